Background: an optimization exercise with open tools, aiming at a short achievable clock period and few clock cycles. Do not read the settings as production practice. Function was checked by simulation only, so behaviour that the tests miss may differ from the original. The runs stand in the order in which they began. Some may have run side by side, so a run need not build on the results above it, and the first need not be the original design. The series may have gaps, and a smaller design here may also do less where the tests do not look. Power figures rest on the tool's default switching activity, not on a simulated workload.

<file path="design/flow/design.v">
module ALU(
	input[31:0] SrcA,
	input[31:0] SrcB,
	input[3:0] ALUOp,
	output reg[31:0] ALUResult,
	output reg[3:0] ALUFlags
	);
	always @ (*)
	begin
		ALUFlags = 4'b0000;
		if(SrcA == SrcB)
			ALUFlags[2] = 1'b1;
		case(ALUOp)
			4'b0010:
			begin
				ALUResult = SrcA - SrcB;
			end
			4'b0100:
			begin
				ALUResult = SrcA + SrcB;
			end
			4'b1010:
			begin
				ALUResult = SrcA - SrcB;
			end
			4'b1101:
			begin
				ALUResult = SrcB;
			end
			default:
			begin
				ALUResult = 32'h00000000;
			end
		endcase
	end
endmodule
module Extend(  
	input[23:0] in,
	input[1:0] ImmSrc,
	output reg[31:0] ExtImm
	);
	integer i;
	always @ (*)
	begin
		case(ImmSrc  )
		  2'b00:
		begin
			ExtImm[7:0] = in[7:0];
			for(i=8; i<32; i=i+1)
				ExtImm[i] = in[7];
		end
		  2'b01:
		begin
			ExtImm[11:0] = in[11:0];
			for(i=12; i<32; i=i+1)
				ExtImm[i] = 'b0;
		end
		  2'b10:
		begin
			ExtImm[1:0] = 2'b00;
			ExtImm[25:2] = in[23:0];
			for(i=26; i<32; i=i+1)
				ExtImm[i] = in[23];
		end
		default:
			ExtImm = 'h00000000;
		endcase
	end
endmodule
module RegisterFile(
	input clk, 
	input reset, 
	input we,
	input[1:0] RegSrc,
	input[3:0] addr1,
	input[3:0] addr2,
	input[3:0] addr3,
	input[3:0] waddr,
	input[31:0] wdata,
	input[31:0] pcin,
	output reg[31:0] data1,
	output reg[31:0] data2,
	output reg[31:0] data3,
	output[31:0] pcout
	);
	reg[31:0] registers[15:0];
	integer idx;
	assign pcout = registers[15];
	always @ (posedge clk)
	begin
		if (reset)
		begin
			for(idx=0; idx<=15; idx=idx+1) begin
				registers[idx] <= 'h00000000;
			end
		end
		else  
		begin
			if(  we)
			begin
				if(RegSrc[0] != 1'b1)
					registers[waddr] <= wdata;
				else
					registers[14] <= registers[15] + 'd4;
			end
			if(  waddr != 4'b1111 || RegSrc[0] == 1'b1 || we == 1'b0)
				registers[15] <= pcin;
		end
	end
	always @ (*)
	begin
		begin
			if(  addr1 == 15)
			begin
				data1 = registers[15] + 32'd8;
			end
			else
			begin
				data1 = registers[addr1];
			end
			if(  addr2 == 15)
			begin
				data2 = registers[15] + 32'd8;
			end
			else
			begin
				if (  RegSrc[1] == 1'b0)
					data2 = registers[addr2];
				else
					data2 = registers[waddr];
			end
			if(  addr3 == 15)
			begin
				data3 = registers[15] + 32'd8;
			end
			else
			begin
				data3 = registers[addr3];
			end
		end
	end
endmodule
module Decoder (
	input[1:0] op,
	input[5:0] funct,
	output reg MemtoReg,
	output reg ALUSrc,
	output reg[1:0] ImmSrc,
	output reg[1:0] RegSrc,
	output reg[3:0] ALUOp,
	output reg Svalue
	);
	always @(*)
	begin
		case (op)
			2'b00:
			begin
				MemtoReg = 1'b0;
				ALUOp = funct[4:1];
				Svalue = funct[0];
				if(funct[5] == 1'b1)
				begin
					ALUSrc = 1'b1;
					ImmSrc = 2'b00;  
					RegSrc = 2'b00;
				end
				else
				begin
					ALUSrc = 1'b0;
					ImmSrc = 2'b00;
					RegSrc = 2'b00;
				end
			end
			2'b01:
			begin
				MemtoReg = 1'b1;
				ALUOp = (funct[3] == 1'b1) ? 4'b0100 : 4'b0010;
				Svalue = 1'b0;
				if(funct[5] == 1'b0)
				begin
					ALUSrc = 1'b1;
					ImmSrc = 2'b01;
					RegSrc = 2'b00;
				end
				else 
				begin
					ALUSrc = 1'b0;
					ImmSrc = 2'b01;
					RegSrc = 2'b00;				
				end
			end
			2'b10:
			begin
				MemtoReg = 1'b0;
				ALUOp = 4'b0100;
				Svalue = 1'b0;
				ALUSrc = 1'b1;
				ImmSrc = 2'b10;
				RegSrc = 2'b01;
			end
			default:
			begin
				MemtoReg = 1'b0;
				ALUOp = 4'b0000;
				Svalue = 1'b0;
				ALUSrc = 1'b0;
				ImmSrc = 2'b00;
				RegSrc = 2'b00;
			end
		endcase
	end
endmodule
module ConditionalLogic (
	input clk,
	input reset,
	input[1:0] op,
	input[5:0] funct,
	input[3:0] cond,
	input[3:0] ALUFlags,
	output reg PCSrc,
	output reg RegWrite,
	output reg MemWrite
	);
	reg condEx;
	reg Zero;
	always @(posedge clk)
	begin
		if (reset)
			Zero <= 1'b0;
		else if (op == 2'b00 && funct[4:1] == 4'b1010 && condEx == 1'b1)
			Zero <= ALUFlags[2];
	end
	always @(*)
	begin
		case(cond)
			4'b0000: condEx = (Zero == 1'b1) ? 1'b1 : 1'b0;
			4'b0001: condEx = (Zero == 1'b0) ? 1'b1 : 1'b0;
			default: condEx = 1'b1;
		endcase
	end
	always @(*)
	begin
		case(op)
			2'b00: 
			begin
				PCSrc = 1'b0;
				MemWrite = 1'b0;
				if(condEx == 1'b1)
					RegWrite = (funct[4:1] == 4'b0010 || funct[4:1] == 4'b0100 || funct[4:1] == 4'b1101) ? 1'b1 : 1'b0;
				else
					RegWrite = 1'b0;
			end
			2'b01:
			begin
				PCSrc = 1'b0;
				if(condEx == 1'b1)
				begin
					MemWrite = ~funct[0];
					RegWrite = funct[0];
				end
				else
				begin
					MemWrite = 1'b0;
					RegWrite = 1'b0;
				end
			end
			2'b10:
			begin
				MemWrite = 1'b0;
				if(condEx == 1'b1)
				begin
					PCSrc = 1'b1;
					RegWrite = (funct[4] == 1'b1) ? 1'b1 : 1'b0;
				end
				else
				begin
					PCSrc = 1'b0;
					RegWrite = 1'b0;
				end
			end
			default:
			begin
				PCSrc = 1'b0;
				MemWrite = 1'b0;
				RegWrite = 1'b0;
			end
		endcase
	end
endmodule
module ControlUnit(
	input clk,
	input reset,
	input[3:0] ALUFlags,
	input[3:0] cond,
	input[1:0] op,
	input[5:0] funct,
	output[3:0] ALUOp,
	output[1:0] ImmSrc,
	output[1:0] RegSrc,
	output PCSrc,
	output RegWrite,
	output MemWrite,
	output MemtoReg,
	output ALUSrc,
	output Svalue
	);
	Decoder _decoder(
		.op			(op),
		.funct		(funct),
		.MemtoReg	(MemtoReg),
		.ALUSrc		(ALUSrc),
		.ImmSrc		(ImmSrc),
		.RegSrc		(RegSrc),
		.ALUOp 		(ALUOp),
		.Svalue		(Svalue));
	ConditionalLogic _conditional(
		.clk		(clk),
		.reset		(reset),
		.op			(op),
		.funct		(funct),
		.cond		(cond),
		.ALUFlags	(ALUFlags),
		.PCSrc		(PCSrc),
		.RegWrite	(RegWrite),
		.MemWrite	(MemWrite));
endmodule
module ARMProcessor(
	input clk,
	input reset,
	output[31:0] pc,
	input[31:0] inst,
	input nIRQ,
	output[3:0] be,
	output[31:0] memaddr,
	output memwrite,
	output memread,
	output[31:0] writedata,
	input[31:0] readdata
	);
	assign pc = pctmp;
	assign be = 4'b1111;  
	wire[3:0] ReadAddr1, ReadAddr2, WriteAddr;
	wire[31:0] ReadData1, ReadData2, ReadData3;
	wire[31:0] Result, ExtImm, SrcB, ALUResult, PCPlus4, PCBranch, pctmp;
	wire[3:0] ALUOp, ALUFlags;
	wire[1:0] RegSrc, ImmSrc;
	wire PCSrc, RegWrite, MemWrite, MemtoReg, ALUSrc, Svalue;
	wire[31:0] NextPC;
	assign ReadAddr1 = inst[19:16];
	assign ReadAddr2 = inst[3:0];
	assign WriteAddr = inst[15:12];
	assign memaddr = ALUResult;
	assign memwrite = MemWrite;
	assign memread = 'b1;
	assign writedata = ReadData3;
	assign SrcB = (ALUSrc == 1'b0) ? ReadData2 : ExtImm;
	assign Result = (MemtoReg == 1'b0) ? ALUResult : readdata;
	assign PCPlus4 = pctmp + 32'd4;
	assign PCBranch = pctmp + ExtImm + 32'd8;
	assign NextPC = (PCSrc == 1'b0) ? PCPlus4 : PCBranch;
	ControlUnit _ControlUnit(
			.clk(clk),
			.reset(reset),
			.ALUFlags(ALUFlags), 
			.cond(inst[31:28]), 
			.op(inst[27:26]), 
			.funct(inst[25:20]), 
			.ALUOp(ALUOp), 
			.ImmSrc(ImmSrc), 
			.RegSrc(RegSrc),  
			.PCSrc(PCSrc), 
			.RegWrite(RegWrite), 
			.MemWrite(MemWrite), 
			.MemtoReg(MemtoReg), 
			.ALUSrc(ALUSrc), 
			.Svalue(Svalue)
	);
	RegisterFile _RegisterFile( 
			.clk(clk), 
			.reset(reset), 
			.we(RegWrite), 
			.RegSrc(RegSrc), 
			.addr1(ReadAddr1), 
			.addr2(ReadAddr2), 
			.addr3(WriteAddr),
			.waddr(WriteAddr), 
			.wdata(Result), 
			.pcin(NextPC), 
			.data1(ReadData1), 
			.data2(ReadData2), 
			.data3(ReadData3), 
			.pcout(pctmp)
	);
	Extend _Extend( 
		.in(inst[23:0]), 
		.ImmSrc(ImmSrc), 
		.ExtImm(ExtImm) 
	);
	ALU _ALU( 
		.SrcA(ReadData1), 
		.SrcB(SrcB), 
		.ALUOp(ALUOp), 
		.ALUFlags(ALUFlags), 
		.ALUResult(ALUResult) 
	); 
endmodule
</file>
<file path="design/flow/run.sh">
#!/bin/bash
# synth_recipe.tcl (not shown) runs the flow's synth.tcl, then flattens the netlist and writes it again
# the make line also repeats each setting of config.mk as NAME=value (left out here)
make -C /OpenROAD-flow-scripts/flow DESIGN_CONFIG=/design/flow/config.mk WORK_HOME=/design/flow/orfs CLKGATE_MAP_FILE= SYNTH_SCRIPT=/design/flow/synth_recipe.tcl finish
</file>
<file path="design/flow/config.mk">
export PLATFORM = sky130hd
export DESIGN_NAME = ARMProcessor
export DESIGN_NICKNAME = ARMProcessor
export VERILOG_FILES = /design/flow/design.v
export SDC_FILE = /design/flow/constraint.sdc
export NUM_CORES = 4
export LEC_CHECK = 0
export CAP_MARGIN = 20
export CORE_MARGIN = 2
export CORE_UTILIZATION = 40
export SETUP_SLACK_MARGIN = 2.5
export SLEW_MARGIN = 20
</file>
<file path="design/flow/constraint.sdc">
create_clock -name core_clock -period 9.0 [get_ports {clk}]
set_input_delay 1.8000 -clock core_clock [delete_from_list [all_inputs] [get_ports {clk}]]
set_output_delay 1.8000 -clock core_clock [all_outputs]
set_load 0.01 [all_outputs]
</file>
==> summary.txt, run 1 <==
STA
  • Final setup fails: 0
  • Clk_skew: 0.03386 ns
  • Hold Fails Final Rpt: 0
  • Final Slew Violations: 0
  • Tmin final: ~8 ns
  • Slew @ Worst Pin: ~1.1 ns
  • Fmax achieved: ~130 MHz
  • Total Neg Setup Slack: 0 ns
  • RSZ-0062 raised after global routing: yes
  • Worst rel slew slack: 22.06%
  • Hold WS: roughly 0.53 ns
  • Tcrit/Tclk final: 88.03%

Power
  • Leakage power: around 0.018 uW
  • Power, Total: 8808 uW
  • Power Density: ~180 nW/um2
  • Worst vdd ir: roughly 0.15 mV

Global route
  • Total GRT Usage: about 32%
  • Vias in the first global route: 33,458
  • Largest net degree at the start of global routing: 65
  • First-pass GRT wire length: ~230,000 um
  • Initial antenna violation count: 3
  • Overflow after GRT: 0

Clock network
  • # clock sinks: between 500 and 600
  • H-tree lvl count: 2
  • CTS Hold Buffers Added: 0
  • TritonCTS Buffers: 52
  • Root Driver: clkbuf_16
  • CTS tree: done
  • Clock Path Buffers: 3
  • Clock Latency Late Sink: around 0.66 ns
  • Clk slew on worst S/H paths: ~0.080 ns

Placement
  • DP HPWL: roughly 110,000 um
  • Area after DPL: about 44,000 um2
  • Placer Congestion: 0.9521
  • I/O Buffers: approximately 160

Routing
  • Drt first pass iters: 6
  • Vias: 34,413
  • Drt wl/cell: about 32 um
  • Final wirelength: ~170,000 um
  • Residual DRC: 0
  • Vias per cell: ~6.6
  • Routed Antenna Nets: 0
  • Iteration-0 DRC Markers: 4,916

Logic synthesis
  • Flops & latches, synth: 513
  • Cell Area, Synth: around 39,000 um2
  • Mapped Cells: around 3,500
  • Syn_area_per_cell: about 11 um2
  • Top cells by count, synth: edfxtp_1 (512), nor2_1 (503), mux4_2 (352), nand2_1 (234), clkbuf_1 (179)
  • Post-synth top area share: between 30% and 40%
  • Number of flops mapped to enable cells by yosys: around 510
  • Synth unique cells: between 100 and 150
  • Most common cell in the netlist: edfxtp_1
  • Yosys warns: 5
  • Top post-synthesis cells by area: edfxtp_1 (39%), mux4_2 (20%), nor2_1 (4.8%), ha_1 (4.2%), mux2i_1 (2.6%)
  • Synth area leader: edfxtp_1
  • Seq/Total Area, Yosys: between 30 and 40%
  • Top_reg_cell synth: edfxtp_1
  • Ys async rst share: 0%

Flow run
  • Max_cap viols: 0

Worst setup path
  • WP data required: between 7 and 8 ns
  • Setup Crit Path Kind: in2out
  • Crit-path max FO: 10
  • Critical path capture point type: primary output
  • Most used cell, CP: mux4_2
  • CP delay by family, top: compound AO/OA/AOI/OAI gates
  • WP data arrival: around 6 ns
  • Crit-path cells: clkbuf_16 -> mux4_2 -> mux4_2 -> o21ai_2 -> nor2_1 -> a21oi_2 -> ha_4 -> a21o_2 -> a311o_1 -> a21oi_4 -> a211oi_2 -> buf_4 -> or2_4 -> o41ai_4 -> xnor2_2 -> o22ai_2 -> a21o_1 -> clkdlybuf4s15_2
  • Startpoint Class: input port
  • Delay of the slowest critical-path stage: 0.51 ns
  • WP buf/inv: 3
  • Slowest CP cell: mux4_2

Die
  • Initial Util: between 40% and 50%
  • Die width: between 300 and 400 um
  • Die ar.: 100,700 um2
  • Die Height: about 320 um
  • Cell row count: roughly 110
  • Core ar.: around 97,000 um2
  • Top Ports: 169

Final layout
  • Final nets: approximately 4,100
  • Fill count: around 8,300
  • Syn-to-layout area delta: 27.63%
  • ANT cells: 0
  • Final instance area: between 50,000 and 60,000 um2
  • Layout cells sized above 1: between 30% and 40%
  • Layout Utilization: 51.68%

Status
  • Status: timing/DRC/antenna clean

Min path
  • Hold Path Class: reg2reg
==> cell families (layout without fill, tap and decap cells) <==
logic type      count (synthesis)  after routing  share of synthesized area (%)
compound gates                749            750                          13.30
xor+xnor                       98             98                          2.185
fa+ha+maj                     135            135                          4.358
buf+inv                       405            832                          4.562
flops                         513            513                          39.20
mux                           504            504                          24.35
other cells                     1             35                       0.009548
simple gates                 1050           1050                          12.04
==> through the flow <==
stage,setup WS [ns],cells
CTS,1.081,5122
global placement,0.05981,4876
finish,1.078,5193
floorplan,1.624,3489
detailed placement,0.1453,4876
global route,0.9604,5193
==> flip-flops by register name, summed over array words and instances (netlist names) <==
name                            flops
_RegisterFile.registers           512
_ControlUnit._conditional.Zero      1
==> worst paths after layout <==
check / startpoint / slack (ns) / cells past startpoint / end
worst max-delay path: inst[0] / 1.08 / 18 / memaddr[28]
worst min-delay path: _ControlUnit._conditional.Zero / 0.53 / 2 / _ControlUnit._conditional.Zero
worst max register to register: _RegisterFile.registers[15][4] / 1.58 / 38 / _RegisterFile.registers[8][23]
worst min register to register: _ControlUnit._conditional.Zero / 0.53 / 2 / _ControlUnit._conditional.Zero
==> worst register-to-register path, delay by kind of cell, from the launching register on <==
kind | cells | cell delay [ns]
adders and majority gates | 2 | 0.81
buffers and inverters | 21 | 2.65
AOI/OAI and AO/OA | 6 | 1.25
xor gates and xnor gates | 1 | 0.65
and+or+nand+nor | 7 | 1.02
DFF | 1 | 0.54
muxes | 1 | 0.18
==> timing repair <==
item,CTS,global route
setup endpoints to repair,174,94
gates resized for setup,447,168
buffers inserted,131,67
gates cloned,20,4
pin swaps,114,94
==> cell type report <==
| cell class | count | area (um2) | share of cell area, % |
|---|---|---|---|
| Timing Repair Buffer | 649 | 6633 | 13.23 |
| Clock inverter | 38 | 496.7 | 0.9909 |
| Sequential cell | 513 | 15390 | 30.71 |
| Multi-Input combinational cell | 2572 | 24320 | 48.52 |
| Inverter | 88 | 341.6 | 0.6814 |
| Clock buffer | 57 | 1341 | 2.676 |
| Tap cell | 1276 | 1597 | 3.185 |
==> placed cells by master, fill, tap and decap left out, drive strengths merged, types with 14 or more instances in the layout <==
cell type / count
mux2i: 115
nand3: 49
a221oi: 24
clkdlybuf4s50: 116
o211ai: 55
and3: 17
o21ai: 171
a21o: 29
a21boi: 16
edfxtp: 512
nand4: 22
clkinv: 19
xor2: 40
ha: 132
o22a: 14
clkbuf: 69
a211oi: 35
mux4: 352
nor2b: 36
xnor2: 58
a31oi: 15
nand2b: 17
a22oi: 19
or3: 14
o221ai: 37
o21bai: 15
nor3: 78
o21a: 21
o22ai: 62
nor2: 534
mux2: 37
nand2: 234
and2: 16
a21oi: 139
inv: 90
buf: 511
o31ai: 18
conb: 35
==> where the power goes <==
group / switching (uW) / internal [uW] / total, uW
Clock: 1040 / 1400 / 2430
Combinational: 1980 / 1550 / 3530
Sequential: 107 / 2730 / 2840
Total: 3120 / 5680 / 8810
==> metal layers <==
| metal | vias to the layer above | part of all wire, % | wire [um] | GRT usage (%) |
|---|---|---|---|---|
| li1 | 14222 | - | - | - |
| met1 | 17056 | 36 | 59210 | 39.78 |
| met2 | 2573 | 46 | 76310 | 51.73 |
| met3 | 562 | 13 | 21320 | 9.691 |
| met4 | 0 | 5.9 | 9848 | 16.13 |
| met5 | - | 0 | 0 | 0 |
Testbench counts, summed over its fixed seeds: cycles 35,358.
==> run 2: changes to the inputs <==
==> design/flow/design.v (replaced) <==
module ARMProcessor(
	input clk,
	input reset,
	output[31:0] pc,
	input[31:0] inst,
	input nIRQ,
	output[3:0] be,
	output[31:0] memaddr,
	output memwrite,
	output memread,
	output[31:0] writedata,
	input[31:0] readdata
	);
	assign be = 4'b1111;
	assign memread = 1'b1;
	reg [31:0] pcF;
	reg [31:0] rf [0:14];
	reg        Z;
	reg        vE;
	reg [31:0] opA, opB, opD;
	reg        cinE;
	reg        eqE, neE;         
	reg        wrRegE;           
	reg        blE;              
	reg        wrPcE;            
	reg        cmpE, ldE, stE, ldpcE;
	reg [3:0]  rdE;
	reg [31:0] maddrM, wdataM;
	reg        mwM, ldM, ldpcM;
	reg [3:0]  rdM;
	assign pc = pcF;
	assign memaddr = maddrM;
	assign memwrite = mwM;
	assign writedata = wdataM;
	wire        condE = ~((eqE & ~Z) | (neE & Z));
	wire        exE   = vE & condE;
	wire [31:0] sum   = opA + opB + {31'd0, cinE};
	wire        wrE   = exE & wrRegE;
	wire [31:0] wdE   = blE ? opD : sum;
	wire        redirE = exE & wrPcE;
	wire        ldpcEx = exE & ldE & ldpcE;
	wire        ldEx   = exE & ldE & ~ldpcE;
	wire [3:0]  cond = inst[31:28];
	wire [1:0]  op   = inst[27:26];
	wire [3:0]  cmd  = inst[24:21];
	wire [3:0]  rn   = inst[19:16];
	wire [3:0]  rd   = inst[15:12];
	wire [3:0]  rm   = inst[3:0];
	wire        isDP = (op == 2'b00);
	wire        isLS = (op == 2'b01);
	wire        isB  = (op == 2'b10);
	wire        cADD = (cmd == 4'b0100);
	wire        cSUB = (cmd == 4'b0010);
	wire        cMOV = (cmd == 4'b1101);
	wire        cCMP = (cmd == 4'b1010);
	wire        dpWr = isDP & (cADD | cSUB | cMOV);
	wire [31:0] pc8 = pcF + 32'd8;
	wire [31:0] pc4 = pcF + 32'd4;
	function [31:0] rd_rf;
		input [3:0] a;
		begin
			case (a)
			4'd0: rd_rf = rf[0];   4'd1: rd_rf = rf[1];
			4'd2: rd_rf = rf[2];   4'd3: rd_rf = rf[3];
			4'd4: rd_rf = rf[4];   4'd5: rd_rf = rf[5];
			4'd6: rd_rf = rf[6];   4'd7: rd_rf = rf[7];
			4'd8: rd_rf = rf[8];   4'd9: rd_rf = rf[9];
			4'd10: rd_rf = rf[10]; 4'd11: rd_rf = rf[11];
			4'd12: rd_rf = rf[12]; 4'd13: rd_rf = rf[13];
			4'd14: rd_rf = rf[14]; default: rd_rf = 32'd0;
			endcase
		end
	endfunction
	function [31:0] rdval;
		input [3:0] a;
		begin
			if (a == 4'd15)
				rdval = pc8;
			else if (wrE && rdE == a)
				rdval = wdE;
			else if (ldM && rdM == a)
				rdval = readdata;
			else
				rdval = rd_rf(a);
		end
	endfunction
	wire [31:0] vn = rdval(rn);
	wire [31:0] vm = rdval(rm);
	wire [31:0] vd = rdval(rd);
	wire [31:0] imm8  = {{24{inst[7]}}, inst[7:0]};
	wire [31:0] imm12 = {20'd0, inst[11:0]};
	wire [31:0] imm24 = {{6{inst[23]}}, inst[23:0], 2'b00};
	reg  [31:0] b0;
	reg  [31:0] a0;
	reg         inv;
	always @(*) begin
		case (op)
		2'b00: begin
			b0 = inst[25] ? imm8 : vm;
			a0 = cMOV ? 32'd0 : vn;
			inv = cSUB | cCMP;
		end
		2'b01: begin
			b0 = inst[25] ? vm : imm12;
			a0 = vn;
			inv = ~inst[23];
		end
		default: begin
			b0 = imm24;
			a0 = pc8;
			inv = 1'b0;
		end
		endcase
	end
	wire useRn = (isDP & (cADD | cSUB | cCMP)) | isLS;
	wire useRm = (isDP & ~inst[25] & (cADD | cSUB | cMOV | cCMP)) | (isLS & inst[25]);
	wire useRd = isLS & ~inst[20];
	wire stallF = ldEx & ((useRn & rn == rdE) | (useRm & rm == rdE) | (useRd & rd == rdE));
	wire killF = redirE | ldpcEx | ldpcM | stallF;
	integer i;
	always @(posedge clk) begin
		if (reset) begin
			pcF <= 32'd0;
			vE <= 1'b0;
			Z <= 1'b0;
			mwM <= 1'b0;
			ldM <= 1'b0;
			ldpcM <= 1'b0;
			for (i = 0; i < 15; i = i + 1)
				rf[i] <= 32'd0;
		end else begin
			if (ldpcM)
				pcF <= readdata;
			else if (redirE)
				pcF <= sum;
			else if (!stallF)
				pcF <= pc4;
			vE <= ~killF;
			for (i = 0; i < 15; i = i + 1) begin
				if (wrE && rdE == i)
					rf[i] <= wdE;
				else if (ldM && rdM == i)
					rf[i] <= readdata;
			end
			if (exE & cmpE)
				Z <= &(opA ^ opB);
			mwM <= exE & stE;
			ldM <= ldEx;
			ldpcM <= ldpcEx;
		end
		maddrM <= sum;
		wdataM <= opD;
		rdM <= rdE;
		opA <= a0;
		opB <= inv ? ~b0 : b0;
		cinE <= inv;
		opD <= isB ? pc4 : vd;
		eqE <= (cond == 4'b0000);
		neE <= (cond == 4'b0001);
		wrRegE <= (dpWr & rd != 4'd15) | (isB & inst[24]);
		blE <= isB;
		wrPcE <= (dpWr & rd == 4'd15) | isB;
		cmpE <= isDP & cCMP;
		ldE <= isLS & inst[20];
		stE <= isLS & ~inst[20];
		ldpcE <= rd == 4'd15;
		rdE <= isB ? 4'd14 : rd;
	end
endmodule
--- a/design/flow/config.mk
+++ b/design/flow/config.mk
@@ -7,2 +7,3 @@
 export LEC_CHECK = 0
+export ABC_CLOCK_PERIOD_IN_PS = 3000
 export CAP_MARGIN = 20
@@ -10,3 +11,3 @@
 export CORE_UTILIZATION = 40
-export SETUP_SLACK_MARGIN = 2.5
+export SETUP_SLACK_MARGIN = 5
 export SLEW_MARGIN = 20
==> run 2 against run 1 <==
Still clean; final area increased by 2.4%; final cell count increased by 29%; first-iteration DRC count increased by 120%; critical path depth decreased by 6; non-clock buffer count decreased by 236; via count increased by 44%; wire length increased by 51%; power decreased by 4.2%; combinational power decreased by 59%; largest cell class unchanged.
==> summary.txt, run 2 <==
Placement
  • Area after DPL: roughly 47,000 um2
  • I/O Buffers: around 160
  • DP HPWL: between 150,000 and 200,000 um
  • Placer Congestion: ~1.0

Worst setup path
  • Setup Crit Path Kind: in2reg
  • Worst setup path startpoint: inst[3]
  • Crit-path max FO: 28
  • Critical path capture point type: register
  • Crit path to: opB[12]
  • Startpoint Class: input port
  • R2r setup slk: 5.07 ns
  • WP data arrival: just under 5 ns
  • R2R depth: 10
  • Reg2Reg Launch Point: opA[4]
  • WP data required: just under 10 ns
  • RR Endpoint: opB[11]

Final layout
  • Max reg flops: 480
  • Layout cells sized above 1: about an eighth
  • Most frequent cells in the layout: dfxtp_1 (693), nor2_1 (659), a211oi_1 (613)
  • Syn-to-layout area delta: 16.99%
  • Leading cell type in the layout, fill and taps excluded: dfxtp_1
  • Final instance area: ~50,000 um2
  • Most flops, register: rf
  • Final nets: 5,328

Logic synthesis
  • Mux share of post-synthesis cell area: ~10%
  • Flops & latches, synth: just under 700
  • Post-synthesis compound-gate area fraction: 31.60%
  • Syn_area_per_cell: a little over 8 um2
  • Mapped Cells: 5,349
  • Number of flops mapped to enable cells by yosys: 0
  • Synth unique cells: roughly 120
  • Top_reg_cell synth: dfxtp_1
  • Synth area leader: dfxtp_1
  • Top cells by count, synth: nor2_1 (701), dfxtp_1 (695), a211oi_1 (615), clkbuf_1 (454), a22oi_1 (444)
  • Ys async rst share: 0%
  • Largest family of logic cells by synthesized area: compound AO/OA/AOI/OAI gates
  • Top post-synthesis cells by area: dfxtp_1 (32%), a211oi_1 (11%), mux2i_1 (9.2%), a22oi_1 (7.6%), nor2_1 (6.0%)
  • Seq/Total Area, Yosys: a little under a third
  • Adder-cell share of the synthesized area: 1.033%
  • Cell Area, Synth: around 44,000 um2
  • Post-synth top area share: a little under a third
  • Yosys warns: 2
  • Most common cell in the netlist: nor2_1
  • Xor and xnor area share after synthesis: around 2.5%
  • Synth Area in Simple Gates: roughly 17%

STA
  • Fmax achieved: ~240 MHz
  • Hold Fails Final Rpt: 0
  • Clk_skew: around 0.034 ns
  • Final setup fails: 0
  • Slew @ Worst Pin: about 1.3 ns
  • RSZ-0062 raised after global routing: yes
  • Tcrit/Tclk final: between 40% and 50%
  • Final Slew Violations: 0
  • Tmin final: roughly 4.2 ns
  • Total Neg Setup Slack: 0 ns
  • Worst rel slew slack: 11.54%

Global route
  • Met2 global-route usage: between 50% and 60%
  • Overflow after GRT: 0
  • Met1 Usage GRT: 52.29%
  • Total GRT Usage: 42.81%
  • First-pass GRT wire length: around 350,000 um
  • Vias in the first global route: between 40,000 and 50,000
  • Grt peak-use layer: met2
  • M3 GR Usage: roughly 20%
  • Initial antenna violation count: 14
  • Largest net degree at the start of global routing: 122

Routing
  • Iteration-0 DRC Markers: 10,579
  • Vias per cell: ~7.4
  • Drt wl/cell: approximately 37 um
  • Vias: between 40,000 and 50,000
  • Residual DRC: 0
  • Final wirelength: 251,600 um
  • Drt first pass iters: 13
  • Routed Antenna Nets: 0

Clock network
  • Clk slew on worst S/H paths: around 0.06 ns
  • # clock sinks: just under 700
  • CTS tree: done
  • CTS Hold Buffers Added: 0
  • H-tree lvl count: 3
  • TritonCTS Buffers: slightly above 80
  • Clock Latency Late Sink: about 0.7 ns
  • Clock Path Buffers: 3
  • Root Driver: clkbuf_16

Status
  • Status: timing/DRC/antenna clean

Min path
  • Hold Crit Start: opD[15]
  • Hold Path Class: reg2reg

Die
  • Initial Util: a little over 40%
  • Die width: around 340 um
  • Cell row count: around 120
  • Top Ports: ~170
  • Die Height: between 300 and 400 um
  • Core ar.: roughly 110,000 um2
  • Die ar.: 112,300 um2

Power
  • Power Density: 164.5 nW/um2
  • Power, Total: between 8000 and 9000 uW
  • Reg power frac: 38.8%
  • Sw frac: a little under a third
  • Worst vdd ir: between 0.1 and 0.15 mV
  • Internal power: roughly 6000 uW
  • Combinational share of power: roughly 17%
  • Clock share of power: between 40 and 50%
  • Leakage power: approximately 0.019 uW
  • Sw power: 2591 uW

Flow run
  • Max_cap viols: 0
[run 2: stage by stage]
| stage | hold WS [ns] | setup slack [ns] | utilization, % | std cells |
|---|---|---|---|---|
| 2_1_floorplan | 0.3236 | 5.020 | - | 5353 |
| 3_3_place_gp | 0.3428 | 2.857 | 42.80 | 6486 |
| 3_5_place_dp | 0.3367 | 2.819 | 42.80 | 6486 |
| 4_1_cts | 0.3504 | 5.003 | 46.58 | 6685 |
| 5_1_grt | 0.3541 | 4.888 | 47.12 | 6709 |
| 6_report | 0.3502 | 4.794 | 47.14 | 6715 |
[run 2: area by class of cell]
type / count / area [um2]
Sequential cell: 695 / 13920
Multi-Input combinational cell: 4000 / 28270
Tap cell: 1414 / 1769
Fill cell: 10457 / 57540
Clock buffer: 113 / 2371
Antenna cell: 10 / 25.02
Timing Repair Buffer: 413 / 4278
Clock inverter: 36 / 548.0
Inverter: 34 / 130.1
[run 2: what timing repair did]
| item | in CTS | in global routing |
|---|---|---|
| setup endpoints to repair | 141 | 130 |
| pin swaps | 19 | 13 |
| cloned | 10 | 3 |
| setup buffers | 40 | 16 |
| resized for setup | 172 | 84 |
[run 2: cell families (layout without fill, tap and decap cells)]
kind of cell / after synthesis / in the layout
AOI/OAI and AO/OA: 1858 / 1858
and+or+nand+nor: 1531 / 1536
DFF: 695 / 695
buffers and inverters: 663 / 596
muxes: 443 / 443
xor gates and xnor gates: 123 / 123
adders and majority gates: 35 / 35
other: 1 / 15
[run 2: per-layer routing]
metal	share of wire, %	routed length (um)
met1	36	91280
met3	16	39950
met2	39	98310
met4	8.6	21720
met5	0.12	309
[run 2: worst min path at each step]
stage / end / slack [ns] / cells past startpoint
6_report: wdataM[15] / 0.35 / 0
5_1_grt: wdataM[15] / 0.35 / 0
4_1_cts: wdataM[15] / 0.35 / 0
3_5_place_dp: wdataM[15] / 0.34 / 0
3_3_place_gp: wdataM[7] / 0.34 / 0
2_1_floorplan: wdataM[25] / 0.32 / 0
[run 2: power groups by stage]
stage	clock [uW]	combinational, uW	sequential, uW
after global routing	3840	1440	3280
after floorplan	0	689	3320
final	3730	1430	3270
after global placement	0	1260	3340
after detailed placement	0	1260	3340
after CTS	3720	1320	3270
[run 2: critical path, cell delays in order]
cell	delay, ns
buf_8	0.16
buf_12	0.24
nor2_1	0.79
buf_4	0.34
nand3_1	0.09
nand2_1	0.07
a222oi_1	0.05
and3_2	0.28
a21oi_1	0.20
a2111oi_2	0.09
a311oi_1	0.43
mux2i_1	0.22
Testbench counts for the RTL of run 2, summed over its fixed seeds: cycles 41,778.
==> run 3: changes to the inputs <==
--- a/design/flow/design.v
+++ b/design/flow/design.v
@@ -57,2 +57,3 @@
 	wire [31:0] pc8 = pcF + 32'd8;
+	wire [31:0] imm8  = {{24{inst[7]}}, inst[7:0]};
 	wire [31:0] pc4 = pcF + 32'd4;
@@ -89,3 +90,2 @@
 	wire [31:0] vd = rdval(rd);
-	wire [31:0] imm8  = {{24{inst[7]}}, inst[7:0]};
 	wire [31:0] imm12 = {20'd0, inst[11:0]};
@@ -118,2 +118,20 @@
 	wire stallF = ldEx & ((useRn & rn == rdE) | (useRm & rm == rdE) | (useRd & rd == rdE));
+	wire        zE   = &(opA ^ opB);
+	wire        Zeff = (exE & cmpE) ? zE : Z;
+	wire        condF = ~(((cond == 4'b0000) & ~Zeff) | ((cond == 4'b0001) & Zeff));
+	wire [5:0]  hi   = pc8[31:26];
+	wire [5:0]  hiP  = hi + 6'd1;
+	wire [5:0]  hiM  = hi - 6'd1;
+	wire [24:0] loB  = {1'b0, pc8[25:2]} + {1'b0, inst[23:0]};
+	wire [5:0]  hiB  = inst[23] ? (loB[24] ? hi : hiM) : (loB[24] ? hiP : hi);
+	wire [31:0] tgtB = {hiB, loB[23:0], pc8[1:0]};
+	wire [23:0] hj   = pc8[31:8];
+	wire [23:0] hjP  = hj + 24'd1;
+	wire [23:0] hjM  = hj - 24'd1;
+	wire [8:0]  loJ  = {1'b0, pc8[7:0]} + {1'b0, inst[7:0]};
+	wire [23:0] hiJ  = inst[7] ? (loJ[8] ? hj : hjM) : (loJ[8] ? hjP : hj);
+	wire [31:0] tgtJ = cMOV ? imm8 : {hiJ, loJ[7:0]};
+	wire jmpF = isDP & inst[25] & (rd == 4'd15) & (cMOV | (cADD & rn == 4'd15));
+	wire brF  = isB & condF;
+	wire jF   = jmpF & condF;
 	wire killF = redirE | ldpcEx | ldpcM | stallF;
@@ -135,3 +153,9 @@
 				pcF <= sum;
-			else if (!stallF)
+			else if (ldpcEx | stallF)
+				pcF <= pcF;
+			else if (brF)
+				pcF <= tgtB;
+			else if (jF)
+				pcF <= tgtJ;
+			else
 				pcF <= pc4;
@@ -161,3 +185,3 @@
 		blE <= isB;
-		wrPcE <= (dpWr & rd == 4'd15) | isB;
+		wrPcE <= dpWr & rd == 4'd15 & ~jmpF;
 		cmpE <= isDP & cCMP;
==> run 3 against run 2 <==
Still clean; wire length up 9.5%; global-route usage up 1.3 points; critical path depth up 2; non-clock buffer count up 178; maximum frequency down 1.8%; area after synthesis up 5.5%; final area up 11%; clock skew down 0.0014 ns.
==> summary.txt, run 3 <==
STA
  • Final Slew Violations: 0
  • Hold WS: around 0.35 ns
  • Total Neg Setup Slack: 0 ns
  • Tmin final: 4.284 ns
  • Hold Fails Final Rpt: 0
  • Final setup fails: 0
  • Fmax achieved: 233.4 MHz
  • Slew @ Worst Pin: about 1.2 ns
  • Clk_skew: 0.03273 ns
  • Tcrit/Tclk final: a little under half
  • Worst rel slew slack: around 20%
  • RSZ-0062 raised after global routing: yes
  • Final worst setup slack: ~4.7 ns

Routing
  • Residual DRC: 0
  • Vias: 55,167
  • Drt wl/cell: between 30 and 40 um
  • Drt first pass iters: 11
  • Final wirelength: between 200,000 and 300,000 um
  • Vias per cell: about 7.4
  • Iteration-0 DRC Markers: between 10,000 and 15,000
  • Routed Antenna Nets: 0

Worst setup path
  • Reg2Reg Launch Point: pcF[3]
  • Worst setup path startpoint: inst[0]
  • R2r setup slk: roughly 5.0 ns
  • Startpoint Class: input port
  • Crit-path max FO: 3
  • WP data required: between 9 and 10 ns
  • Critical path capture point type: register
  • Setup Crit Path Kind: in2reg
  • WP data arrival: 4.89 ns

Clock network
  • CTS tree: done
  • TritonCTS Buffers: between 80 and 90
  • H-tree lvl count: 3
  • Root Driver: clkbuf_16
  • CTS Hold Buffers Added: 0
  • Clock Latency Late Sink: 0.72 ns
  • Clk slew on worst S/H paths: roughly 0.07 ns
  • Clock Path Buffers: 3
  • # clock sinks: roughly 700

Final layout
  • Register area: about 14,000 um2
  • Fill count: 10,798
  • Area of the multi-input gates: roughly 32,000 um2
  • Syn-to-layout area delta: 23.17%
  • Max reg flops: between 400 and 500
  • Most frequent cells in the layout: nor2_1 (737), dfxtp_1 (676), a211oi_1 (527)
  • Final nets: 5,962
  • Layout cells sized above 1: ~16%
  • Leading cell type in the layout, fill and taps excluded: nor2_1
  • Most flops, register: rf

Logic synthesis
  • Top post-synthesis cells by area: dfxtp_1 (30%), mux2i_1 (11%), a211oi_1 (8.7%), a22oi_1 (6.9%), nor2_1 (6.4%)
  • Cell Area, Synth: 46,280 um2
  • Post-synth top area share: around 30%
  • Synth unique cells: 89
  • Number of flops mapped to enable cells by yosys: 0
  • Mapped Cells: about 5,800
  • Flops & latches, synth: approximately 700
  • Syn_area_per_cell: 8.011 um2
  • Seq/Total Area, Yosys: 30.06%
  • Most common cell in the netlist: nor2_1
  • Synth area leader: dfxtp_1
  • Ys async rst share: 0%
  • Top cells by count, synth: nor2_1 (784), dfxtp_1 (695), clkbuf_1 (550), a211oi_1 (539), mux2i_1 (486)
  • Top_reg_cell synth: dfxtp_1
  • Yosys warns: 2

Power
  • Clock share of power: just under 40%
  • Power Density: roughly 150 nW/um2
  • Sw frac: approximately 35%
  • Reg power frac: between 30% and 40%
  • Power, Total: ~9000 uW
  • Combinational share of power: 23.4%
  • Internal power: around 5800 uW
  • Leakage power: about 0.021 uW
  • Worst vdd ir: approximately 0.12 mV
  • Sw power: 3037 uW

Die
  • Die width: 344.2 um
  • Die ar.: around 120,000 um2
  • Top Ports: ~170
  • Die Height: between 300 and 400 um
  • Core ar.: 114,500 um2
  • Initial Util: around two fifths
  • Cell row count: approximately 120

Placement
  • DP HPWL: roughly 160,000 um
  • Placer Congestion: ~1.1
  • Pre-CTS setup slack: about 2.8 ns
  • I/O Buffers: 162

Global route
  • Vias in the first global route: 49,638
  • Overflow after GRT: 0
  • Largest net degree at the start of global routing: between 200 and 250
  • Total GRT Usage: between 40% and 50%
  • First-pass GRT wire length: 376,900 um
  • Initial antenna violation count: 20

Min path
  • Hold Crit Start: opD[9]
  • Hold Path Class: reg2reg

Status
  • Status: timing/DRC/antenna clean

Flow run
  • Max_cap viols: 0
==> run 3: cell count changes after synthesis, sizes merged, moves of 29 or more <==
cell,before,now
a211oi,626,539
a221oi,64,101
a22o,59,88
buf,175,84
clkbuf,454,550
ha,33,67
inv,31,65
mux2i,407,486
nor2,702,784
nor2b,86,16
o21ai,143,243
==> run 3: power groups by stage <==
stage,logic (uW),registers (uW),clock network [uW]
after global placement,1690,3380,0
after floorplan,956,3340,0
after global routing,2090,3320,3510
final,2060,3320,3410
after CTS,1830,3310,3390
after detailed placement,1690,3380,0
==> run 3: path summary, 6_finish.rpt <==
check / endpoint / cells after the start
worst max-delay path: pcF[29] / 14
worst min-delay path: wdataM[9] / 0
worst max register to register: pcF[29] / 15
worst min register to register: wdataM[9] / 0
==> run 3: cells by family after synthesis <==
kind of cell / count (synthesis) / share of synthesized area [%]
adders and majority gates: 71 / 1.984
muxes: 513 / 11.17
DFF: 695 / 30.06
other: 1 / 0.008103
AOI/OAI and AO/OA: 2017 / 31.49
and+or+nand+nor: 1608 / 16.23
xor gates and xnor gates: 167 / 3.177
buffers and inverters: 705 / 5.883
==> run 3: metrics by stage <==
step           instance area, um2  instances  util (%)
6_report                    57000       7413     49.78
4_1_cts                     54890       7288     47.94
5_1_grt                     56970       7402     49.76
2_1_floorplan               46780       5781         -
3_3_place_gp                49600       7012     43.32
3_5_place_dp                49630       7013     43.34
==> run 3: per-layer routing <==
metal | global-route usage [%] | up-vias | wire (um)
li1 | - | 22205 | -
met1 | 53.33 | 25852 | 97230
met2 | 60.38 | 5345 | 106800
met3 | 20.10 | 1737 | 43920
met4 | 33.18 | 28 | 26890
met5 | 2.003 | - | 641
==> run 3: repair_timing <==
action,in CTS,in global routing
endpoints found under the setup margin,291,210
gates cloned,11,6
buffers inserted,117,105
pin swaps,61,82
resized for setup,353,268
==> run 3: area by class of cell <==
| class | instances | area share, % |
|---|---|---|
| diodes | 13 | 0.05707 |
| clock buffers | 118 | 4.243 |
| clock inverters | 29 | 0.3600 |
| inverters | 71 | 0.4917 |
| multi-input cells | 4384 | 56.07 |
| flip-flops and latches | 695 | 24.50 |
| well taps | 1512 | 3.319 |
| repair buffers | 591 | 10.96 |
==> run 3: worst max-delay path, stage by stage <==
cell       delay [ns]
buf_16           0.12
ha_4             0.15
fa_2             0.37
a211oi_4         0.33
o21ai_4          0.12
a211oi_4         0.28
nand4_1          0.16
buf_6            0.19
or2_4            0.24
or4_4            0.45
a2bb2oi_4        0.20
xnor2_1          0.14
o22ai_1          0.09
o32ai_1          0.25
Testbench counts for the RTL of run 3, summed over its fixed seeds: cycles 35,561.
==> run 4: changes to the inputs <==
==> design/flow/design.v (replaced) <==
module Adder32(
	input  [31:0] a,
	input  [31:0] b,
	input         cin,
	output [31:0] s
	);
	wire [32:0] t = {a, 1'b1} + {b, cin};
	assign s = t[32:1];
endmodule
module PcInc(
	input  [31:0] pc,
	output [31:0] pc4,
	output [31:0] pc8,
	output [21:0] bhiP,    
	output [21:0] bhiM,    
	output [23:0] jhiP,    
	output [23:0] jhiM     
	);
	assign pc4 = pc + 32'd4;
	assign pc8 = pc + 32'd8;
	wire [31:0] bp = pc + 32'd8 + 32'd1024;
	wire [31:0] bm = pc + 32'd8 - 32'd1024;
	wire [31:0] jp = pc + 32'd8 + 32'd256;
	wire [31:0] jm = pc + 32'd8 - 32'd256;
	assign bhiP = bp[31:10];
	assign bhiM = bm[31:10];
	assign jhiP = jp[31:8];
	assign jhiM = jm[31:8];
endmodule
module ShortTarget(
	input  [31:0] pc8,
	input  [21:0] bhiP,
	input  [21:0] bhiM,
	input  [23:0] jhiP,
	input  [23:0] jhiM,
	input  [7:0]  imm,
	output [31:0] tgtB,
	output [31:0] tgtJ
	);
	wire [8:0]  lb = {1'b0, pc8[9:2]} + {1'b0, imm};
	wire [21:0] hb = imm[7] ? (lb[8] ? pc8[31:10] : bhiM) : (lb[8] ? bhiP : pc8[31:10]);
	assign tgtB = {hb, lb[7:0], pc8[1:0]};
	wire [8:0]  lj = {1'b0, pc8[7:0]} + {1'b0, imm};
	wire [23:0] hj = imm[7] ? (lj[8] ? pc8[31:8] : jhiM) : (lj[8] ? jhiP : pc8[31:8]);
	assign tgtJ = {hj, lj[7:0]};
endmodule
module RegRead(
	input  [479:0] regs,
	input  [31:0]  pc8,
	input  [3:0]   a,
	output reg [31:0] d
	);
	always @(*) begin
		case (a)
		4'd0:  d = regs[0*32 +: 32];
		4'd1:  d = regs[1*32 +: 32];
		4'd2:  d = regs[2*32 +: 32];
		4'd3:  d = regs[3*32 +: 32];
		4'd4:  d = regs[4*32 +: 32];
		4'd5:  d = regs[5*32 +: 32];
		4'd6:  d = regs[6*32 +: 32];
		4'd7:  d = regs[7*32 +: 32];
		4'd8:  d = regs[8*32 +: 32];
		4'd9:  d = regs[9*32 +: 32];
		4'd10: d = regs[10*32 +: 32];
		4'd11: d = regs[11*32 +: 32];
		4'd12: d = regs[12*32 +: 32];
		4'd13: d = regs[13*32 +: 32];
		4'd14: d = regs[14*32 +: 32];
		default: d = pc8;
		endcase
	end
endmodule
module ARMProcessor(
	input clk,
	input reset,
	output[31:0] pc,
	input[31:0] inst,
	input nIRQ,
	output[3:0] be,
	output[31:0] memaddr,
	output memwrite,
	output memread,
	output[31:0] writedata,
	input[31:0] readdata
	);
	assign be = 4'b1111;
	assign memread = 1'b1;
	reg [31:0] pcF;
	reg [31:0] rf [0:14];
	reg        Z;
	reg        vE;
	reg [31:0] rawA, rawB, rawD;
	reg        f1A, f2A, f1B, f2B, f1D, f2D;    
	reg        invE;
	reg        eqE, neE;         
	reg        wrRegE;           
	reg        pcAluE;           
	reg        pcBrE;            
	reg        cmpE, ldE, stE, ldpcE;
	reg [3:0]  rdE;
	reg [31:0] pc8E, offE;
	reg [31:0] resM, maddrM, wdataM, btgtM;
	reg        mwM, wrM, ldM, ldpcM;
	reg        pendM, pendBrM;   
	reg [3:0]  rdM;
	reg [31:0] resW;
	assign pc = pcF;
	assign memaddr = maddrM;
	assign memwrite = mwM;
	assign writedata = wdataM;
	wire        condE = ~((eqE & ~Z) | (neE & Z));
	wire        exE   = vE & condE;
	wire [31:0] opA = f1A ? resM : f2A ? resW : rawA;
	wire [31:0] opB = (f1B ? resM : f2B ? resW : rawB) ^ {32{invE}};
	wire [31:0] opD = f1D ? resM : f2D ? resW : rawD;
	wire [31:0] sum;
	Adder32 _add(.a(opA), .b(opB), .cin(invE), .s(sum));
	wire [31:0] btgt;
	Adder32 _badd(.a(pc8E), .b(offE), .cin(1'b0), .s(btgt));
	wire        zE    = &(opA ^ opB);
	wire        wrE   = exE & wrRegE;
	wire        redirE = exE & (pcAluE | pcBrE);
	wire        ldpcEx = exE & ldE & ldpcE;
	wire        ldEx   = exE & ldE & ~ldpcE;
	wire        memE   = exE & (ldE | stE);
	wire [3:0]  cond = inst[31:28];
	wire [1:0]  op   = inst[27:26];
	wire [3:0]  cmd  = inst[24:21];
	wire [3:0]  rn   = inst[19:16];
	wire [3:0]  rd   = inst[15:12];
	wire [3:0]  rm   = inst[3:0];
	wire        isDP = (op == 2'b00);
	wire        isLS = (op == 2'b01);
	wire        isB  = (op == 2'b10);
	wire        cADD = (cmd == 4'b0100);
	wire        cSUB = (cmd == 4'b0010);
	wire        cMOV = (cmd == 4'b1101);
	wire        cCMP = (cmd == 4'b1010);
	wire        dpWr = isDP & (cADD | cSUB | cMOV);
	wire [31:0] pc4, pc8;
	wire [21:0] bhiP, bhiM;
	wire [23:0] jhiP, jhiM;
	PcInc _inc(.pc(pcF), .pc4(pc4), .pc8(pc8), .bhiP(bhiP), .bhiM(bhiM), .jhiP(jhiP), .jhiM(jhiM));
	wire [31:0] tgtB, tgtJ;
	ShortTarget _tgt(.pc8(pc8), .bhiP(bhiP), .bhiM(bhiM), .jhiP(jhiP), .jhiM(jhiM),
		.imm(inst[7:0]), .tgtB(tgtB), .tgtJ(tgtJ));
	wire [31:0] imm8  = {{24{inst[7]}}, inst[7:0]};
	wire [31:0] imm12 = {20'd0, inst[11:0]};
	wire [31:0] imm24 = {{6{inst[23]}}, inst[23:0], 2'b00};
	wire [479:0] regs;
	genvar g;
	generate
		for (g = 0; g < 15; g = g + 1) begin : pack
			assign regs[g*32 +: 32] = rf[g];
		end
	endgenerate
	wire [31:0] rvn, rvm, rvd;
	RegRead _rn(.regs(regs), .pc8(pc8), .a(rn), .d(rvn));
	RegRead _rm(.regs(regs), .pc8(pc8), .a(rm), .d(rvm));
	RegRead _rd(.regs(regs), .pc8(pc8), .a(rd), .d(rvd));
	wire useRn = (isDP & (cADD | cSUB | cCMP)) | isLS;
	wire useRm = (isDP & ~inst[25] & (cADD | cSUB | cMOV | cCMP)) | (isLS & inst[25]);
	wire useRd = isLS & ~inst[20];
	wire wrE1 = wrE;                  
	wire n1 = wrE1 & (rdE == rn), n2 = wrM & (rdM == rn);
	wire m1 = wrE1 & (rdE == rm), m2 = wrM & (rdM == rm);
	wire d1 = wrE1 & (rdE == rd), d2 = wrM & (rdM == rd);
	wire stallF = ldEx & ((useRn & rn == rdE) | (useRm & rm == rdE) | (useRd & rd == rdE));
	wire        Zeff = (exE & cmpE) ? zE : Z;
	wire        condF = ~(((cond == 4'b0000) & ~Zeff) | ((cond == 4'b0001) & Zeff));
	wire shortB = (inst[23:7] == 17'h1ffff) | (inst[23:7] == 17'h0);
	wire jmpF = isDP & inst[25] & (rd == 4'd15) & (cMOV | (cADD & rn == 4'd15));
	wire brF  = isB & shortB & condF;
	wire jF   = jmpF & condF;
	wire killF = ldpcM | pendM | redirE | ldpcEx | stallF;
	integer i;
	always @(posedge clk) begin
		if (reset) begin
			pcF <= 32'd0;
			vE <= 1'b0;
			Z <= 1'b0;
			mwM <= 1'b0;
			wrM <= 1'b0;
			ldM <= 1'b0;
			ldpcM <= 1'b0;
			pendM <= 1'b0;
			for (i = 0; i < 15; i = i + 1)
				rf[i] <= 32'd0;
		end else begin
			if (ldpcM)
				pcF <= readdata;
			else if (pendM)
				pcF <= pendBrM ? btgtM : resM;
			else if (redirE | ldpcEx | stallF)
				pcF <= pcF;
			else if (brF)
				pcF <= tgtB;
			else if (jF)
				pcF <= (isDP & cMOV) ? imm8 : tgtJ;
			else
				pcF <= pc4;
			vE <= ~killF;
			for (i = 0; i < 15; i = i + 1)
				if (wrM && rdM == i)
					rf[i] <= ldM ? readdata : resM;
			if (exE & cmpE)
				Z <= zE;
			mwM <= exE & stE;
			wrM <= wrE | ldEx;
			ldM <= ldEx;
			ldpcM <= ldpcEx;
			pendM <= redirE;
		end
		resM <= sum;
		if (memE)
			maddrM <= sum;
		if (exE & stE)
			wdataM <= opD;
		btgtM <= btgt;
		pendBrM <= pcBrE;
		rdM <= rdE;
		resW <= ldM ? readdata : resM;
		if (isB) begin
			rawA <= pc4;              
			rawB <= 32'd0;
		end else begin
			rawA <= (isDP & cMOV) ? 32'd0 : rvn;
			rawB <= (isDP ? inst[25] : ~inst[25]) ? (isDP ? imm8 : imm12) : rvm;
		end
		rawD <= rvd;
		f1A <= useRn & n1;  f2A <= useRn & n2;
		f1B <= useRm & m1;  f2B <= useRm & m2;
		f1D <= useRd & d1;  f2D <= useRd & d2;
		invE <= (isDP & (cSUB | cCMP)) | (isLS & ~inst[23]);
		pc8E <= pc8;
		offE <= imm24;
		eqE <= (cond == 4'b0000);
		neE <= (cond == 4'b0001);
		wrRegE <= (dpWr & rd != 4'd15) | (isB & inst[24]);
		pcAluE <= dpWr & rd == 4'd15 & ~jmpF;
		pcBrE <= isB & ~shortB;
		cmpE <= isDP & cCMP;
		ldE <= isLS & inst[20];
		stE <= isLS & ~inst[20];
		ldpcE <= rd == 4'd15;
		rdE <= isB ? 4'd14 : rd;
	end
endmodule
==> design/flow/flow/run.sh (new file) <==
#!/bin/bash
set -euo pipefail
bash standard.sh SETUP_SLACK_MARGIN=6.0 finish > standard.log 2>&1
==> design/flow/standard.sh (new file) <==
#!/bin/bash
# synth_recipe.tcl (not shown) runs the flow's synth.tcl, then flattens the netlist and writes it again
# the make line also repeats each setting of config.mk as NAME=value (left out here)
make -C /OpenROAD-flow-scripts/flow DESIGN_CONFIG=/design/flow/config.mk WORK_HOME=/design/flow/orfs CLKGATE_MAP_FILE= SYNTH_SCRIPT=/design/flow/synth_recipe.tcl "${@:-finish}"
--- a/design/flow/config.mk
+++ b/design/flow/config.mk
@@ -7,3 +7,2 @@
 export LEC_CHECK = 0
-export ABC_CLOCK_PERIOD_IN_PS = 3000
 export CAP_MARGIN = 20
@@ -11,3 +10,3 @@
 export CORE_UTILIZATION = 40
-export SETUP_SLACK_MARGIN = 5
 export SLEW_MARGIN = 20
+export SYNTH_HIERARCHICAL = 1
removed: design/flow/run.sh
==> run 4 against run 3 <==
Still clean on timing, DRC and antenna; power increased by 30%; wire length grew 10%; largest cell class unchanged; combinational power increased by 34%; via count grew 7.4%; count of clock-buffer cells in the layout up 17; sequential power rose by 29%; register-to-register slack better by 0.23 ns; final area is 24% higher; hold slack better by 0.087 ns; first-iteration DRC count fell by 13%.
==> summary.txt, run 4 <==
Status
  • Status: timing/DRC/antenna clean

Worst setup path
  • R2r setup slk: ~5.2 ns
  • Startpoint Class: register
  • Critical path capture point type: register
  • Worst setup path startpoint: pcF[3]
  • RR Endpoint: pcF[24]
  • R2R depth: 17
  • WP data required: 9.66 ns
  • Most used cell, CP: or4_4
  • Crit-path max FO: 5
  • Delay of the slowest critical-path stage: a little under 0.5 ns
  • Setup Crit Path Kind: reg2reg
  • Slowest CP cell: or4_4
  • WP data arrival: ~4.5 ns
  • Reg2Reg Launch Point: pcF[3]
  • Crit-path cells: ha_4 -> nand2_1 -> nor4_2 -> nor2_2 -> clkinvlp_4 -> ha_2 -> nand2_4 -> o21bai_4 -> or4_4 -> or4_4 -> buf_6 -> nor2_4 -> xnor2_1 -> nand4b_1 -> o211ai_2 -> a211oi_2 -> o31ai_1

Power
  • Power, Total: approximately 11,000 uW
  • Sw power: ~3900 uW
  • Sw frac: about 34%
  • Power Density: around 160 nW/um2
  • Clock share of power: about two fifths
  • Reg power frac: 37.4%
  • Worst vdd ir: roughly 0.15 mV
  • Combinational share of power: about 24%
  • Internal power: 7583 uW
  • Leakage power: 0.02500 uW

Placement
  • I/O Buffers: 162
  • DP HPWL: about 170,000 um
  • Placer Congestion: between 0.9 and 1
  • Area after DPL: roughly 56,000 um2

Clock network
  • TritonCTS Buffers: 96
  • Clk slew on worst S/H paths: around 0.070 ns
  • Root Driver: clkbuf_16
  • Clock Path Buffers: 3
  • H-tree lvl count: 3
  • Clock Latency Late Sink: 0.76 ns
  • CTS Hold Buffers Added: 0
  • CTS tree: done
  • # clock sinks: around 860

Routing
  • Iteration-0 DRC Markers: 10,424
  • Vias: between 50,000 and 60,000
  • Drt wl/cell: between 30 and 40 um
  • Vias per cell: 7.060
  • Final wirelength: roughly 300,000 um
  • Routed Antenna Nets: 0
  • Residual DRC: 0
  • Drt first pass iters: 13

STA
  • Final Slew Violations: 0
  • Hold Fails Final Rpt: 0
  • Tmin final: between 3 and 4 ns
  • Total Neg Setup Slack: 0 ns
  • Clk_skew: approximately 0.039 ns
  • Final setup fails: 0
  • RSZ-0062 raised after global routing: yes
  • Fmax achieved: between 200 and 300 MHz
  • Tcrit/Tclk final: ~42%
  • Worst rel slew slack: 17.00%
  • Slew @ Worst Pin: about 1.2 ns

Logic synthesis
  • Synth area leader: dfxtp_1
  • Synth Area in Simple Gates: 16.08%
  • Mapped Cells: 6,193
  • Number of flops mapped to enable cells by yosys: between 60 and 70
  • Cell Area, Synth: approximately 53,000 um2
  • Adder-cell share of the synthesized area: 2.188%
  • Largest family of logic cells by synthesized area: compound AO/OA/AOI/OAI gates
  • Mux share of post-synthesis cell area: slightly above 8%
  • Post-synth top area share: between 20% and 30%
  • Yosys warns: 9
  • Top cells by count, synth: dfxtp_1 (792), nor2_1 (626), a211oi_1 (505), nand2_1 (443), clkbuf_1 (362)
  • Most common cell in the netlist: dfxtp_1
  • Post-synthesis compound-gate area fraction: between 20% and 30%
  • Flops & latches, synth: around 860
  • Top_reg_cell synth: dfxtp_1
  • Syn_area_per_cell: roughly 8.6 um2
  • Top post-synthesis cells by area: dfxtp_1 (30%), a211oi_1 (7.1%), mux2i_1 (5.6%), nor2_1 (4.4%), a22oi_1 (3.8%)
  • Xor and xnor area share after synthesis: 4.346%
  • Seq/Total Area, Yosys: between 30% and 40%
  • Ys async rst share: 0%
  • Synth unique cells: around 110

Die
  • Die ar.: roughly 140,000 um2
  • Top Ports: 169
  • Initial Util: between 40% and 50%
  • Core ar.: between 100,000 and 150,000 um2
  • Die Height: between 300 and 400 um
  • Die width: around 370 um
  • Cell row count: about 130

Min path
  • Min-Delay Path Depth: 0
  • Hold path endpoint: rdM[2]
  • Hold Crit Start: rdE[2]
  • Hold Path Class: reg2reg

Global route
  • Total GRT Usage: a little over 40%
  • Largest net degree at the start of global routing: between 100 and 150
  • Initial antenna violation count: 29
  • First-pass GRT wire length: ~410,000 um
  • Overflow after GRT: 0
  • Vias in the first global route: around 53,000

Final layout
  • Final instance area: a little over 70,000 um2
  • Final nets: roughly 6,700
  • Leading cell type in the layout, fill and taps excluded: dfxtp_1
  • Max reg flops: 480
  • Layout Utilization: ~53%
  • Most flops, register: rf
  • Syn-to-layout area delta: 32.72%
  • Layout cells sized above 1: roughly 28%
  • Most frequent cells in the layout: dfxtp_1 (749), nor2_1 (599), a211oi_1 (495)

Flow run
  • Max_cap viols: 0
==> run 4: logic make-up (layout without fill, tap and decap cells) <==
family / Yosys count / count (layout)
fa+ha+maj: 91 / 91
mux: 426 / 426
other cells: 2 / 27
simple gates: 1724 / 1742
buf+inv: 698 / 1086
compound gates: 2131 / 2132
flops: 856 / 856
xor+xnor: 265 / 265
==> run 4: layout make-up <==
type	instances	area, um2
Fill cell	11760	62070
Multi-Input combinational cell	4666	36940
Antenna cell	17	42.54
Tap cell	1768	2212
Timing Repair Buffer	812	9896
Inverter	96	400.4
Clock inverter	43	624.3
Sequential cell	856	17910
Clock buffer	135	2854
==> run 4: power groups by stage <==
| stage | logic, uW | clock network, uW | registers (uW) |
|---|---|---|---|
| 2_1_floorplan | 1290 | 0 | 4180 |
| 3_3_place_gp | 1980 | 0 | 4330 |
| 3_5_place_dp | 1990 | 0 | 4330 |
| 4_1_cts | 2430 | 4380 | 4250 |
| 5_1_grt | 2790 | 4550 | 4270 |
| 6_report | 2760 | 4400 | 4280 |
==> run 4: Yosys stat by module, one instance, submodules excluded <==
module	cell area (um2)	flip-flops and latches
RegRead	4290	0
ARMProcessor	31520	856
Adder32	1735	0
PcInc	2929	0
ShortTarget	2618	0
==> run 4: stage by stage <==
step	setup WS (ns)	instances	hold WS (ns)
2_1_floorplan	5.082	6201	0.3745
3_3_place_gp	3.501	7665	0.3997
3_5_place_dp	3.497	7666	0.3982
4_1_cts	5.323	8197	0.4333
5_1_grt	5.019	8378	0.4468
6_report	5.184	8393	0.4354
==> run 4: how the worst max path moves through the flow <==
stage | end | cells after the start
after floorplan | pcF[14] | 11
after global placement | pcF[30] | 15
after detailed placement | pcF[30] | 15
after CTS | pcF[13] | 12
after global routing | pcF[21] | 17
final | pcF[24] | 17
==> run 4: per-layer routing <==
metal | track usage [%] | part of all wire [%] | routed length [um]
met1 | 49.45 | 35 | 105900
met2 | 57.92 | 39 | 118800
met3 | 17.13 | 15 | 45820
met4 | 32.32 | 10 | 31810
met5 | 1.318 | 0.23 | 686
==> run 4: timing repair <==
action	4_1_cts	5_1_grt
resized for setup	1260	360
setup buffers	274	160
gates cloned	79	18
pin swaps	159	169
setup endpoints to repair	498	277
==> run 4: worst max-delay path, delay by kind of cell (launching register included) <==
family | cells | cell delay [ns]
and+or+nand+nor | 8 | 1.80
AOI/OAI and AO/OA | 4 | 0.65
adders and majority gates | 2 | 0.47
DFF | 1 | 0.40
buffers and inverters | 2 | 0.26
xor gates and xnor gates | 1 | 0.13
Testbench counts for the RTL of run 4, summed over its fixed seeds: cycles 35,561.
==> run 5: changes to the inputs <==
--- a/design/flow/design.v
+++ b/design/flow/design.v
@@ -13,34 +13,72 @@
 	output [31:0] pc8,
-	output [21:0] bhiP,    
-	output [21:0] bhiM,    
-	output [23:0] jhiP,    
-	output [23:0] jhiM     
-	);
+	output [21:0] bM1, bP1, bP2,    
+	output [23:0] jM1, jP1, jP2,    
+	output [8:0]  pb,               
+	output [8:0]  pj                
+	);
+	assign pb = {1'b0, pc[9:2]} + 9'd2;
+	assign pj = {1'b0, pc[7:0]} + 9'd8;
 	assign pc4 = pc + 32'd4;
 	assign pc8 = pc + 32'd8;
-	wire [31:0] bp = pc + 32'd8 + 32'd1024;
-	wire [31:0] bm = pc + 32'd8 - 32'd1024;
-	wire [31:0] jp = pc + 32'd8 + 32'd256;
-	wire [31:0] jm = pc + 32'd8 - 32'd256;
-	assign bhiP = bp[31:10];
-	assign bhiM = bm[31:10];
-	assign jhiP = jp[31:8];
-	assign jhiM = jm[31:8];
-endmodule
-module ShortTarget(
-	input  [31:0] pc8,
-	input  [21:0] bhiP,
-	input  [21:0] bhiM,
-	input  [23:0] jhiP,
-	input  [23:0] jhiM,
+	assign bM1 = pc[31:10] - 22'd1;
+	assign bP1 = pc[31:10] + 22'd1;
+	assign bP2 = pc[31:10] + 22'd2;
+	assign jM1 = pc[31:8] - 24'd1;
+	assign jP1 = pc[31:8] + 24'd1;
+	assign jP2 = pc[31:8] + 24'd2;
+endmodule
+module ShortAdd(
+	input  [8:0]  pb,               
+	input  [8:0]  pj,               
 	input  [7:0]  imm,
-	output [31:0] tgtB,
-	output [31:0] tgtJ
-	);
-	wire [8:0]  lb = {1'b0, pc8[9:2]} + {1'b0, imm};
-	wire [21:0] hb = imm[7] ? (lb[8] ? pc8[31:10] : bhiM) : (lb[8] ? bhiP : pc8[31:10]);
-	assign tgtB = {hb, lb[7:0], pc8[1:0]};
-	wire [8:0]  lj = {1'b0, pc8[7:0]} + {1'b0, imm};
-	wire [23:0] hj = imm[7] ? (lj[8] ? pc8[31:8] : jhiM) : (lj[8] ? jhiP : pc8[31:8]);
-	assign tgtJ = {hj, lj[7:0]};
+	input         mov,
+	output [7:0]  lb,
+	output        cb,
+	output [7:0]  lj,
+	output        cj
+	);
+	wire [8:0] b = {1'b0, pb[7:0]} + {1'b0, imm};
+	wire [8:0] j = {1'b0, pj[7:0]} + {1'b0, imm};
+	assign lb = b[7:0];
+	assign cb = b[8];
+	assign lj = mov ? imm : j[7:0];
+	assign cj = j[8];
+endmodule
+module HiCand(
+	input  [31:0] pc,
+	input  [21:0] bM1, bP1, bP2,    
+	input  [23:0] jM1, jP1, jP2,    
+	input         pb8, pj8, s, mov,
+	output [21:0] xb0, xb1,
+	output [23:0] xj0, xj1
+	);
+	wire [21:0] b0 = pc[31:10];
+	wire [23:0] j0 = pc[31:8];
+	assign xb0 = pb8 ? (s ? b0 : bP1) : (s ? bM1 : b0);
+	assign xb1 = pb8 ? (s ? bP1 : bP2) : (s ? b0 : bP1);
+	assign xj0 = mov ? {24{s}} : pj8 ? (s ? j0 : jP1) : (s ? jM1 : j0);
+	assign xj1 = mov ? {24{s}} : pj8 ? (s ? jP1 : jP2) : (s ? j0 : jP1);
+endmodule
+module PcRest(
+	input  [31:0] rdata, resM, btgtM, tgtE, pc4E, pc, pc4,
+	input         rst, sRd, sResM, sBtgt, sTgtE, sPc4E, sHold,
+	output [31:0] rest
+	);
+	assign rest = rst ? 32'd0 : sRd ? rdata : sResM ? resM : sBtgt ? btgtM : sTgtE ? tgtE :
+	              sPc4E ? pc4E : sHold ? pc : pc4;
+endmodule
+module PcSel(
+	input  [31:0] b0, b1, j0, j1, rest,
+	input         sB, sJ, cb, cj,
+	output [31:0] next
+	);
+	wire sb1 = sB & cb, sb0 = sB & ~cb, sj1 = sJ & cj, sj0 = sJ & ~cj, sr = ~sB & ~sJ;
+	assign next = ({32{sb1}} & b1) | ({32{sb0}} & b0) | ({32{sj1}} & j1) | ({32{sj0}} & j0) |
+	              ({32{sr}} & rest);
+endmodule
+module Pass(
+	input  [31:0] i,
+	output [31:0] o
+	);
+	assign o = i;
 endmodule
@@ -73,2 +111,35 @@
 endmodule
+module FetchCtl(
+	input  [31:0] inst,
+	input         Z,          
+	input         cmpInE,     
+	input         ldEx,       
+	input  [3:0]  rdE,
+	output        brF,        
+	output        jF,         
+	output        stallF      
+	);
+	wire [3:0] cond = inst[31:28];
+	wire [1:0] op   = inst[27:26];
+	wire [3:0] cmd  = inst[24:21];
+	wire [3:0] rn   = inst[19:16];
+	wire [3:0] rd   = inst[15:12];
+	wire [3:0] rm   = inst[3:0];
+	wire isDP = (op == 2'b00);
+	wire isLS = (op == 2'b01);
+	wire cADD = (cmd == 4'b0100);
+	wire cSUB = (cmd == 4'b0010);
+	wire cMOV = (cmd == 4'b1101);
+	wire cCMP = (cmd == 4'b1010);
+	wire condZ = ~(((cond == 4'b0000) & ~Z) | ((cond == 4'b0001) & Z));
+	wire isEqNe = (cond[3:1] == 3'b000);
+	wire condB = cmpInE ? (~isEqNe | inst[23]) : condZ;
+	wire condJ = cmpInE ? ~isEqNe : condZ;
+	assign brF = (op == 2'b10) & condB;
+	assign jF  = isDP & inst[25] & (rd == 4'd15) & (cMOV | (cADD & rn == 4'd15)) & condJ;
+	wire useRn = (isDP & (cADD | cSUB | cCMP)) | isLS;
+	wire useRm = (isDP & ~inst[25] & (cADD | cSUB | cMOV | cCMP)) | (isLS & inst[25]);
+	wire useRd = isLS & ~inst[20];
+	assign stallF = ldEx & ((useRn & rn == rdE) | (useRm & rm == rdE) | (useRd & rd == rdE));
+endmodule
 module ARMProcessor(
@@ -89,2 +160,3 @@
 	reg [31:0] pcF;
+	reg [31:0] pcOut;            
 	reg [31:0] rf [0:14];
@@ -93,3 +165,4 @@
 	reg [31:0] rawA, rawB, rawD;
-	reg        f1A, f2A, f1B, f2B, f1D, f2D;    
+	reg        a1, a2, a0, d1, d2, d0;    
+	reg        b1p, b1n, b2p, b2n, b0;    
 	reg        invE;
@@ -102,2 +175,5 @@
 	reg [31:0] pc8E, offE;
+	reg [31:0] tgtE, pc4E;       
+	reg        ftE;              
+	reg        shortE;           
 	reg [31:0] resM, maddrM, wdataM, btgtM;
@@ -107,3 +183,4 @@
 	reg [31:0] resW;
-	assign pc = pcF;
+	reg [31:0] resMn, resWn;
+	assign pc = pcOut;
 	assign memaddr = maddrM;
@@ -113,5 +190,6 @@
 	wire        exE   = vE & condE;
-	wire [31:0] opA = f1A ? resM : f2A ? resW : rawA;
-	wire [31:0] opB = (f1B ? resM : f2B ? resW : rawB) ^ {32{invE}};
-	wire [31:0] opD = f1D ? resM : f2D ? resW : rawD;
+	wire [31:0] opA = ({32{a1}} & resM) | ({32{a2}} & resW) | ({32{a0}} & rawA);
+	wire [31:0] opB = ({32{b1p}} & resM) | ({32{b1n}} & resMn) | ({32{b2p}} & resW) |
+	                  ({32{b2n}} & resWn) | ({32{b0}} & rawB);
+	wire [31:0] opD = ({32{d1}} & resM) | ({32{d2}} & resW) | ({32{d0}} & rawD);
 	wire [31:0] sum;
@@ -126,2 +204,5 @@
 	wire        memE   = exE & (ldE | stE);
+	wire        fixTake = exE & shortE & ~ftE;
+	wire        fixFall = vE & ~condE & ftE;
+	wire        cmpInE  = exE & cmpE;
 	wire [3:0]  cond = inst[31:28];
@@ -141,8 +222,18 @@
 	wire [31:0] pc4, pc8;
-	wire [21:0] bhiP, bhiM;
-	wire [23:0] jhiP, jhiM;
-	PcInc _inc(.pc(pcF), .pc4(pc4), .pc8(pc8), .bhiP(bhiP), .bhiM(bhiM), .jhiP(jhiP), .jhiM(jhiM));
-	wire [31:0] tgtB, tgtJ;
-	ShortTarget _tgt(.pc8(pc8), .bhiP(bhiP), .bhiM(bhiM), .jhiP(jhiP), .jhiM(jhiM),
-		.imm(inst[7:0]), .tgtB(tgtB), .tgtJ(tgtJ));
+	wire [21:0] bM1, bP1, bP2;
+	wire [23:0] jM1, jP1, jP2;
+	wire [8:0]  pbI, pjI;
+	PcInc _inc(.pc(pcF), .pc4(pc4), .pc8(pc8), .bM1(bM1), .bP1(bP1), .bP2(bP2),
+		.jM1(jM1), .jP1(jP1), .jP2(jP2), .pb(pbI), .pj(pjI));
+	wire [7:0]  lb, lj;
+	wire        cb, cj;
+	ShortAdd _sa(.pb(pbI), .pj(pjI), .imm(inst[7:0]), .mov(cMOV), .lb(lb), .cb(cb), .lj(lj), .cj(cj));
+	wire [21:0] xb0, xb1;
+	wire [23:0] xj0, xj1;
+	HiCand _hc(.pc(pcF), .bM1(bM1), .bP1(bP1), .bP2(bP2), .jM1(jM1), .jP1(jP1), .jP2(jP2),
+		.pb8(pbI[8]), .pj8(pjI[8]), .s(inst[7]), .mov(cMOV), .xb0(xb0), .xb1(xb1), .xj0(xj0), .xj1(xj1));
+	wire [31:0] tb0 = {xb0, lb, pcF[1:0]};
+	wire [31:0] tb1 = {xb1, lb, pcF[1:0]};
+	wire [31:0] tj0 = {xj0, lj};
+	wire [31:0] tj1 = {xj1, lj};
 	wire [31:0] imm8  = {{24{inst[7]}}, inst[7:0]};
@@ -164,18 +255,25 @@
 	wire useRd = isLS & ~inst[20];
-	wire wrE1 = wrE;                  
-	wire n1 = wrE1 & (rdE == rn), n2 = wrM & (rdM == rn);
-	wire m1 = wrE1 & (rdE == rm), m2 = wrM & (rdM == rm);
-	wire d1 = wrE1 & (rdE == rd), d2 = wrM & (rdM == rd);
-	wire stallF = ldEx & ((useRn & rn == rdE) | (useRm & rm == rdE) | (useRd & rd == rdE));
-	wire        Zeff = (exE & cmpE) ? zE : Z;
-	wire        condF = ~(((cond == 4'b0000) & ~Zeff) | ((cond == 4'b0001) & Zeff));
+	wire n1 = useRn & wrE & (rdE == rn), n2 = useRn & wrM & (rdM == rn);
+	wire m1 = useRm & wrE & (rdE == rm), m2 = useRm & wrM & (rdM == rm);
+	wire e1 = useRd & wrE & (rdE == rd), e2 = useRd & wrM & (rdM == rd);
+	wire brF, jF, stallF;
+	FetchCtl _fc(.inst(inst), .Z(Z), .cmpInE(cmpInE), .ldEx(ldEx), .rdE(rdE), .brF(brF), .jF(jF), .stallF(stallF));
 	wire shortB = (inst[23:7] == 17'h1ffff) | (inst[23:7] == 17'h0);
 	wire jmpF = isDP & inst[25] & (rd == 4'd15) & (cMOV | (cADD & rn == 4'd15));
-	wire brF  = isB & shortB & condF;
-	wire jF   = jmpF & condF;
-	wire killF = ldpcM | pendM | redirE | ldpcEx | stallF;
+	wire invF = (isDP & (cSUB | cCMP)) | (isLS & ~inst[23]);
+	wire killF = ldpcM | pendM | fixTake | fixFall | redirE | ldpcEx | stallF;
+	wire early = ldpcM | pendM | fixTake | fixFall | redirE | ldpcEx | reset;
+	wire [31:0] pcRest, pcNext, pcNext2;
+	PcRest _pr(.rdata(readdata), .resM(resM), .btgtM(btgtM), .tgtE(tgtE), .pc4E(pc4E),
+		.pc(pcF), .pc4(pc4), .rst(reset),
+		.sRd(ldpcM), .sResM(pendM & ~pendBrM), .sBtgt(pendM & pendBrM), .sTgtE(fixTake),
+		.sPc4E(fixFall), .sHold(redirE | ldpcEx | stallF), .rest(pcRest));
+	PcSel _ps(.b0(tb0), .b1(tb1), .j0(tj0), .j1(tj1), .rest(pcRest),
+		.sB(brF & ~early), .sJ(jF & ~early), .cb(cb), .cj(cj), .next(pcNext));
+	Pass _pp(.i(pcNext), .o(pcNext2));
 	integer i;
 	always @(posedge clk) begin
+		pcF <= pcNext;
+		pcOut <= pcNext2;
 		if (reset) begin
-			pcF <= 32'd0;
 			vE <= 1'b0;
@@ -190,14 +288,2 @@
 		end else begin
-			if (ldpcM)
-				pcF <= readdata;
-			else if (pendM)
-				pcF <= pendBrM ? btgtM : resM;
-			else if (redirE | ldpcEx | stallF)
-				pcF <= pcF;
-			else if (brF)
-				pcF <= tgtB;
-			else if (jF)
-				pcF <= (isDP & cMOV) ? imm8 : tgtJ;
-			else
-				pcF <= pc4;
 			vE <= ~killF;
@@ -223,2 +309,4 @@
 		resW <= ldM ? readdata : resM;
+		resMn <= ~sum;
+		resWn <= ~(ldM ? readdata : resM);
 		if (isB) begin
@@ -228,10 +316,15 @@
 			rawA <= (isDP & cMOV) ? 32'd0 : rvn;
-			rawB <= (isDP ? inst[25] : ~inst[25]) ? (isDP ? imm8 : imm12) : rvm;
+			rawB <= ((isDP ? inst[25] : ~inst[25]) ? (isDP ? imm8 : imm12) : rvm) ^ {32{invF}};
 		end
 		rawD <= rvd;
-		f1A <= useRn & n1;  f2A <= useRn & n2;
-		f1B <= useRm & m1;  f2B <= useRm & m2;
-		f1D <= useRd & d1;  f2D <= useRd & d2;
-		invE <= (isDP & (cSUB | cCMP)) | (isLS & ~inst[23]);
+		a1 <= n1;  a2 <= ~n1 & n2;  a0 <= ~n1 & ~n2;
+		b1p <= m1 & ~invF;  b2p <= ~m1 & m2 & ~invF;
+		b1n <= m1 & invF;   b2n <= ~m1 & m2 & invF;   b0 <= ~m1 & ~m2;
+		d1 <= e1;  d2 <= ~e1 & e2;  d0 <= ~e1 & ~e2;
+		invE <= invF;
 		pc8E <= pc8;
+		pc4E <= pc4;
+		tgtE <= isB ? (cb ? tb1 : tb0) : (cj ? tj1 : tj0);
+		ftE <= brF | jF;
+		shortE <= (isB & shortB) | jmpF;
 		offE <= imm24;
--- a/design/flow/config.mk
+++ b/design/flow/config.mk
@@ -9,3 +9,3 @@
 export CORE_MARGIN = 2
-export CORE_UTILIZATION = 40
+export CORE_UTILIZATION = 45
 export SLEW_MARGIN = 20
==> run 5 against run 4 <==
Synthesized cell count grew 10%; highest routed layer unchanged; final cell count grew 7.3%; sequential cell count is 167 higher; largest cell class unchanged.
==> summary.txt, run 5 <==
STA
  • Final Slew Violations: 0
  • RSZ-0062 raised after global routing: yes
  • Tcrit/Tclk final: around two fifths
  • Final setup fails: 0
  • Slew @ Worst Pin: ~1.2 ns
  • Fmax achieved: approximately 280 MHz
  • Final worst setup slack: around 5.4 ns
  • Worst rel slew slack: between 20% and 30%
  • Tmin final: approximately 3.6 ns
  • Clk_skew: 0.09094 ns
  • Hold Fails Final Rpt: 0
  • Total Neg Setup Slack: 0 ns

Global route
  • Total GRT Usage: a little over two fifths
  • Vias in the first global route: between 50,000 and 60,000
  • Initial antenna violation count: 23
  • Largest net degree at the start of global routing: 178
  • Met1 Usage GRT: 51.91%
  • Overflow after GRT: 0
  • Met2 global-route usage: a little over three fifths
  • M3 GR Usage: about 17%
  • First-pass GRT wire length: roughly 430,000 um
  • Grt peak-use layer: met2

Die
  • Cell row count: 134
  • Top Ports: around 170
  • Die ar.: 137,400 um2
  • Die Height: around 370 um
  • Core ar.: about 130,000 um2
  • Die width: ~370 um
  • Initial Util: between 40% and 50%

Placement
  • I/O Buffers: around 160
  • Pre-CTS setup slack: around 3.3 ns
  • Placer Congestion: 1.006
  • DP HPWL: about 180,000 um

Clock network
  • # clock sinks: just over 1,000
  • Clock Path Buffers: 3
  • CTS Hold Buffers Added: 0
  • Clock Latency Late Sink: just over 0.8 ns
  • H-tree lvl count: 3
  • TritonCTS Buffers: 114
  • Clk slew on worst S/H paths: 0.07 ns
  • CTS tree: done
  • Root Driver: clkbuf_16

Logic synthesis
  • Post-synth top area share: a little under a third
  • Top cells by count, synth: dfxtp_1 (959), nor2_1 (692), a211oi_1 (519), clkbuf_1 (382), nand2_1 (367)
  • Yosys warns: 9
  • Most common cell in the netlist: dfxtp_1
  • Top post-synthesis cells by area: dfxtp_1 (32%), a211oi_1 (6.4%), mux2i_1 (4.8%), nor2_1 (4.3%), a22oi_1 (3.7%)
  • Number of flops mapped to enable cells by yosys: 64
  • Syn_area_per_cell: between 8 and 9 um2
  • Mapped Cells: 6,825
  • Seq/Total Area, Yosys: 34.90%
  • Synth area leader: dfxtp_1
  • Synth unique cells: 110
  • Cell Area, Synth: 60,510 um2
  • Top_reg_cell synth: dfxtp_1
  • Flops & latches, synth: 1,023
  • Ys async rst share: 0%

Worst setup path
  • Critical path capture point type: register
  • R2r setup slk: about 5.4 ns
  • Crit-path max FO: 10
  • Setup Crit Path Kind: in2reg
  • Delay of the slowest critical-path stage: 0.54 ns
  • Crit-path cells: buf_16 -> buf_4 -> buf_12 -> buf_16 -> buf_12 -> and4b_4 -> a2bb2oi_1 -> o221ai_1 -> o32a_1 -> o21ai_2 -> xnor2_1 -> nor2_1
  • Reg2Reg Launch Point: pcF[9]
  • Slowest CP cell: o32a_1
  • WP data required: ~9.7 ns
  • RR Endpoint: pcOut[23]
  • WP data arrival: about 4.3 ns
  • Startpoint Class: input port
  • R2R depth: 10

Final layout
  • Syn-to-layout area delta: 29.87%
  • Most frequent cells in the layout: dfxtp_1 (913), nor2_1 (662), a211oi_1 (507)
  • Leading cell type in the layout, fill and taps excluded: dfxtp_1
  • Most flops, register: rf
  • Layout cells sized above 1: 27.83%
  • Final nets: about 7,300
  • Max reg flops: 480
  • Fill count: around 11,000

Min path
  • Hold path endpoint: pendBrM
  • Hold Crit Start: pcBrE
  • Hold Path Class: reg2reg
  • Min-Delay Path Depth: 0

Power
  • Power Density: ~190 nW/um2
  • Worst vdd ir: around 0.19 mV
  • Leakage power: between 0.02 and 0.03 uW

Routing
  • Final wirelength: around 320,000 um
  • Routed Antenna Nets: 0
  • Drt wl/cell: ~36 um
  • Iteration-0 DRC Markers: approximately 11,000
  • Residual DRC: 0
  • Vias: 63,648
  • Drt first pass iters: 9
  • Vias per cell: a little over 7

Flow run
  • Max_cap viols: 0

Status
  • Status: timing/DRC/antenna clean
run 5: kinds of logic (layout without fill, tap and decap cells):
| family | count (synthesis) | count (layout) | share of synthesized area, % |
|---|---|---|---|
| AO/OA/AOI/OAI | 2212 | 2212 | 27.22 |
| flip-flops | 1023 | 1023 | 34.90 |
| AND/OR/NAND/NOR | 1735 | 1752 | 14.26 |
| multiplexers | 533 | 533 | 9.501 |
| adder cells (fa/ha/maj) | 97 | 97 | 2.055 |
| other | 2 | 27 | 0.01241 |
| buffers and inverters | 891 | 1261 | 7.245 |
| XOR/XNOR | 332 | 332 | 4.805 |
run 5: layout make-up:
cell class	count	area, um2	area share (%)
clock inverters	50	571.8	0.7276
clock buffers	157	3236	4.117
well taps	1768	2212	2.815
multi-input cells	4936	39910	50.78
inverters	180	686.9	0.8741
repair buffers	874	10700	13.62
diodes	17	42.54	0.05413
flip-flops and latches	1023	21230	27.01
run 5: Yosys stat by module (local to each module, per instance), a selection:
| module | flip-flops and latches | cells |
|---|---|---|
| Adder32 | 0 | 243 |
| FetchCtl | 0 | 41 |
| Pass | 0 | 32 |
| PcRest | 0 | 367 |
| PcSel | 0 | 180 |
| ShortAdd | 0 | 99 |
run 5: per-layer routing:
layer	wire (um)	vias to the layer above
li1	-	26286
met1	112100	30276
met2	128800	5304
met3	45810	1768
met4	33700	14
met5	220	-
run 5: timing repair:
action / in CTS / in global routing
pin swaps: 239 / 239
gates resized for setup: 1255 / 359
setup endpoints to repair: 748 / 685
setup buffers: 304 / 156
cloned: 82 / 19
run 5: critical path, delay by kind of cell:
| family | cells | cell delay (ns) |
|---|---|---|
| buf+inv | 5 | 0.70 |
| compound gates | 4 | 1.29 |
| xor+xnor | 1 | 0.13 |
| simple gates | 2 | 0.37 |
run 5: how the worst max path moves through the flow:
stage / slack, ns / depth (start not counted) / startpoint / endpoint
2_1_floorplan: 4.97 / 14 / inst[0] / pcOut[27]
3_3_place_gp: 3.38 / 13 / inst[1] / pcOut[23]
3_5_place_dp: 3.34 / 13 / inst[1] / pcOut[23]
4_1_cts: 5.52 / 15 / inst[0] / pcOut[25]
5_1_grt: 5.40 / 15 / inst[0] / pcOut[21]
6_report: 5.37 / 12 / inst[0] / rawB[20]
run 5: power by group:
part           switching, uW  total, uW  internal (uW)
sequential               397       5410           5010
combinational           2580       4330           1750
clock                   2170       4840           2670
total                   5150      14600           9430
run 5: stage by stage:
step                      total power [uW]  cells  instance area [um2]  utilization (%)  hold slack [ns]
after floorplan                       7404   6833                61810                -           0.3314
after global placement                8569   8219                62960            47.18           0.3632
after detailed placement              8597   8219                62960            47.18           0.3611
after CTS                            14030   8812                75030            56.22           0.3799
after global routing                 14840   8988                78540            58.85           0.3869
final                                14580   9005                78580            58.88           0.3845
Testbench counts for the RTL of run 5, summed over its fixed seeds: cycles 36,525.
==> run 6: changes to the inputs <==
--- a/design/flow/design.v
+++ b/design/flow/design.v
@@ -1 +1,14 @@
+module PNode(
+	input  g, p, gl, pl,
+	output go, po
+	);
+	assign go = g | (p & gl);
+	assign po = p & pl;
+endmodule
+module GNode(
+	input  g, p, gl,
+	output go
+	);
+	assign go = g | (p & gl);
+endmodule
 module Adder32(
@@ -6,4 +19,68 @@
 	);
-	wire [32:0] t = {a, 1'b1} + {b, cin};
-	assign s = t[32:1];
+	wire [32:0] g0 = {a & b, cin};
+	wire [32:0] p0 = {a | b, 1'b0};
+	wire [32:0] g1, p1, g2, p2, g3, p3, g4, p4, g5;
+	genvar i;
+	generate
+		for (i = 0; i < 33; i = i + 1) begin : l
+			if (i >= 1) begin : n1
+				PNode n(.g(g0[i]), .p(p0[i]), .gl(g0[i-1]), .pl(p0[i-1]), .go(g1[i]), .po(p1[i]));
+			end else begin : w1
+				assign g1[i] = g0[i]; assign p1[i] = p0[i];
+			end
+			if (i >= 2) begin : n2
+				PNode n(.g(g1[i]), .p(p1[i]), .gl(g1[i-2]), .pl(p1[i-2]), .go(g2[i]), .po(p2[i]));
+			end else begin : w2
+				assign g2[i] = g1[i]; assign p2[i] = p1[i];
+			end
+			if (i >= 4) begin : n3
+				PNode n(.g(g2[i]), .p(p2[i]), .gl(g2[i-4]), .pl(p2[i-4]), .go(g3[i]), .po(p3[i]));
+			end else begin : w3
+				assign g3[i] = g2[i]; assign p3[i] = p2[i];
+			end
+			if (i >= 8) begin : n4
+				PNode n(.g(g3[i]), .p(p3[i]), .gl(g3[i-8]), .pl(p3[i-8]), .go(g4[i]), .po(p4[i]));
+			end else begin : w4
+				assign g4[i] = g3[i]; assign p4[i] = p3[i];
+			end
+			if (i >= 16) begin : n5
+				GNode n(.g(g4[i]), .p(p4[i]), .gl(g4[i-16]), .go(g5[i]));
+			end else begin : w5
+				assign g5[i] = g4[i];
+			end
+		end
+	endgenerate
+	assign s = a ^ b ^ g5[31:0];
+endmodule
+module Adder8(
+	input  [7:0] a,
+	input  [7:0] b,
+	output [7:0] s,
+	output       co
+	);
+	wire [7:0] g0 = a & b;
+	wire [7:0] p0 = a | b;
+	wire [7:0] g1, p1, g2, p2, g3;
+	genvar i;
+	generate
+		for (i = 0; i < 8; i = i + 1) begin : l
+			if (i >= 1) begin : n1
+				PNode n(.g(g0[i]), .p(p0[i]), .gl(g0[i-1]), .pl(p0[i-1]), .go(g1[i]), .po(p1[i]));
+			end else begin : w1
+				assign g1[i] = g0[i]; assign p1[i] = p0[i];
+			end
+			if (i >= 2) begin : n2
+				PNode n(.g(g1[i]), .p(p1[i]), .gl(g1[i-2]), .pl(p1[i-2]), .go(g2[i]), .po(p2[i]));
+			end else begin : w2
+				assign g2[i] = g1[i]; assign p2[i] = p1[i];
+			end
+			if (i >= 4) begin : n3
+				GNode n(.g(g2[i]), .p(p2[i]), .gl(g2[i-4]), .go(g3[i]));
+			end else begin : w3
+				assign g3[i] = g2[i];
+			end
+		end
+	endgenerate
+	assign s = a ^ b ^ {g3[6:0], 1'b0};
+	assign co = g3[7];
 endmodule
@@ -39,8 +116,6 @@
 	);
-	wire [8:0] b = {1'b0, pb[7:0]} + {1'b0, imm};
-	wire [8:0] j = {1'b0, pj[7:0]} + {1'b0, imm};
-	assign lb = b[7:0];
-	assign cb = b[8];
-	assign lj = mov ? imm : j[7:0];
-	assign cj = j[8];
+	wire [7:0] jl;
+	Adder8 _b(.a(pb[7:0]), .b(imm), .s(lb), .co(cb));
+	Adder8 _j(.a(pj[7:0]), .b(imm), .s(jl), .co(cj));
+	assign lj = mov ? imm : jl;
 endmodule
@@ -165,2 +240,4 @@
 	reg [31:0] rawA, rawB, rawD;
+	reg [31:0] immE;             
+	reg        aL, bI;           
 	reg        a1, a2, a0, d1, d2, d0;    
@@ -190,5 +267,5 @@
 	wire        exE   = vE & condE;
-	wire [31:0] opA = ({32{a1}} & resM) | ({32{a2}} & resW) | ({32{a0}} & rawA);
+	wire [31:0] opA = ({32{a1}} & resM) | ({32{a2}} & resW) | ({32{a0}} & rawA) | ({32{aL}} & pc4E);
 	wire [31:0] opB = ({32{b1p}} & resM) | ({32{b1n}} & resMn) | ({32{b2p}} & resW) |
-	                  ({32{b2n}} & resWn) | ({32{b0}} & rawB);
+	                  ({32{b2n}} & resWn) | ({32{b0}} & rawB) | ({32{bI}} & immE);
 	wire [31:0] opD = ({32{d1}} & resM) | ({32{d2}} & resW) | ({32{d0}} & rawD);
@@ -238,2 +315,5 @@
 	wire [31:0] tj1 = {xj1, lj};
+	wire [7:0]  lbE, ljE;
+	wire        cbE, cjE;
+	ShortAdd _saE(.pb(pbI), .pj(pjI), .imm(inst[7:0]), .mov(cMOV), .lb(lbE), .cb(cbE), .lj(ljE), .cj(cjE));
 	wire [31:0] imm8  = {{24{inst[7]}}, inst[7:0]};
@@ -263,2 +343,4 @@
 	wire invF = (isDP & (cSUB | cCMP)) | (isLS & ~inst[23]);
+	wire movF = isDP & cMOV;
+	wire regB = ~isB & (isDP ? ~inst[25] : inst[25]);    
 	wire killF = ldpcM | pendM | fixTake | fixFall | redirE | ldpcEx | stallF;
@@ -311,13 +393,11 @@
 		resWn <= ~(ldM ? readdata : resM);
-		if (isB) begin
-			rawA <= pc4;              
-			rawB <= 32'd0;
-		end else begin
-			rawA <= (isDP & cMOV) ? 32'd0 : rvn;
-			rawB <= ((isDP ? inst[25] : ~inst[25]) ? (isDP ? imm8 : imm12) : rvm) ^ {32{invF}};
-		end
+		rawA <= rvn;
+		rawB <= rvm ^ {32{invF}};
+		immE <= (isDP ? imm8 : imm12) ^ {32{invF}};
 		rawD <= rvd;
-		a1 <= n1;  a2 <= ~n1 & n2;  a0 <= ~n1 & ~n2;
-		b1p <= m1 & ~invF;  b2p <= ~m1 & m2 & ~invF;
-		b1n <= m1 & invF;   b2n <= ~m1 & m2 & invF;   b0 <= ~m1 & ~m2;
+		aL <= isB;
+		a1 <= ~isB & ~movF & n1;  a2 <= ~isB & ~movF & ~n1 & n2;  a0 <= ~isB & ~movF & ~n1 & ~n2;
+		b1p <= regB & m1 & ~invF;  b2p <= regB & ~m1 & m2 & ~invF;
+		b1n <= regB & m1 & invF;   b2n <= regB & ~m1 & m2 & invF;   b0 <= regB & ~m1 & ~m2;
+		bI <= ~isB & ~regB;
 		d1 <= e1;  d2 <= ~e1 & e2;  d0 <= ~e1 & ~e2;
@@ -326,3 +406,3 @@
 		pc4E <= pc4;
-		tgtE <= isB ? (cb ? tb1 : tb0) : (cj ? tj1 : tj0);
+		tgtE <= isB ? {cbE ? xb1 : xb0, lbE, pcF[1:0]} : {cjE ? xj1 : xj0, ljE};
 		ftE <= brF | jF;
==> run 6 against run 5 <==
Still clean on timing, DRC and antenna; final cell count is 4.4% higher; power decreased by 1.2%; critical path depth is 2 higher; global-route usage fell by 2.6 points; sequential cell count up 15; via count shrank 0.40%; hold slack lost 0.031 ns; synthesized cell count is 7.7% higher; register-to-register slack gained 0.14 ns; core utilization is 4.2 points lower; sequential power is essentially flat; area after synthesis rose by 7.1%; largest power group unchanged.
==> summary.txt, run 6 <==
Placement
  • DP HPWL: just under 200,000 um
  • Area after DPL: a little under 70,000 um2
  • Pre-CTS setup slack: approximately 3.4 ns
  • Placer Congestion: between 1 and 1.5
  • I/O Buffers: approximately 160

STA
  • Slew @ Worst Pin: about 1.1 ns
  • Final Slew Violations: 0
  • Final worst setup slack: 5.524 ns
  • Final setup fails: 0
  • Fmax achieved: around 290 MHz
  • Total Neg Setup Slack: 0 ns
  • RSZ-0062 raised after global routing: yes
  • Clk_skew: around 0.044 ns
  • Tcrit/Tclk final: between 30 and 40%
  • Hold Fails Final Rpt: 0
  • Tmin final: about 3.5 ns
  • Worst rel slew slack: 22.18%

Global route
  • Vias in the first global route: 59,865
  • Total GRT Usage: between 40% and 50%
  • Largest net degree at the start of global routing: 202
  • Overflow after GRT: 0
  • First-pass GRT wire length: between 400,000 and 500,000 um
  • Initial antenna violation count: 21

Routing
  • Routed Antenna Nets: 0
  • Final wirelength: roughly 320,000 um
  • Drt first pass iters: 10
  • Iteration-0 DRC Markers: between 10,000 and 15,000
  • Vias per cell: around 6.7
  • Vias: roughly 63,000
  • Drt wl/cell: 34.00 um
  • Residual DRC: 0

Final layout
  • Most frequent cells in the layout: dfxtp_1 (930), nor2_1 (599), a211oi_1 (482)
  • Layout Utilization: between 50% and 60%
  • Syn-to-layout area delta: 20.85%
  • Leading cell type in the layout, fill and taps excluded: dfxtp_1
  • Register area: 21,510 um2
  • Fill count: about 13,000
  • Layout cells sized above 1: between 20% and 30%
  • Final nets: about 7,700
  • Final instance area: a little under 80,000 um2
  • Max reg flops: 480
  • Most flops, register: rf
  • Area of the multi-input gates: 41,620 um2

Worst setup path
  • WP data required: around 9.7 ns
  • Crit-path max FO: 8
  • CP delay by family, top: simple AND/OR/NAND/NOR gates
  • Crit-path cells: buf_12 -> or3b_1 -> a21oi_2 -> o2111ai_2 -> o41a_1 -> o21ai_2 -> or2_4 -> buf_12 -> buf_16 -> mux2_4 -> o2111ai_2 -> o21ai_1 -> nand2_1 -> nand2_2
  • Startpoint Class: input port
  • Slowest CP cell: or3b_1
  • Delay of the slowest critical-path stage: ~0.38 ns
  • Critical path capture point type: register
  • WP buf/inv: 3
  • WP data arrival: between 4 and 5 ns
  • Setup Crit Path Kind: in2reg

Die
  • Die width: 383.4 um
  • Top Ports: about 170
  • Cell row count: around 140
  • Initial Util: a little under half
  • Core ar.: approximately 140,000 um2
  • Die Height: between 300 and 400 um
  • Die ar.: around 150,000 um2

Power
  • Leakage power: about 0.031 uW
  • Power Density: roughly 180 nW/um2
  • Power, Total: 14,400 uW
  • Worst vdd ir: 0.1704 mV

Clock network
  • TritonCTS Buffers: about 110
  • # clock sinks: ~1,000
  • Clock Latency Late Sink: approximately 0.8 ns
  • Root Driver: clkbuf_16
  • H-tree lvl count: 3
  • Clk slew on worst S/H paths: roughly 0.060 ns
  • CTS tree: done
  • Clock Path Buffers: 3

Logic synthesis
  • Yosys warns: 9
  • Cell Area, Synth: about 65,000 um2
  • Mapped Cells: ~7,300
  • Syn_area_per_cell: ~8.8 um2

Flow run
  • Max_cap viols: 0

Min path
  • Hold Path Class: reg2reg

Status
  • Status: timing/DRC/antenna clean
==> run 6: worst paths after layout <==
| path | from | endpoint | slack (ns) | depth (start not counted) |
|---|---|---|---|---|
| setup / recovery | inst[22] | pcOut[13] | 5.52 | 14 |
| hold / removal | pcBrE | pendBrM | 0.35 | 0 |
| setup reg to reg | pcF[2] | pcOut[28] | 5.58 | 11 |
| hold reg to reg | pcBrE | pendBrM | 0.35 | 0 |
==> run 6: per-stage QoR <==
step                hold WS [ns]  instances
detailed placement        0.3394       8903
floorplan                 0.3314       7361
global placement          0.3415       8901
CTS                       0.3523       9303
global route              0.3673       9384
finish                    0.3536       9404
==> run 6: area by class of cell <==
| class | count | share of cell area [%] |
|---|---|---|
| Multi-Input combinational cell | 5247 | 53.15 |
| Clock inverter | 50 | 0.7367 |
| Timing Repair Buffer | 574 | 9.309 |
| Antenna cell | 21 | 0.06712 |
| Clock buffer | 160 | 4.165 |
| Inverter | 411 | 2.058 |
| Sequential cell | 1038 | 27.47 |
| Tap cell | 1903 | 3.041 |
==> run 6: routing by layer <==
metal / share of wire, % / global-route usage (%) / routed length (um) / up-vias
met3: 12 / 12.56 / 39450 / 1647
met1: 36 / 48.51 / 114300 / 30056
met4: 10 / 31.96 / 31870 / 14
met5: 0.074 / 0.5848 / 236 / -
li1: - / - / - / 26959
met2: 42 / 61.71 / 133800 / 4716
==> run 6: report_power, final <==
group / leakage, uW / total, uW / switching [uW] / internal [uW]
registers: 0.00858 / 5420 / 376 / 5050
clock network: 0.00189 / 4900 / 2120 / 2790
logic: 0.0210 / 4070 / 2490 / 1590
==> run 6: what timing repair did <==
| action | CTS | global route |
|---|---|---|
| setup buffers | 126 | 64 |
| gates resized for setup | 959 | 247 |
| setup endpoints to repair | 523 | 429 |
| hold buffers | 0 | 0 |
| cloned | 64 | 16 |
| pin swaps | 75 | 83 |
Testbench counts for the RTL of run 6, summed over its fixed seeds: cycles 36,525.
==> run 7: changes to the inputs <==
--- a/design/flow/design.v
+++ b/design/flow/design.v
@@ -144,10 +144,37 @@
 endmodule
+module SelGen(
+	input  sB, sJ, cb, cj, sH,
+	input  early,               
+	input  rst,                 
+	output sb1, sb0, sj1, sj0, sh, sr
+	);
+	assign sb1 = sB & ~early & cb & ~rst;
+	assign sb0 = sB & ~early & ~cb & ~rst;
+	assign sj1 = sJ & ~early & cj & ~rst;
+	assign sj0 = sJ & ~early & ~cj & ~rst;
+	assign sh  = sH & ~rst;
+	assign sr  = ((~sB & ~sJ & ~sH) | early) & ~rst;
+endmodule
+module Ao6(
+	input  b0, b1, j0, j1, h, r,
+	input  sb0, sb1, sj0, sj1, sh, sr,
+	output o
+	);
+	assign o = (sb1 & b1) | (sb0 & b0) | (sj1 & j1) | (sj0 & j0) | (sh & h) | (sr & r);
+endmodule
 module PcSel(
-	input  [31:0] b0, b1, j0, j1, rest,
-	input         sB, sJ, cb, cj,
+	input  [31:0] b0, b1, j0, j1, hold, rest,
+	input         sB, sJ, cb, cj, sH, early, rst,
 	output [31:0] next
 	);
-	wire sb1 = sB & cb, sb0 = sB & ~cb, sj1 = sJ & cj, sj0 = sJ & ~cj, sr = ~sB & ~sJ;
-	assign next = ({32{sb1}} & b1) | ({32{sb0}} & b0) | ({32{sj1}} & j1) | ({32{sj0}} & j0) |
-	              ({32{sr}} & rest);
+	wire sb1, sb0, sj1, sj0, sh, sr;
+	SelGen _g(.sB(sB), .sJ(sJ), .cb(cb), .cj(cj), .sH(sH), .early(early), .rst(rst),
+		.sb1(sb1), .sb0(sb0), .sj1(sj1), .sj0(sj0), .sh(sh), .sr(sr));
+	genvar i;
+	generate
+		for (i = 0; i < 32; i = i + 1) begin : sel
+			Ao6 _m(.b0(b0[i]), .b1(b1[i]), .j0(j0[i]), .j1(j1[i]), .h(hold[i]), .r(rest[i]),
+				.sb0(sb0), .sb1(sb1), .sj0(sj0), .sj1(sj1), .sh(sh), .sr(sr), .o(next[i]));
+		end
+	endgenerate
 endmodule
@@ -186,2 +213,32 @@
 endmodule
+module BrCtl(
+	input  [31:0] inst,
+	output        b0, b1, bp,   
+	output        j0, j1, jp    
+	);
+	wire [3:0] cond = inst[31:28];
+	wire [1:0] op   = inst[27:26];
+	wire [3:0] cmd  = inst[24:21];
+	wire [3:0] rn   = inst[19:16];
+	wire [3:0] rd   = inst[15:12];
+	wire isEQ = (cond == 4'b0000);
+	wire isNE = (cond == 4'b0001);
+	wire isB  = (op == 2'b10);
+	wire isJ  = (op == 2'b00) & inst[25] & (rd == 4'd15) &
+	            ((cmd == 4'b1101) | ((cmd == 4'b0100) & rn == 4'd15));
+	assign b0 = isB & ~isEQ;
+	assign b1 = isB & ~isNE;
+	assign bp = isB & ((~isEQ & ~isNE) | inst[23]);
+	assign j0 = isJ & ~isEQ;
+	assign j1 = isJ & ~isNE;
+	assign jp = isJ & ~isEQ & ~isNE;
+endmodule
+module BrSel(
+	input  b0, b1, bp, j0, j1, jp,
+	input  Z, cmpInE,
+	output sB, sJ
+	);
+	assign sB = cmpInE ? bp : Z ? b1 : b0;
+	assign sJ = cmpInE ? jp : Z ? j1 : j0;
+endmodule
 module FetchCtl(
@@ -219,2 +276,25 @@
 endmodule
+module StallCtl(
+	input  [31:0] inst,
+	input         ldEx,
+	input  [3:0]  rdE,
+	input         block,      
+	output        sH          
+	);
+	wire [1:0] op  = inst[27:26];
+	wire [3:0] cmd = inst[24:21];
+	wire [3:0] rn  = inst[19:16];
+	wire [3:0] rd  = inst[15:12];
+	wire [3:0] rm  = inst[3:0];
+	wire isDP = (op == 2'b00);
+	wire isLS = (op == 2'b01);
+	wire cADD = (cmd == 4'b0100);
+	wire cSUB = (cmd == 4'b0010);
+	wire cMOV = (cmd == 4'b1101);
+	wire cCMP = (cmd == 4'b1010);
+	wire useRn = (isDP & (cADD | cSUB | cCMP)) | isLS;
+	wire useRm = (isDP & ~inst[25] & (cADD | cSUB | cMOV | cCMP)) | (isLS & inst[25]);
+	wire useRd = isLS & ~inst[20];
+	assign sH = ldEx & ~block & ((useRn & rn == rdE) | (useRm & rm == rdE) | (useRd & rd == rdE));
+endmodule
 module ARMProcessor(
@@ -273,2 +353,4 @@
 	Adder32 _add(.a(opA), .b(opB), .cin(invE), .s(sum));
+	wire [31:0] sumM;
+	Pass _ps2(.i(sum), .o(sumM));
 	wire [31:0] btgt;
@@ -346,10 +428,18 @@
 	wire killF = ldpcM | pendM | fixTake | fixFall | redirE | ldpcEx | stallF;
-	wire early = ldpcM | pendM | fixTake | fixFall | redirE | ldpcEx | reset;
+	wire early = ldpcM | pendM | fixTake | fixFall | redirE | ldpcEx;
+	wire sB, sJ;
+	wire bc0, bc1, bcp, jc0, jc1, jcp;
+	BrCtl _bc(.inst(inst), .b0(bc0), .b1(bc1), .bp(bcp), .j0(jc0), .j1(jc1), .jp(jcp));
+	BrSel _bs(.b0(bc0), .b1(bc1), .bp(bcp), .j0(jc0), .j1(jc1), .jp(jcp), .Z(Z), .cmpInE(cmpInE),
+		.sB(sB), .sJ(sJ));
 	wire [31:0] pcRest, pcNext, pcNext2;
 	PcRest _pr(.rdata(readdata), .resM(resM), .btgtM(btgtM), .tgtE(tgtE), .pc4E(pc4E),
-		.pc(pcF), .pc4(pc4), .rst(reset),
+		.pc(pcF), .pc4(pc4), .rst(1'b0),
 		.sRd(ldpcM), .sResM(pendM & ~pendBrM), .sBtgt(pendM & pendBrM), .sTgtE(fixTake),
-		.sPc4E(fixFall), .sHold(redirE | ldpcEx | stallF), .rest(pcRest));
-	PcSel _ps(.b0(tb0), .b1(tb1), .j0(tj0), .j1(tj1), .rest(pcRest),
-		.sB(brF & ~early), .sJ(jF & ~early), .cb(cb), .cj(cj), .next(pcNext));
+		.sPc4E(fixFall), .sHold(redirE | ldpcEx), .rest(pcRest));
+	wire sH;
+	StallCtl _st(.inst(inst), .ldEx(ldEx), .rdE(rdE),
+		.block(ldpcM | pendM | fixTake | fixFall), .sH(sH));
+	PcSel _ps(.b0(tb0), .b1(tb1), .j0(tj0), .j1(tj1), .hold(pcF), .rest(pcRest),
+		.sB(sB), .sJ(sJ), .cb(cb), .cj(cj), .sH(sH), .early(early), .rst(reset), .next(pcNext));
 	Pass _pp(.i(pcNext), .o(pcNext2));
@@ -383,6 +473,4 @@
 		resM <= sum;
-		if (memE)
-			maddrM <= sum;
-		if (exE & stE)
-			wdataM <= opD;
+		maddrM <= sumM;              
+		wdataM <= opD;
 		btgtM <= btgt;
==> design/flow/flow/run.sh (replaced) <==
#!/bin/bash
set -euo pipefail
bash standard.sh SETUP_SLACK_MARGIN=5.5 finish > standard.log 2>&1
==> run 7 against run 6 <==
Maximum frequency decreased by 4.1%; sequential share of layout area increased by 1.0 points; core utilization decreased by 3.2 points; via count decreased by 2.9%.
==> summary.txt, run 7 <==
Status
  • Status: timing/DRC/antenna clean

Placement
  • DP HPWL: approximately 190,000 um
  • Area after DPL: approximately 66,000 um2
  • Placed cell count: a little under 9,000
  • Placer Congestion: between 1 and 1.5
  • I/O Buffers: roughly 160
  • Pre-CTS setup slack: about 3.8 ns

Min path
  • Hold Path Class: reg2reg

Final layout
  • Most frequent cells in the layout: dfxtp_1 (1,022), nor2_1 (603), a211oi_1 (480)
  • Final Non-Filler Cells: roughly 9,000
  • Layout cells sized above 1: a little over an eighth
  • Leading cell type in the layout, fill and taps excluded: dfxtp_1
  • Max reg flops: 480
  • Most flops, register: rf
  • Final nets: approximately 7,500
  • Final instance area: ~73,000 um2
  • Syn-to-layout area delta: 13.25%

Worst setup path
  • Critical path capture point type: register
  • CP delay by family, top: compound AO/OA/AOI/OAI gates
  • RR Endpoint: resMn[28]
  • Slowest CP cell: o221ai_1
  • Setup Crit Path Kind: in2reg
  • Crit-path cells: buf_4 -> buf_16 -> nor2b_2 -> buf_4 -> a22oi_1 -> o221ai_1 -> o32a_1
  • Crit path to: rawD[16]
  • Delay of the slowest critical-path stage: 0.63 ns
  • Startpoint Class: input port
  • WP buf/inv: 3
  • Most used cell, CP: buf_4
  • Worst setup path startpoint: inst[13]
  • Reg2Reg Launch Point: b0
  • R2R depth: 11
  • WP data required: roughly 9.7 ns
  • WP data arrival: about 4.3 ns
  • R2r setup slk: 5.48 ns
  • Crit-path max FO: 78
  • Number of cells on the critical path: 7

Routing
  • Vias: 61,527
  • Residual DRC: 0
  • Iteration-0 DRC Markers: about 9,300
  • Vias per cell: between 6 and 7
  • Drt first pass iters: 10
  • Max layer used: met5
  • Final wirelength: between 200,000 and 300,000 um
  • DR WL met2: between 100,000 and 150,000 um
  • Routed met3 length: between 30,000 and 40,000 um
  • M1 WL: 112,800 um
  • Routed Antenna Nets: 0
  • Drt wl/cell: approximately 32 um

STA
  • Final setup fails: 0
  • RSZ-0062 raised after global routing: yes
  • Final worst setup slack: 5.375 ns
  • Tcrit/Tclk final: between 40 and 50%
  • Total Neg Setup Slack: 0 ns
  • Worst rel slew slack: around 17%
  • Hold Fails Final Rpt: 0
  • Slew @ Worst Pin: ~1.2 ns
  • Clk_skew: about 0.070 ns
  • Fmax achieved: 275.9 MHz
  • Tmin final: between 3 and 4 ns
  • Final Slew Violations: 0

Power
  • Worst vdd ir: between 0.15 and 0.2 mV
  • Power, Total: approximately 13,000 uW
  • Leakage power: between 0.02 and 0.03 uW
  • Power Density: ~180 nW/um2

Logic synthesis
  • Syn_area_per_cell: 8.734 um2
  • Yosys warns: 9
  • Cell Area, Synth: between 60,000 and 70,000 um2
  • Mapped Cells: approximately 7,400

Die
  • Core ar.: roughly 140,000 um2
  • Top Ports: between 150 and 200
  • Die Height: roughly 380 um
  • Die width: between 300 and 400 um
  • Cell row count: ~140
  • Initial Util: approximately 45%
  • Die ar.: 146,300 um2

Global route
  • First-pass GRT wire length: ~420,000 um
  • Largest net degree at the start of global routing: between 150 and 200
  • Initial antenna violation count: 16
  • Total GRT Usage: between 30% and 40%
  • Overflow after GRT: 0
  • Vias in the first global route: 57,157

Clock network
  • Clock Path Buffers: 3
  • Clk slew on worst S/H paths: ~0.060 ns
  • CTS tree: done
  • H-tree lvl count: 3
  • Root Driver: clkbuf_16
  • Clock Latency Late Sink: approximately 0.79 ns
  • TritonCTS Buffers: approximately 120
  • # clock sinks: between 1,000 and 1,500

Flow run
  • Max_cap viols: 0
==> run 7: how the worst min path moves through the flow <==
stage               slack [ns]   from  cells past startpoint      end
floorplan                 0.33  pcBrE                      0  pendBrM
global placement          0.35  pcBrE                      0  pendBrM
detailed placement        0.34  pcBrE                      0  pendBrM
CTS                       0.35  pcBrE                      0  pendBrM
global route              0.35  pcBrE                      0  pendBrM
finish                    0.35  pcBrE                      0  pendBrM
==> run 7: repair_timing <==
item                                    4_1_cts  5_1_grt
setup buffers                                40       24
resized for setup                           219      114
gates cloned                                 21        5
endpoints found under the setup margin      281      216
pin swaps                                    25       55
hold buffers                                  0        0
==> run 7: final cells by class <==
cell class | count | area (um2)
inverter | 414 | 1562
tap | 1890 | 2365
timing repair buffer | 413 | 4415
fill | 13340 | 68900
antenna | 22 | 55.05
multi-input combinational | 5253 | 39820
clock buffer | 156 | 3308
clock inverter | 60 | 680.7
sequential | 1038 | 20820
==> run 7: where the power goes <==
| part | leakage, uW | switching, uW | internal [uW] | total, uW |
|---|---|---|---|---|
| Clock | 0.00195 | 2150 | 2870 | 5030 |
| Combinational | 0.0188 | 1750 | 903 | 2660 |
| Sequential | 0.00849 | 317 | 4920 | 5240 |
==> run 7: routing by layer <==
metal  global-route usage [%]  vias up
met5                        0        -
met4                    26.52        4
met2                    56.44     4384
met3                    12.19     1036
li1                         -    26714
met1                    48.22    29389
==> run 7: metrics by stage <==
step	hold slack (ns)	utilization, %
3_5_place_dp	0.3416	46.83
4_1_cts	0.3453	50.78
2_1_floorplan	0.3314	-
6_report	0.3460	51.45
5_1_grt	0.3540	51.42
3_3_place_gp	0.3453	46.81
Testbench counts for the RTL of run 7, summed over its fixed seeds: cycles 36,525.
==> run 8: changes to the inputs <==
--- a/design/flow/design.v
+++ b/design/flow/design.v
@@ -299,2 +299,13 @@
 endmodule
+module EarlyCtl(
+	input  Z, vE, eqE, neE,
+	input  pcAluE, pcBrE, ldE, ldpcE, shortE, ftE,
+	input  ldpcM, pendM,
+	output early
+	);
+	wire condE = ~((eqE & ~Z) | (neE & Z));
+	wire exE = vE & condE;
+	assign early = ldpcM | pendM | (exE & (pcAluE | pcBrE | (ldE & ldpcE) | (shortE & ~ftE))) |
+	               (vE & ~condE & ftE);
+endmodule
 module ARMProcessor(
@@ -428,3 +439,6 @@
 	wire killF = ldpcM | pendM | fixTake | fixFall | redirE | ldpcEx | stallF;
-	wire early = ldpcM | pendM | fixTake | fixFall | redirE | ldpcEx;
+	wire early;
+	EarlyCtl _ec(.Z(Z), .vE(vE), .eqE(eqE), .neE(neE), .pcAluE(pcAluE), .pcBrE(pcBrE),
+		.ldE(ldE), .ldpcE(ldpcE), .shortE(shortE), .ftE(ftE), .ldpcM(ldpcM), .pendM(pendM),
+		.early(early));
 	wire sB, sJ;
==> run 8 against run 7 <==
Global-route usage fell by 1.1 points; still clean on timing, DRC and antenna; core utilization decreased by 0.25 points; clock power about the same; clock skew shrank 0.047 ns; synthesized cell count about the same.
==> summary.txt, run 8 <==
Status
  • Status: timing/DRC/antenna clean

Routing
  • Vias: between 60,000 and 70,000
  • Drt wl/cell: 31.37 um
  • Drt first pass iters: 9
  • Vias per cell: ~6.6
  • Final wirelength: between 200,000 and 300,000 um
  • Iteration-0 DRC Markers: 9,061
  • Residual DRC: 0
  • Routed Antenna Nets: 0

Power
  • Power, Total: around 13,000 uW
  • Worst vdd ir: around 0.18 mV
  • Leakage power: around 0.029 uW
  • Power Density: between 150 and 200 nW/um2

STA
  • Tmin final: approximately 3.6 ns
  • RSZ-0062 raised after global routing: yes
  • Worst rel slew slack: 20.36%
  • Hold Fails Final Rpt: 0
  • Total Neg Setup Slack: 0 ns
  • Slew @ Worst Pin: roughly 1.2 ns
  • Final setup fails: 0
  • Fmax achieved: around 270 MHz
  • Clk_skew: between 0.02 and 0.025 ns
  • Tcrit/Tclk final: 40.44%
  • Final Slew Violations: 0

Final layout
  • Most flops, register: rf
  • Fill count: approximately 13,000
  • Max reg flops: 480
  • Leading cell type in the layout, fill and taps excluded: dfxtp_1
  • Area of the multi-input gates: roughly 40,000 um2
  • Register area: roughly 21,000 um2
  • Most frequent cells in the layout: dfxtp_1 (1,024), nor2_1 (604), a211oi_1 (481)
  • Final nets: 7,499
  • Syn-to-layout area delta: 12.64%
  • Layout cells sized above 1: 13.16%

Global route
  • Total GRT Usage: a little under two fifths
  • Initial antenna violation count: 22
  • Vias in the first global route: around 57,000
  • Largest net degree at the start of global routing: about 170
  • Overflow after GRT: 0
  • First-pass GRT wire length: 407,100 um

Clock network
  • Root Driver: clkbuf_16
  • Clock Path Buffers: 3
  • H-tree lvl count: 3
  • TritonCTS Buffers: between 100 and 150
  • CTS tree: done
  • # clock sinks: approximately 1,000
  • CTS Hold Buffers Added: 0
  • Clock Latency Late Sink: 0.77 ns
  • Clk slew on worst S/H paths: 0.06 ns

Worst setup path
  • Startpoint Class: input port
  • WP data required: 9.63 ns
  • Critical path capture point type: register
  • WP data arrival: roughly 4.3 ns
  • Setup Crit Path Kind: in2reg
  • Crit-path max FO: between 40 and 50
  • R2r setup slk: ~5.5 ns

Placement
  • DP HPWL: approximately 200,000 um
  • Placer Congestion: ~1.0
  • I/O Buffers: around 160

Die
  • Top Ports: 169
  • Die width: 382.7 um
  • Core ar.: 141,900 um2
  • Die ar.: 146,400 um2
  • Cell row count: around 140
  • Die Height: ~380 um
  • Initial Util: 45.46%

Logic synthesis
  • Mapped Cells: 7,389
  • Yosys warns: 9
  • Syn_area_per_cell: approximately 8.7 um2
  • Cell Area, Synth: roughly 65,000 um2

Flow run
  • Max_cap viols: 0

Min path
  • Hold Path Class: reg2reg
-- run 8: critical path, cell delays in order --
cell	delay, ns
buf_12	0.28
buf_12	0.34
nand2b_1	0.34
buf_4	0.41
o221ai_1	0.47
o32a_1	0.50
-- run 8: layout make-up --
cell class              count  area share [%]
multi-input cells        5259           54.82
inverters                 414           2.143
well taps                1890           3.254
repair buffers            402           5.710
diodes                      2        0.006886
flip-flops and latches   1038           28.63
clock buffers             165           4.590
clock inverters            47          0.8487
-- run 8: timing repair --
action,4_1_cts,5_1_grt
cloned,15,7
gates resized for setup,208,140
pin swaps,12,43
setup endpoints to repair,380,234
buffers inserted,23,24
-- run 8: report_power, final --
part	leakage [uW]	switching [uW]	total [uW]	internal, uW
logic	0.0186	1720	2620	892
clock network	0.00191	2140	5000	2870
registers	0.00849	301	5220	4920
-- run 8: final timing paths --
check,startpoint,end,cells past startpoint
worst min register to register,pcBrE,pendBrM,0
worst min-delay path,pcBrE,pendBrM,0
worst max register to register,b0,Z,7
worst max-delay path,inst[12],rawD[0],6
-- run 8: layer usage --
layer | GRT usage, % | routed length (um) | share of wire (%) | up-vias
met1 | 47.00 | 110500 | 38 | 29130
met2 | 56.95 | 123100 | 43 | 4012
met5 | 0 | 124 | 0.043 | -
met3 | 9.825 | 32600 | 11 | 1026
met4 | 24.16 | 22910 | 7.9 | 20
li1 | - | - | - | 26678
-- run 8: per-stage QoR --
| stage | setup WS (ns) | instances | utilization, % | hold WS (ns) | cell area (um2) |
|---|---|---|---|---|---|
| floorplan | 5.006 | 7403 | - | 0.3516 | 64620 |
| global placement | 3.699 | 8931 | 46.87 | 0.3665 | 66520 |
| detailed placement | 3.656 | 8933 | 46.90 | 0.3668 | 66560 |
| CTS | 5.316 | 9183 | 50.54 | 0.3794 | 71730 |
| global route | 5.423 | 9215 | 51.20 | 0.3850 | 72670 |
| finish | 5.361 | 9217 | 51.21 | 0.3814 | 72680 |
Testbench counts for the RTL of run 8, summed over its fixed seeds: cycles 36,525.
==> run 9: changes to the inputs <==
==> design/flow/flow/run.sh (replaced) <==
#!/bin/bash
set -euo pipefail
bash standard.sh SETUP_SLACK_MARGIN=6.0 finish > standard.log 2>&1
==> run 9 against run 8 <==
Count of clock-buffer cells in the layout shrank 13; synthesized cell count unchanged; critical path type is now reg2reg; still clean; area after synthesis is the same; final area is 8.5% higher; clock skew increased by 0.057 ns; critical endpoint is now pcF[28].
==> summary.txt, run 9 <==
Routing
  • Final wirelength: ~320,000 um
  • Drt wl/cell: ~33 um
  • Vias per cell: roughly 6.7
  • Iteration-0 DRC Markers: 9,692
  • Residual DRC: 0
  • Vias: between 60,000 and 70,000
  • Drt first pass iters: 10
  • Routed Antenna Nets: 0

Logic synthesis
  • Mapped Cells: around 7,400
  • Yosys warns: 9
  • Syn_area_per_cell: 8.732 um2
  • Cell Area, Synth: approximately 65,000 um2

STA
  • Fmax achieved: 286.0 MHz
  • Total Neg Setup Slack: 0 ns
  • Final setup fails: 0
  • Tmin final: around 3.5 ns
  • Clk_skew: 0.08111 ns
  • Worst rel slew slack: 5.771%
  • Hold Fails Final Rpt: 0
  • Final Slew Violations: 0
  • Tcrit/Tclk final: between 30% and 40%
  • RSZ-0062 raised after global routing: yes
  • Slew @ Worst Pin: around 1.4 ns

Worst setup path
  • WP data required: between 9 and 10 ns
  • Setup Crit Path Kind: reg2reg
  • R2r setup slk: 5.50 ns
  • R2R depth: 15
  • Startpoint Class: register
  • WP data arrival: 4.14 ns
  • Crit-path max FO: 8
  • Critical path capture point type: register

Min path
  • Min-Delay Path Depth: 0
  • Hold Path Class: reg2reg

Clock network
  • # clock sinks: 1,038
  • H-tree lvl count: 3
  • Clock Latency Late Sink: between 0.8 and 0.9 ns
  • CTS Hold Buffers Added: 0
  • CTS tree: done
  • TritonCTS Buffers: 117
  • Clock Path Buffers: 3
  • Clk slew on worst S/H paths: ~0.070 ns
  • Root Driver: clkbuf_16

Die
  • Die ar.: between 100,000 and 150,000 um2
  • Cell row count: 138
  • Initial Util: a little under half
  • Die Height: around 380 um
  • Core ar.: approximately 140,000 um2
  • Top Ports: 169
  • Die width: around 380 um

Placement
  • DP HPWL: between 150,000 and 200,000 um
  • I/O Buffers: 162
  • Placer Congestion: just over 1

Final layout
  • Syn-to-layout area delta: 22.25%
  • Layout cells sized above 1: 21.60%
  • Most flops, register: rf
  • Final nets: slightly below 8,000
  • Area of the multi-input gates: about 42,000 um2
  • Max reg flops: 480
  • Leading cell type in the layout, fill and taps excluded: dfxtp_1
  • Most frequent cells in the layout: dfxtp_1 (961), nor2_1 (599), a211oi_1 (458)
  • Fill count: around 13,000
  • Register area: ~21,000 um2

Power
  • Clock share of power: 38.1%
  • Combinational share of power: approximately 23%
  • Sw power: between 4000 and 5000 uW
  • Leakage power: ~0.032 uW
  • Power Density: approximately 170 nW/um2
  • Sw frac: 33.20%
  • Reg power frac: 39.4%
  • Internal power: 8876 uW
  • Worst vdd ir: 0.1963 mV
  • Power, Total: about 13,000 uW

Flow run
  • Max_cap viols: 0

Global route
  • Total GRT Usage: between 40% and 50%
  • First-pass GRT wire length: 429,200 um
  • Vias in the first global route: 58,764
  • Largest net degree at the start of global routing: approximately 180
  • Overflow after GRT: 0
  • Initial antenna violation count: 27

Status
  • Status: timing/DRC/antenna clean
run 9: cell type report:
class | count | share of cell area [%]
multi-input cells | 5269 | 52.63
clock buffers | 152 | 4.157
inverters | 414 | 2.041
repair buffers | 677 | 10.69
flip-flops and latches | 1038 | 26.50
diodes | 16 | 0.05076
well taps | 1890 | 2.998
clock inverters | 64 | 0.9374
run 9: worst paths after layout:
path | from | endpoint
setup / recovery | Z | pcF[28]
hold / removal | pcBrE | pendBrM
setup reg to reg | Z | pcF[28]
hold reg to reg | pcBrE | pendBrM
run 9: worst max-delay path, cell delays in order (launching register included):
cell and delay, ns:
dfxtp_4 0.37, mux2i_4 0.26, nor2_4 0.06, buf_12 0.12, or4_4 0.56, nor3b_4 0.24
nand4_1 0.09, or4b_1 0.48, o211ai_1 0.22, or3_4 0.22, a21oi_4 0.05, buf_12 0.16
buf_6 0.12, buf_16 0.15, a22oi_2 0.17, nand3_2 0.12
run 9: per-layer routing:
| metal | vias up | track usage [%] | wire (um) |
|---|---|---|---|
| li1 | 27316 | - | - |
| met1 | 30438 | 48.18 | 113600 |
| met2 | 4822 | 59.88 | 130700 |
| met3 | 1531 | 12.76 | 40300 |
| met4 | 24 | 29.13 | 31060 |
| met5 | - | 0 | 156 |
run 9: repair_timing:
item                       4_1_cts  5_1_grt
resized for setup              985      305
setup endpoints to repair      515      392
cloned                          52       24
pin swaps                      121       99
setup buffers                  149      129
run 9: power groups by stage:
| stage | clock (uW) | sequential, uW | combinational [uW] |
|---|---|---|---|
| finish | 5060 | 5230 | 2990 |
| global route | 5270 | 5240 | 3060 |
| CTS | 5070 | 5200 | 2690 |
| detailed placement | 0 | 5290 | 2410 |
| global placement | 0 | 5290 | 2390 |
| floorplan | 0 | 5170 | 1560 |
run 9: per-stage QoR:
stage | std cells | instance area (um2) | hold WS [ns] | setup WS [ns] | utilization (%)
after global placement | 8929 | 66930 | 0.3617 | 3.728 | 47.16
after global routing | 9505 | 78840 | 0.3703 | 5.447 | 55.55
after floorplan | 7403 | 65770 | 0.3516 | 5.006 | -
final | 9520 | 78880 | 0.3678 | 5.504 | 55.58
after CTS | 9350 | 75900 | 0.3660 | 5.552 | 53.48
after detailed placement | 8933 | 66990 | 0.3612 | 3.628 | 47.20

==> afterwards: timing with drivers on the ports <==
The flow's constraints put no driver on any port. The routed layouts listed below were extracted and timed again, unchanged, in two steps.
Step 1, drivers: a clkbuf_16 drives clk and a buf_2 each remaining input, both assumed.
Step 2, shift: input delay + t, output delay - t, t = (earliest + latest rising clock arrival at the registers) / 2. This alone moves slack from input paths to output paths.
Slacks: no drivers / after step 1 / after step 2; pairs: no drivers / after step 1.
run | shift t [ns] | slack for setup (ns) | worst setup path after step 2
run 1 | 0.704 | 1.078 / 0.776 / 0.346 | input to register
run 2 | 0.755 | 4.794 / 4.832 / 4.077 | input to register
run 3 | 0.772 | 4.716 / 4.721 / 3.948 | input to register
run 4 | 0.815 | 5.184 / 5.170 / 4.355 | input to register
run 5 | 0.862 | 5.374 / 5.248 / 4.386 | input to register
run 6 | 0.848 | 5.524 / 5.385 / 4.537 | input to register
run 7 | 0.839 | 5.375 / 5.337 / 4.499 | input to register
run 8 | 0.835 | 5.361 / 5.307 / 4.472 | input to register
run 9 | 0.852 | 5.504 / 5.504 / 4.682 | input to register
After both steps setup and hold are still met in every run listed. For run 5, which loses most, drivers alone change the setup slack by -0.126 ns; drivers and shift together by -0.988 ns.
